Source: an optimization exercise on an open RTL-to-GDS flow (aim: a short achievable clock period and few clock cycles). Production flows keep margins and buffers that such runs may drop.
RTL that was checked went through simulation tests only; none was proved equivalent to the original.
The runs stand in the order in which they began. Some may have run side by side, so a run need not build on the results above it, and the first need not be the original design.
Not every run is shown, and edits may drop behaviour that the tests do not exercise.
Function not checked in run 1: the RTL went through the layout flow alone.
Power figures rest on the tool's default switching activity, not on a simulated workload.

==> design/flow/design.v <==
`timescale 1ns / 1ps
`timescale 1ns / 1ps
module RV32Core(
    input wire CPU_CLK,
    input wire CPU_RST,
    output wire [31:0] imem_addr,
    input wire [31:0] imem_rdata,
    output wire [31:0] dmem_addr,
    output wire [3:0] dmem_we,
    output wire [31:0] dmem_wdata,
    input wire [31:0] dmem_rdata
    );
    wire clk = CPU_CLK;
    wire rst = CPU_RST;
    integer k;
    wire stall;              
    wire mis_e, mis_m;       
    wire redir = mis_e | mis_m;
    wire [31:0] redir_pc;
    reg  [31:0] pc_f;
    assign imem_addr = pc_f;
    reg  [31:0] btb_v;
    reg  [7:0]  btb_tag [0:31];
    reg  [11:0] btb_tgt [0:31];
    reg  [1:0]  btb_ctr [0:31];
    wire [4:0]  f_idx = pc_f[6:2];
    wire        f_take = btb_v[f_idx] & (btb_tag[f_idx] == pc_f[14:7]) & btb_ctr[f_idx][1];
    wire [31:0] pc_f4 = pc_f + 32'd4;
    wire [31:0] pred_npc = f_take ? {18'b0, btb_tgt[f_idx], 2'b00} : pc_f4;
    always @(posedge clk)
        if (rst)         pc_f <= 32'b0;
        else if (redir)  pc_f <= redir_pc;
        else if (!stall) pc_f <= pred_npc;
    reg        v_i;
    reg [31:0] pc_i, npcp_i;
    reg        held;         
    reg [31:0] ibuf;
    wire [31:0] instr_i = held ? ibuf : imem_rdata;
    always @(posedge clk) begin
        if (rst | redir)  v_i <= 1'b0;
        else if (!stall)  v_i <= 1'b1;
        if (!stall) begin
            pc_i   <= pc_f;
            npcp_i <= pred_npc;
        end
        held <= ~rst & ~redir & stall;
        if (stall) ibuf <= instr_i;
    end
    reg        v_d;
    reg [31:0] instr_d, pc_d, npcp_d;
    always @(posedge clk) begin
        if (rst | redir)  v_d <= 1'b0;
        else if (!stall)  v_d <= v_i;
        if (!stall) begin
            instr_d <= instr_i;
            pc_d    <= pc_i;
            npcp_d  <= npcp_i;
        end
    end
    wire [6:0] op  = instr_d[6:0];
    wire [2:0] f3  = instr_d[14:12];
    wire       f7b = instr_d[30];
    wire [4:0] rs1 = instr_d[19:15];
    wire [4:0] rs2 = instr_d[24:20];
    wire [4:0] rd  = instr_d[11:7];
    wire d_lui   = (op == 7'b0110111);
    wire d_auipc = (op == 7'b0010111);
    wire d_jal   = (op == 7'b1101111);
    wire d_jalr  = (op == 7'b1100111);
    wire d_br    = (op == 7'b1100011);
    wire d_load  = (op == 7'b0000011);
    wire d_store = (op == 7'b0100011);
    wire d_alui  = (op == 7'b0010011);
    wire d_alur  = (op == 7'b0110011);
    wire d_use1 = d_jalr | d_br | d_load | d_store | d_alui | d_alur;
    wire d_use2 = d_br | d_store | d_alur;
    wire d_wen  = (d_lui | d_auipc | d_jal | d_jalr | d_load | d_alui | d_alur) & (rd != 5'd0);
    wire [31:0] immI = {{20{instr_d[31]}}, instr_d[31:20]};
    wire [31:0] immS = {{20{instr_d[31]}}, instr_d[31:25], instr_d[11:7]};
    wire [31:0] immB = {{20{instr_d[31]}}, instr_d[7], instr_d[30:25], instr_d[11:8], 1'b0};
    wire [31:0] immU = {instr_d[31:12], 12'b0};
    wire [31:0] immJ = {{12{instr_d[31]}}, instr_d[19:12], instr_d[20], instr_d[30:21], 1'b0};
    wire d_isop  = d_alui | d_alur;
    wire d_sub   = (d_alur & (f3 == 3'b000) & f7b) | (d_isop & (f3 == 3'b010 || f3 == 3'b011)) | d_br;
    wire d_s_add = (d_isop & (f3 == 3'b000)) | d_lui | d_auipc | d_load | d_store;
    wire d_s_sll = d_isop & (f3 == 3'b001);
    wire d_s_sr  = d_isop & (f3 == 3'b101);
    wire d_sra   = f7b;
    wire d_s_slt = d_isop & (f3 == 3'b010);
    wire d_s_sltu= d_isop & (f3 == 3'b011);
    wire d_s_xor = d_isop & (f3 == 3'b100);
    wire d_s_or  = d_isop & (f3 == 3'b110);
    wire d_s_and = d_isop & (f3 == 3'b111);
    wire d_link  = d_jal | d_jalr;
    reg [31:0] rf [1:31];
    wire [31:0] rf1 = (rs1 == 5'd0) ? 32'b0 : rf[rs1];
    wire [31:0] rf2 = (rs2 == 5'd0) ? 32'b0 : rf[rs2];
    reg        v_e, wen_e, load_e;
    reg [4:0]  rd_e;
    reg        v_m, wen_m, load_m;
    reg [4:0]  rd_m;
    reg [31:0] res_m;
    reg        v_w, wen_w, load_w;
    reg [4:0]  rd_w;
    reg [31:0] res_w;
    reg        v_x, wen_x;
    reg [4:0]  rd_x;
    reg [31:0] res_x;
    wire [31:0] alu_res_e;    
    wire [31:0] ldat_w;       
    wire e1 = v_e & wen_e & (rd_e == rs1);
    wire m1 = v_m & wen_m & (rd_m == rs1);
    wire w1 = v_w & wen_w & (rd_w == rs1);
    wire x1 = v_x & wen_x & (rd_x == rs1);
    wire e2 = v_e & wen_e & (rd_e == rs2);
    wire m2 = v_m & wen_m & (rd_m == rs2);
    wire w2 = v_w & wen_w & (rd_w == rs2);
    wire x2 = v_x & wen_x & (rd_x == rs2);
    assign stall = v_d & ((d_use1 & ((e1 & load_e) | (~e1 & m1 & load_m))) |
                          (d_use2 & ((e2 & load_e) | (~e2 & m2 & load_m))));
    wire [31:0] r1_early = m1 ? res_m : (w1 & ~load_w) ? res_w : x1 ? res_x : rf1;
    wire [31:0] r2_early = m2 ? res_m : (w2 & ~load_w) ? res_w : x2 ? res_x : rf2;
    wire        r1_ld = ~e1 & ~m1 & w1 & load_w;
    wire        r2_ld = ~e2 & ~m2 & w2 & load_w;
    wire [31:0] r1 = e1 ? alu_res_e : r1_ld ? ldat_w : r1_early;
    wire [31:0] r2 = e2 ? alu_res_e : r2_ld ? ldat_w : r2_early;
    wire        a_pc   = d_auipc | d_jal;
    wire        a_zero = d_lui;
    wire [31:0] a_early = a_pc ? pc_d : a_zero ? 32'b0 : r1_early;
    wire [31:0] opa_n = (a_pc | a_zero) ? a_early :
                        e1 ? alu_res_e : r1_ld ? ldat_w : r1_early;
    wire        b_reg  = d_alur | d_br;
    wire [31:0] immX = d_store ? immS : (d_lui | d_auipc) ? immU : immI;
    wire [31:0] opb_n = b_reg ? r2 : immX;
    reg [31:0] opa_e, opb_e, sd_e, pc_e, npcp_e, link_e, tgt_e;
    reg        sub_e, s_add_e, s_sll_e, s_sr_e, sra_e, s_slt_e, s_sltu_e;
    reg        s_xor_e, s_or_e, s_and_e, link_sel_e;
    reg        br_e, jal_e, jalr_e, store_e;
    reg [2:0]  f3_e;
    always @(posedge clk) begin
        if (rst | redir | stall) v_e <= 1'b0;
        else                     v_e <= v_d;
        opa_e   <= opa_n;
        opb_e   <= opb_n;
        sd_e    <= r2;
        pc_e    <= pc_d;
        npcp_e  <= npcp_d;
        link_e  <= pc_d + 32'd4;
        tgt_e   <= pc_d + (d_jal ? immJ : immB);
        wen_e   <= d_wen;
        load_e  <= d_load;
        rd_e    <= rd;
        sub_e   <= d_sub;
        s_add_e <= d_s_add;
        s_sll_e <= d_s_sll;
        s_sr_e  <= d_s_sr;
        sra_e   <= d_sra;
        s_slt_e <= d_s_slt;
        s_sltu_e<= d_s_sltu;
        s_xor_e <= d_s_xor;
        s_or_e  <= d_s_or;
        s_and_e <= d_s_and;
        link_sel_e <= d_link;
        br_e    <= d_br;
        jal_e   <= d_jal;
        jalr_e  <= d_jalr;
        store_e <= d_store;
        f3_e    <= f3;
    end
    wire [31:0] b_in = opb_e ^ {32{sub_e}};
    wire [32:0] sum33 = {1'b0, opa_e} + {1'b0, b_in} + {32'b0, sub_e};
    wire [31:0] sum = sum33[31:0];
    wire        ltu = ~sum33[32];
    wire        lt  = (opa_e[31] ^ opb_e[31]) ? opa_e[31] : sum[31];
    wire        eq  = (opa_e == opb_e);
    wire [31:0] shl = opa_e << opb_e[4:0];
    wire [31:0] shr = $signed({sra_e & opa_e[31], opa_e}) >>> opb_e[4:0];
    assign alu_res_e = ({32{s_add_e}}  & sum)
                     | ({32{s_sll_e}}  & shl)
                     | ({32{s_sr_e}}   & shr)
                     | ({32{s_slt_e}}  & {31'b0, lt})
                     | ({32{s_sltu_e}} & {31'b0, ltu})
                     | ({32{s_xor_e}}  & (opa_e ^ opb_e))
                     | ({32{s_or_e}}   & (opa_e | opb_e))
                     | ({32{s_and_e}}  & (opa_e & opb_e))
                     | ({32{link_sel_e}} & link_e);
    reg cond;
    always @(*)
        case (f3_e)
            3'b000:  cond = eq;
            3'b001:  cond = ~eq;
            3'b100:  cond = lt;
            3'b101:  cond = ~lt;
            3'b110:  cond = ltu;
            default: cond = ~ltu;
        endcase
    wire taken_e = jal_e | (br_e & cond);
    wire eqT = (tgt_e == npcp_e);
    wire eqN = (link_e == npcp_e);
    assign mis_e = v_e & ~jalr_e & ~mis_m & (taken_e ? ~eqT : ~eqN);
    reg [31:0] addr_m, wdata_m, tgt_m, npcp_m, pc_m;
    reg [3:0]  we_m;
    reg        jalr_m, ctl_m, taken_m, jal_m;
    reg [1:0]  off_m;
    reg [2:0]  f3_m;
    wire [3:0] st_mask = (f3_e[1:0] == 2'b00) ? 4'b0001 :
                         (f3_e[1:0] == 2'b01) ? 4'b0011 : 4'b1111;
    always @(posedge clk) begin
        if (rst) begin
            v_m  <= 1'b0;
            we_m <= 4'b0;
        end else begin
            v_m  <= v_e & ~mis_m;
            we_m <= (v_e & store_e & ~mis_m) ? (st_mask << sum[1:0]) : 4'b0;
        end
        addr_m  <= sum;
        wdata_m <= sd_e << {sum[1:0], 3'b000};
        res_m   <= alu_res_e;
        rd_m    <= rd_e;
        wen_m   <= wen_e;
        load_m  <= load_e;
        off_m   <= sum[1:0];
        f3_m    <= f3_e;
        jalr_m  <= jalr_e;
        jal_m   <= jal_e;
        ctl_m   <= br_e | jal_e | jalr_e;
        taken_m <= taken_e | jalr_e;
        tgt_m   <= jalr_e ? {sum[31:1], 1'b0} : tgt_e;
        npcp_m  <= npcp_e;
        pc_m    <= pc_e;
    end
    assign dmem_addr  = addr_m;
    assign dmem_we    = we_m;
    assign dmem_wdata = wdata_m;
    assign mis_m = v_m & jalr_m & (tgt_m != npcp_m);
    assign redir_pc = mis_m ? tgt_m : (taken_e ? tgt_e : link_e);
    wire [4:0] u_idx = pc_m[6:2];
    wire       u_hit = btb_v[u_idx] & (btb_tag[u_idx] == pc_m[14:7]);
    wire [1:0] u_ctr = btb_ctr[u_idx];
    always @(posedge clk) begin
        if (rst)
            btb_v <= 32'b0;
        else if (v_m & ctl_m & taken_m)
            btb_v[u_idx] <= 1'b1;
        if (v_m & ctl_m) begin
            if (taken_m) begin
                btb_tag[u_idx] <= pc_m[14:7];
                btb_tgt[u_idx] <= tgt_m[13:2];
                btb_ctr[u_idx] <= (u_hit & (u_ctr != 2'b00)) ? ((u_ctr == 2'b11) ? 2'b11 : u_ctr + 2'b01)
                                                               : 2'b10;
            end else if (u_hit) begin
                btb_ctr[u_idx] <= (u_ctr == 2'b00) ? 2'b00 : u_ctr - 2'b01;
            end
        end
    end
    reg [1:0] off_w;
    reg [2:0] f3_w;
    always @(posedge clk) begin
        if (rst) v_w <= 1'b0;
        else     v_w <= v_m;
        res_w  <= res_m;
        rd_w   <= rd_m;
        wen_w  <= wen_m;
        load_w <= load_m;
        off_w  <= off_m;
        f3_w   <= f3_m;
    end
    wire [15:0] ld_half = off_w[1] ? dmem_rdata[31:16] : dmem_rdata[15:0];
    wire [7:0]  ld_byte = off_w[0] ? ld_half[15:8] : ld_half[7:0];
    wire        ld_sgn  = ~f3_w[2];
    assign ldat_w = (f3_w[1:0] == 2'b10) ? dmem_rdata :
                    (f3_w[1:0] == 2'b01) ? {{16{ld_sgn & ld_half[15]}}, ld_half} :
                                           {{24{ld_sgn & ld_byte[7]}}, ld_byte};
    always @(posedge clk) begin
        if (rst) v_x <= 1'b0;
        else     v_x <= v_w;
        res_x <= load_w ? ldat_w : res_w;
        rd_x  <= rd_w;
        wen_x <= wen_w;
    end
    always @(posedge clk)
        if (rst) begin
            for (k = 1; k < 32; k = k + 1) rf[k] <= 32'b0;
        end else if (v_x & wen_x)
            rf[rd_x] <= res_x;
endmodule
==> design/flow/run.sh <==
#!/bin/bash
# synth_recipe.tcl (not shown) runs the flow's synth.tcl, then flattens the netlist and writes it again
# the make line also repeats each setting of config.mk as NAME=value (left out here)
make -C /OpenROAD-flow-scripts/flow DESIGN_CONFIG=/design/flow/config.mk WORK_HOME=/design/flow/orfs CLKGATE_MAP_FILE= SYNTH_SCRIPT=/design/flow/synth_recipe.tcl finish
==> design/flow/config.mk <==
export PLATFORM = sky130hd
export DESIGN_NAME = RV32Core
export DESIGN_NICKNAME = RV32Core
export VERILOG_FILES = /design/flow/design.v
export SDC_FILE = /design/flow/constraint.sdc
export NUM_CORES = 4
export LEC_CHECK = 0
export ABC_CLOCK_PERIOD_IN_PS = 3000
export CAP_MARGIN = 20
export CORE_MARGIN = 2
export CORE_UTILIZATION = 30
export PLACE_DENSITY = 0.45
export SLEW_MARGIN = 20
==> design/flow/constraint.sdc <==
create_clock -name core_clock -period 12.0 [get_ports {CPU_CLK}]
set_input_delay 2.4000 -clock core_clock [delete_from_list [all_inputs] [get_ports {CPU_CLK}]]
set_output_delay 2.4000 -clock core_clock [all_outputs]
set_load 0.01 [all_outputs]
==> results of run 1 <==
[where the power goes]
| part | internal (mW) | switching [mW] |
|---|---|---|
| logic | 1.27 | 1.86 |
| clock network | 5.17 | 3.77 |
| registers | 9.66 | 0.429 |
| total | 16.1 | 6.06 |
[sequential cells by signal, indices dropped and copies added (netlist names), 64 cells and up, named ones only]
signal and cells:
btb_tgt 384, rf 1024, btb_tag 256, btb_ctr 64
[metrics by stage]
| step | std cells | total power, mW | instance area, um2 |
|---|---|---|---|
| final | 14100 | 22.2 | 140000 |
| after CTS | 14100 | 22.3 | 139000 |
| after global routing | 14100 | 22.8 | 140000 |
| after detailed placement | 13500 | 13.4 | 130000 |
| after global placement | 13500 | 13.4 | 130000 |
| after floorplan | 8387 | 11.9 | 122000 |
[critical path, cell delays in order (launching register included)]
cell and delay (ns):
dfxtp_4 0.76, mux2i_1 0.37, inv_1 0.14, fa_2 0.41, a21o_1 0.21, a311oi_1 0.29
o21bai_1 0.17, o21a_1 0.28, o211ai_2 0.22, a21boi_1 0.11, o41a_1 0.46, o22ai_4 0.25
buf_4 0.58, mux2i_4 0.33, buf_4 0.45, a221oi_1 0.18, a211oi_2 0.24
[final cells by class]
cell class,instances,area share
Inverter,163,0.00438
Antenna cell,39,0.000699
Tap cell,5405,0.0484
Multi-Input combinational cell,5035,0.355
Clock buffer,385,0.0579
Sequential cell,2507,0.498
Clock inverter,148,0.00968
Timing Repair Buffer,413,0.0258
[layout by cell type (no fill, tap or decap), types with 26 or more instances in the layout]
cell             instances
nand2_1                351
diode_2                 39
mux2_2                 159
a22oi_1                 89
nand3_1                 62
xnor2_1                136
mux2i_1                126
nor2_1                 363
dfxtp_1                547
nor2_2                  31
nor4_1                  44
clkdlybuf4s50_1        164
clkinv_1                51
ha_1                   134
nor3_1                  67
a211oi_1                62
xor2_1                 148
a221o_1                 63
clkinv_2                52
a31oi_1                 29
a21oi_1                248
and2_1                1024
nor2_4                  34
nand2b_1                27
nor2b_1                 30
buf_4                  241
inv_1                  157
o21ai_0                221
nand4_1                 59
mux4_2                 985
edfxtp_1              1920
clkbuf_1                64
a21o_1                  58
or2_2                   30
a221oi_1                83
dfxtp_2                 26
clkbuf_16              304
[cells by family after synthesis]
group,synth area share
flops,0.570
fa+ha+maj,0.0141
compound gates,0.0613
buf+inv,0.0278
simple gates,0.0983
mux,0.207
xor+xnor,0.0212
[layer usage]
metal | part of all wire | GRT usage | vias to the layer above
met5 | 0.000039 | 0 | -
met3 | 0.071 | 0.0378 | 689
met1 | 0.42 | 0.301 | 41400
met2 | 0.47 | 0.354 | 3444
met4 | 0.042 | 0.0830 | 2
li1 | - | - | 32400
[worst min-delay path by stage]
stage,endpoint,cells after the start
after floorplan,f3_w[0],0
after global placement,f3_w[0],0
after detailed placement,pc_m[10],0
after CTS,npcp_e[1],0
after global routing,npcp_e[1],0
final,f3_w[1],0
==> run summary, run 1 <==
* NumNets Final at between 8,000 and 9,000
* Min-Delay Path Class: flop to flop
* All-layer global routing usage at 0.221
* Final-report setup violation count at 0
* Layout cells sized above 1 at 0.235
* Clock sinks at 2,507
* Worst Setup EP: pc_f[29]
* Die Ht at between 600 and 700 um
* Setup Total Neg Slack at 0 ns
* Bufs on Longest Clock Path at 4
* Ports at 166
* Final Hold Slack at ~0.33 ns
* CTS tree: built
* Top-area cell type share of the netlist area at 0.473
* CP Capture Type: flop
* Synth top area cells: edfxtp_1, mux4_2, dfxtp_1
* Count leader, synth: edfxtp_1
* Crit start category: flop
* Final wirelength at 465,000 um
* Reg2reg path depth at 16
* Ys flop type: edfxtp_1
* Via/cell ratio at around 5.5
* Grt ovf at 0
* Post-synthesis sequential area ratio at 0.570
* Synth cell types at between 80 and 90
* Setup Skew at a little under 0.09 ns
* Lkg Pwr at between 40 and 50 nW
* Hold Vio Cnt, Final at 0
* Worst Setup SP: opb_e[0]
* Critical path class: flop to flop
* # Max-Cap Violations at 0
* Tcrit/Tclk final at 0.475
* CTS Root Cell: clkbuf_16
* Max-slew violations at 0
* Worst Min Path Start: f3_m[1]
* CP Max Fanout at 38
* Die width at about 640 um
* Critical path arrival at roughly 6.5 ns
* Multi-input logic area at 49,600 um2
* Synth warnings at 1
* Initial DRC Count at 8,804
* Synth Cell Area at 122,000 um2
* Fill count at around 39,000
* Clock latency on the worst-skew pair at 0.94 ns
* First-pass GRT wire length at between 600,000 and 700,000 um
* Post-synth top area cell: edfxtp_1
* Wire per inst at 33.0 um
* Worst slew pin tran at approximately 1.1 ns
* # DRC at 0
* PostCTS Resize Cnt at 0
* ANT nets after route at 0
* FF/Latch Area at slightly below 70,000 um2
* Starting Density at 0.302
* HPWL Detailed at a little over 300,000 um
* VDD IR-drop max at 0.000112 V
* Hold buffers post-CTS at 0
* Unrepaired setup endpoints after global routing: false
* Outcome: finished clean
* Core area at between 400,000 and 500,000 um2
* Largest net degree at the start of global routing at a little over 100
* H-tree levels at 5
* Iteration count of the initial detailed-routing pass at 8
* GPL Wtd Cong at about 0.9
* Site Rows at 233
* Total Die Area at 411,000 um2
* Worst path required time at approximately 13 ns
* Synth-to-Final Area Change at 14.6%
* TritonCTS buffer count at 296
* Reg-to-reg critical path startpoint: opb_e[0]
* PwrDens at 159 nW/um2
* Vias in the first global route at 77,900
* Fin crit period at 5.70 ns
* Initial antenna violation count at between 40 and 50
* Post-CTS setup buffer count at 0
* Fin util at 0.346
* Rel. slew slack at 0.232
* #FFs+latches synth at 2,507
* FFs w/ async S/R, synth at 0
* R2R setup slack at around 6.3 ns
* Vias at slightly below 80,000
* Mapped Cells at ~8,400
* Number of synthesized flops with an enable pin at ~1,900
* Leading post-synthesis cells by instance count: edfxtp_1, and2_1, mux4_2, dfxtp_1, clkbuf_1
* Fmax at between 150 and 200 MHz
* Pre-CTS WS at between 5 and 6 ns
* R2r endpoint: pc_f[29]
* CTS clk-pin slew, worst paths at about 0.080 ns
* Synthesized area per cell at around 15 um2
* Final worst slack at between 6 and 7 ns
* Port bufs at roughly 170
==> run 2: changes to the inputs <==
--- a/design/flow/design.v
+++ b/design/flow/design.v
@@ -31,31 +31,20 @@
         if (rst)         pc_f <= 32'b0;
         else if (redir)  pc_f <= redir_pc;
         else if (!stall) pc_f <= pred_npc;
-    reg        v_i;
-    reg [31:0] pc_i, npcp_i;
+    reg        v_d;
+    reg [31:0] pc_d, npcp_d;
     reg        held;         
     reg [31:0] ibuf;
-    wire [31:0] instr_i = held ? ibuf : imem_rdata;
-    always @(posedge clk) begin
-        if (rst | redir)  v_i <= 1'b0;
-        else if (!stall)  v_i <= 1'b1;
+    wire [31:0] instr_d = held ? ibuf : imem_rdata;
+    always @(posedge clk) begin
+        if (rst | redir)  v_d <= 1'b0;
+        else if (!stall)  v_d <= 1'b1;
         if (!stall) begin
-            pc_i   <= pc_f;
-            npcp_i <= pred_npc;
+            pc_d   <= pc_f;
+            npcp_d <= pred_npc;
         end
         held <= ~rst & ~redir & stall;
-        if (stall) ibuf <= instr_i;
-    end
-    reg        v_d;
-    reg [31:0] instr_d, pc_d, npcp_d;
-    always @(posedge clk) begin
-        if (rst | redir)  v_d <= 1'b0;
-        else if (!stall)  v_d <= v_i;
-        if (!stall) begin
-            instr_d <= instr_i;
-            pc_d    <= pc_i;
-            npcp_d  <= npcp_i;
-        end
+        if (stall) ibuf <= instr_d;
     end
     wire [6:0] op  = instr_d[6:0];
     wire [2:0] f3  = instr_d[14:12];
==> design/flow/flow/run.sh (new file) <==
#!/bin/bash
set -euo pipefail
bash standard.sh SETUP_SLACK_MARGIN=8 TNS_END_PERCENT=20 finish > standard_flow.log 2>&1
==> design/flow/standard.sh (new file) <==
#!/bin/bash
# synth_recipe.tcl (not shown) runs the flow's synth.tcl, then flattens the netlist and writes it again
# the make line also repeats each setting of config.mk as NAME=value (left out here)
make -C /OpenROAD-flow-scripts/flow DESIGN_CONFIG=/design/flow/config.mk WORK_HOME=/design/flow/orfs CLKGATE_MAP_FILE= SYNTH_SCRIPT=/design/flow/synth_recipe.tcl "${@:-finish}"
removed: design/flow/run.sh
==> run summary, run 2 <==
* Outcome: finished clean
* Crit start category: primary input
* Synth top area cells: edfxtp_1, dfxtp_1, mux4_2
* CP Max Fanout at 4
* Vias at 103,000
* Fin util at 0.388
* Iteration count of the initial detailed-routing pass at 7
* ANT nets after route at 0
* R2R setup slack at 7.15 ns
* Worst path required time at around 13 ns
* Site Rows at approximately 230
* Total Die Area at about 410,000 um2
* CTS clk-pin slew, worst paths at roughly 0.060 ns
* Placed Instance Area at around 130,000 um2
* TritonCTS buffer count at roughly 290
* CTS tree: built
* # DRC at 0
* VDD IR-drop max at 0.000113 V
* Number of synthesized flops with an enable pin at 1,824
* All-layer global routing usage at 0.286
* Reg2reg path depth at 17
* Most frequent cells in the layout: nand2_1, edfxtp_1, and2_1, nand3_1, dfxtp_1
* Reg power frac at 0.415
* Share of total power in combinational logic at 0.210
* Critical path arrival at between 6 and 7 ns
* CP Capture Type: flop
* Setup Skew at 0.0956 ns
* Rel. slew slack at 0.122
* Setup Total Neg Slack at 0 ns
* Wire per inst at between 30 and 40 um
* Commonest non-fill, non-tap cell in the layout: nand2_1
* HPWL Detailed at about 320,000 um
* FFs w/ async S/R, synth at 0
* Final wirelength at between 600,000 and 700,000 um
* Ports at ~170
* Lkg Pwr at around 57 nW
* GPL Wtd Cong at approximately 0.95
* Reg-to-reg critical path startpoint: held
* CTS Root Cell: clkbuf_16
* Ys flop type: edfxtp_1
* Post-synthesis sequential area ratio at 0.546
* Post-synth top area cell: edfxtp_1
* Count leader, synth: nand2_1
* Via/cell ratio at 5.95
* Port bufs at between 150 and 200
* Final Cell Area at between 150,000 and 200,000 um2
* Hold Vio Cnt, Final at 0
* Starting Density at 0.301
* Vias in the first global route at just under 100k
* Core area at about 400,000 um2
* Final worst slack at approximately 6.6 ns
* Bufs on Longest Clock Path at 4
* Worst Min Path Start: pc_e[11]
* Initial DRC Count at ~15,000
* WHS Endpoint: pc_m[11]
* Clock latency on the worst-skew pair at 0.95 ns
* Max-slew violations at 0
* Leading post-synthesis cells by instance count: nand2_1, edfxtp_1, and2_1, nand3_1, clkbuf_1
* R2r endpoint: tgt_e[29]
* Largest net degree at the start of global routing at 60
* Mapped Cells at around 11,000
* Top flop regs: rf x1024, btb_tgt x384, btb_tag x256
* Synth cell types at 83
* Clock sinks at between 2,000 and 2,500
* Min-Delay Path Class: flop to flop
* First-pass GRT wire length at between 800,000 and 900,000 um
* Die width at between 600 and 700 um
* Layout cells sized above 1 at 0.244
* Tcrit/Tclk final at 0.448
* Synth-to-Final Area Change at 28.9%
* Fmax at approximately 190 MHz
* #FFs+latches synth at ~2,400
* PwrDens at between 100 and 150 nW/um2
* Top-area cell type share of the netlist area at 0.451
* Sw Share at 0.305
* Worst slew pin tran at between 1 and 1.5 ns
* Switching Power at around 7.1 mW
* Design internal power at between 15 and 20 mW
* Worst Setup SP: imem_rdata[9]
* H-tree levels at 5
* Largest Register: rf
* Critical path class: primary input to flop
* Fill count at approximately 38,000
* Fin crit period at 5.37 ns
* WHS Path Cells at 0
* Grt ovf at 0
* NumNets Final at about 12,000
* Unrepaired setup endpoints after global routing: true
* Final-report setup violation count at 0
* # Max-Cap Violations at 0
* Clock Power Share at 0.375
* Synth Cell Area at roughly 120,000 um2
* Initial antenna violation count at between 50 and 60
* Pre-CTS WS at 3.99 ns
* Largest register FFs at approximately 1,000
* Die Ht at around 640 um
* Synthesized area per cell at approximately 11 um2
* Hold buffers post-CTS at 0
* Synth warnings at 1
run 2: changes by cell type after synthesis, sizes merged, moves of 161 or more:
cell	previous run	this run
and3	24	225
nand3	62	716
a311oi	4	338
mux4	985	385
nand2	353	2151
mux2i	127	288
run 2: worst max-delay path: stages:
cell	delay, ns
clkdlybuf4s50_1	0.61
mux2i_2	0.45
mux2i_4	0.13
fa_2	0.41
a211oi_4	0.29
o21ai_2	0.10
a311o_1	0.36
o211ai_1	0.29
nand3_1	0.14
o211ai_1	0.20
o21a_1	0.26
o21bai_2	0.10
a21o_1	0.17
a21oi_2	0.14
xnor2_1	0.13
run 2: worst max-delay path by stage:
| stage | endpoint | slack, ns | depth (start not counted) |
|---|---|---|---|
| 2_1_floorplan | tgt_e[29] | 6.22 | 21 |
| 3_3_place_gp | opa_e[16] | 3.99 | 15 |
| 3_5_place_dp | opa_e[16] | 3.99 | 15 |
| 4_1_cts | tgt_e[29] | 6.68 | 20 |
| 5_1_grt | tgt_e[29] | 6.55 | 21 |
| 6_report | tgt_e[29] | 6.63 | 15 |
run 2: area by class of cell:
cell class | count | area, um2 | share of cell area
repair inverters | 26 | 394 | 0.00252
well taps | 5405 | 6760 | 0.0432
flip-flops and latches | 2400 | 66400 | 0.424
repair buffers | 1148 | 16000 | 0.102
inverters | 155 | 758 | 0.00485
clock inverters | 145 | 1400 | 0.00897
clock buffers | 366 | 7710 | 0.0493
diodes | 29 | 72.6 | 0.000464
multi-input cells | 7602 | 57000 | 0.364
run 2: repair_timing:
| action | in CTS | in global routing |
|---|---|---|
| endpoints found under the setup margin | 1400 | 1390 |
| pin swaps | 450 | 310 |
| buffers inserted | 371 | 130 |
| resized for setup | 1352 | 348 |
| cloned | 182 | 19 |
run 2: cell families (layout without fill, tap and decap cells):
group / after synthesis / after routing / synth area share
AOI/OAI and AO/OA: 1606 / 1606 / 0.0934
xor gates and xnor gates: 297 / 297 / 0.0214
adders and majority gates: 136 / 136 / 0.0141
buffers and inverters: 1060 / 1840 / 0.0351
DFF: 2400 / 2400 / 0.546
muxes: 742 / 742 / 0.102
other: 0 / 29 / 0
and+or+nand+nor: 4812 / 4821 / 0.188
run 2: power by group through the flow:
stage,combinational [mW],sequential (mW),clock [mW]
6_report,4.88,9.65,8.73
5_1_grt,5.03,9.66,9.11
4_1_cts,4.63,9.64,8.81
3_5_place_dp,3.74,9.86,0
3_3_place_gp,3.72,9.86,0
2_1_floorplan,2.18,9.68,0
run 2: metal layers:
metal,up-vias,global-route usage,wire (um)
li1,41700,-,-
met1,52200,0.378,239000
met2,7107,0.427,263000
met3,1772,0.0641,66200
met4,12,0.170,43200
met5,-,0,68
run 2: through the flow:
| stage | cells | hold WS (ns) | total power, mW |
|---|---|---|---|
| finish | 17300 | 0.328 | 23.3 |
| floorplan | 11100 | 0.310 | 11.9 |
| detailed placement | 16000 | 0.312 | 13.6 |
| CTS | 17100 | 0.327 | 23.1 |
| global placement | 16000 | 0.314 | 13.6 |
| global route | 17300 | 0.337 | 23.8 |
Testbench counts for the RTL of run 2, summed over its fixed seeds: cycles 18,034.
==> run 3: changes to the inputs <==
--- a/design/flow/design.v
+++ b/design/flow/design.v
@@ -1,5 +1,65 @@
 `timescale 1ns / 1ps
 `timescale 1ns / 1ps
+module KSAdd32(
+    input  wire [31:0] a,
+    input  wire [31:0] b,
+    input  wire        cin,
+    output wire [31:0] s,
+    output wire        cout
+    );
+    wire [31:0] p0 = a ^ b;
+    wire [31:0] g0 = {a[31:1] & b[31:1], (a[0] & b[0]) | ((a[0] ^ b[0]) & cin)};
+    wire [31:0] g1, p1, g2, p2, g3, p3, g4, p4, g5;
+    genvar i;
+    generate
+        for (i = 0; i < 32; i = i + 1) begin : lv1
+            if (i == 0) begin : b0
+                assign g1[i] = g0[i];
+                assign p1[i] = 1'b0;
+            end else begin : bn
+                assign g1[i] = g0[i] | (p0[i] & g0[i-1]);
+                assign p1[i] = p0[i] & p0[i-1];
+            end
+        end
+        for (i = 0; i < 32; i = i + 1) begin : lv2
+            if (i < 2) begin : b0
+                assign g2[i] = g1[i];
+                assign p2[i] = 1'b0;
+            end else begin : bn
+                assign g2[i] = g1[i] | (p1[i] & g1[i-2]);
+                assign p2[i] = p1[i] & p1[i-2];
+            end
+        end
+        for (i = 0; i < 32; i = i + 1) begin : lv3
+            if (i < 4) begin : b0
+                assign g3[i] = g2[i];
+                assign p3[i] = 1'b0;
+            end else begin : bn
+                assign g3[i] = g2[i] | (p2[i] & g2[i-4]);
+                assign p3[i] = p2[i] & p2[i-4];
+            end
+        end
+        for (i = 0; i < 32; i = i + 1) begin : lv4
+            if (i < 8) begin : b0
+                assign g4[i] = g3[i];
+                assign p4[i] = 1'b0;
+            end else begin : bn
+                assign g4[i] = g3[i] | (p3[i] & g3[i-8]);
+                assign p4[i] = p3[i] & p3[i-8];
+            end
+        end
+        for (i = 0; i < 32; i = i + 1) begin : lv5
+            if (i < 16) begin : b0
+                assign g5[i] = g4[i];
+            end else begin : bn
+                assign g5[i] = g4[i] | (p4[i] & g4[i-16]);
+            end
+        end
+    endgenerate
+    assign s    = p0 ^ {g5[30:0], cin};
+    assign cout = g5[31];
+endmodule
+`timescale 1ns / 1ps
 module RV32Core(
     input wire CPU_CLK,
     input wire CPU_RST,
@@ -121,6 +181,9 @@
     wire        b_reg  = d_alur | d_br;
     wire [31:0] immX = d_store ? immS : (d_lui | d_auipc) ? immU : immI;
     wire [31:0] opb_n = b_reg ? r2 : immX;
+    wire [31:0] tgt_d;
+    wire        tgt_co;
+    KSAdd32 u_tgt_add(.a(pc_d), .b(d_jal ? immJ : immB), .cin(1'b0), .s(tgt_d), .cout(tgt_co));
     reg [31:0] opa_e, opb_e, sd_e, pc_e, npcp_e, link_e, tgt_e;
     reg        sub_e, s_add_e, s_sll_e, s_sr_e, sra_e, s_slt_e, s_sltu_e;
     reg        s_xor_e, s_or_e, s_and_e, link_sel_e;
@@ -135,7 +198,7 @@
         pc_e    <= pc_d;
         npcp_e  <= npcp_d;
         link_e  <= pc_d + 32'd4;
-        tgt_e   <= pc_d + (d_jal ? immJ : immB);
+        tgt_e   <= tgt_d;
         wen_e   <= d_wen;
         load_e  <= d_load;
         rd_e    <= rd;
@@ -157,9 +220,10 @@
         f3_e    <= f3;
     end
     wire [31:0] b_in = opb_e ^ {32{sub_e}};
-    wire [32:0] sum33 = {1'b0, opa_e} + {1'b0, b_in} + {32'b0, sub_e};
-    wire [31:0] sum = sum33[31:0];
-    wire        ltu = ~sum33[32];
+    wire [31:0] sum;
+    wire        cout;
+    KSAdd32 u_alu_add(.a(opa_e), .b(b_in), .cin(sub_e), .s(sum), .cout(cout));
+    wire        ltu = ~cout;
     wire        lt  = (opa_e[31] ^ opb_e[31]) ? opa_e[31] : sum[31];
     wire        eq  = (opa_e == opb_e);
     wire [31:0] shl = opa_e << opb_e[4:0];
==> run summary, run 3 <==
* Layout cells sized above 1 at 0.259
* Largest register FFs at 1,024
* #FFs+latches synth at ~2,400
* Min-Delay Path Class: flop to flop
* Synth warnings at 1
* Ports at about 170
* ANT nets after route at 0
* Commonest non-fill, non-tap cell in the layout: nand2_1
* Iteration count of the initial detailed-routing pass at 9
* Vias at approximately 110k
* Final Cell Area at around 160,000 um2
* Critical path arrival at approximately 6.2 ns
* Worst Min Path Start: f3_m[1]
* Top flop regs: rf x1024, btb_tgt x384, btb_tag x256
* All-layer global routing usage at 0.296
* Power, Total at between 20 and 25 mW
* Largest Register: rf
* CTS clk-pin slew, worst paths at ~0.060 ns
* CP Cell Sequence: buf_6, nor2b_4, a32oi_4, nor2_4, and2_4, buf_12, buf_12, mux2i_4, fa_2, a21o_1, a21oi_2, nand2b_4, a21boi_4, o31ai_4, a21bo_2, a311o_1, and3_4, o41ai_4, a221o_1, a21oi_2, xnor2_1
* Fin util at 0.400
* Synth-to-Final Area Change at 33.0%
* Synth cell types at between 80 and 90
* Slowest stage delay, CP at between 0.3 and 0.4 ns
* Worst path slowest cell: fa_2
* Fmax at 188 MHz
* Unrepaired setup endpoints after global routing: true
* Top-area cell type share of the netlist area at 0.452
* CP Max Fanout at 5
* Clock latency on the worst-skew pair at approximately 0.94 ns
* Initial antenna violation count at 54
* Max-slew violations at 0
* CTS Root Cell: clkbuf_16
* Core area at between 400,000 and 500,000 um2
* Wire per inst at 35.2 um
* Critical path class: primary input to flop
* Post-synth top area cell: edfxtp_1
* Port bufs at about 170
* Tcrit/Tclk final at 0.443
* Most frequent cells in the layout: nand2_1, edfxtp_1, nand3_1, and2_1, buf_4
* Number of synthesized flops with an enable pin at ~1,800
* Clock sinks at between 2,000 and 2,500
* # Max-Cap Violations at 0
* WHS Path Cells at 0
* Leading post-synthesis cells by instance count: nand2_1, edfxtp_1, nand3_1, and2_1, clkbuf_1
* Outcome: finished clean
* GPL Wtd Cong at ~0.95
* Ys flop type: edfxtp_1
* VDD IR-drop max at roughly 0.00012 V
* NumNets Final at 12,500
* Setup Total Neg Slack at 0 ns
* Reg2reg path depth at 22
* Lkg Pwr at 59.1 nW
* Count leader, synth: nand2_1
* Vias in the first global route at about 100k
* CP Capture Type: flop
* Hold Vio Cnt, Final at 0
* HPWL Detailed at 330,000 um
* Via/cell ratio at just under 6
* R2R setup slack at 6.87 ns
* FFs w/ async S/R, synth at 0
* Setup Skew at 0.0847 ns
* Total Die Area at between 400,000 and 500,000 um2
* Synth top area cells: edfxtp_1, dfxtp_1, nand2_1
* First-pass GRT wire length at approximately 850,000 um
* Worst Setup SP: imem_rdata[0]
* Site Rows at 233
* Die Ht at approximately 640 um
* Starting Density at 0.301
* Final wirelength at between 600,000 and 700,000 um
* Fin crit period at between 5 and 6 ns
* Crit start category: primary input
* Synth Cell Area at around 120,000 um2
* Final Hold Slack at 0.326 ns
* Mapped Cells at around 12,000
* TritonCTS buffer count at slightly below 300
* H-tree levels at 5
* Final-report setup violation count at 0
* CTS tree: built
* WHS Endpoint: f3_w[1]
* Rel. slew slack at 0.121
* Worst path required time at 12.86 ns
* Placed Instance Area at approximately 130,000 um2
* Synthesized area per cell at around 11 um2
* Post-synthesis sequential area ratio at 0.547
* Initial DRC Count at between 15,000 and 20,000
* Die width at 640 um
* Bufs on Longest Clock Path at 4
* R2r endpoint: tgt_e[31]
* PwrDens at between 100 and 150 nW/um2
* Grt ovf at 0
* Largest net degree at the start of global routing at 72
* Hold buffers post-CTS at 0
* Worst slew pin tran at about 1.3 ns
* # DRC at 0
* Reg-to-reg critical path startpoint: held
[run 3: worst max-delay path by stage]
stage / to / slack (ns)
6_report: tgt_e[31] / 6.68
5_1_grt: tgt_e[31] / 6.56
4_1_cts: tgt_e[31] / 6.70
3_5_place_dp: opb_e[31] / 4.11
3_3_place_gp: opa_e[0] / 3.90
2_1_floorplan: tgt_e[31] / 6.13
[run 3: report_power, final]
group | switching (mW) | internal [mW]
registers | 0.396 | 9.29
clock network | 3.79 | 5.28
logic | 3.12 | 2.07
[run 3: logic make-up after synthesis]
| logic type | count (synthesis) | synth area share |
|---|---|---|
| compound gates | 1543 | 0.0894 |
| xor+xnor | 297 | 0.0215 |
| fa+ha+maj | 136 | 0.0142 |
| buf+inv | 1093 | 0.0346 |
| flops | 2400 | 0.547 |
| mux | 581 | 0.0821 |
| simple gates | 5484 | 0.211 |
[run 3: area by class of cell]
class                           instances  area [um2]
Timing Repair Buffer                 1379       19300
Clock inverter                        123        1250
Fill cell                           37800      241000
Timing Repair inverter                 13         206
Inverter                              130         629
Clock buffer                          402        8300
Sequential cell                      2400       66500
Tap cell                             5405        6760
Antenna cell                           17        42.5
Multi-Input combinational cell       8054       58200
[run 3: through the flow]
step | worst slack (ns) | instances
after floorplan | 6.13 | 11500
after global placement | 3.90 | 16500
after detailed placement | 4.11 | 16500
after CTS | 6.70 | 17700
after global routing | 6.56 | 17900
final | 6.68 | 17900
[run 3: worst max-delay path, delay by kind of cell]
kind | cells | cell delay (ns)
compound gates | 10 | 1.98
simple gates | 5 | 0.73
fa+ha+maj | 1 | 0.39
buf+inv | 3 | 0.34
mux | 1 | 0.19
xor+xnor | 1 | 0.12
[run 3: metal layers]
metal / vias to the layer above / global-route usage / part of all wire
li1: 43400 / - / -
met1: 53800 / 0.390 / 0.39
met2: 7607 / 0.437 / 0.42
met3: 1845 / 0.0691 / 0.11
met4: 12 / 0.184 / 0.076
met5: - / 0 / 0.00013
[run 3: repair_timing]
item,4_1_cts,5_1_grt
setup buffers,458,224
setup endpoints to repair,2232,1793
gates cloned,199,25
gates resized for setup,1540,669
pin swaps,483,521
Testbench counts for the RTL of run 3, summed over its fixed seeds: cycles 18,034.
==> run 4: changes to the inputs <==
--- a/design/flow/design.v
+++ b/design/flow/design.v
@@ -129,6 +129,7 @@
     wire [31:0] immB = {{20{instr_d[31]}}, instr_d[7], instr_d[30:25], instr_d[11:8], 1'b0};
     wire [31:0] immU = {instr_d[31:12], 12'b0};
     wire [31:0] immJ = {{12{instr_d[31]}}, instr_d[19:12], instr_d[20], instr_d[30:21], 1'b0};
+    wire [31:0] immT = d_jal ? immJ : immB;
     wire d_isop  = d_alui | d_alur;
     wire d_sub   = (d_alur & (f3 == 3'b000) & f7b) | (d_isop & (f3 == 3'b010 || f3 == 3'b011)) | d_br;
     wire d_s_add = (d_isop & (f3 == 3'b000)) | d_lui | d_auipc | d_load | d_store;
@@ -141,9 +142,12 @@
     wire d_s_or  = d_isop & (f3 == 3'b110);
     wire d_s_and = d_isop & (f3 == 3'b111);
     wire d_link  = d_jal | d_jalr;
+    wire [31:0] pdiff_d;
+    wire        pdiff_co;
+    KSAdd32 u_pdiff(.a(npcp_d), .b(~pc_d), .cin(1'b1), .s(pdiff_d), .cout(pdiff_co));
+    wire eqT_d = (pdiff_d == immT);
+    wire eqN_d = (pdiff_d == 32'd4);
     reg [31:0] rf [1:31];
-    wire [31:0] rf1 = (rs1 == 5'd0) ? 32'b0 : rf[rs1];
-    wire [31:0] rf2 = (rs2 == 5'd0) ? 32'b0 : rf[rs2];
     reg        v_e, wen_e, load_e;
     reg [4:0]  rd_e;
     reg        v_m, wen_m, load_m;
@@ -165,59 +169,117 @@
     wire m2 = v_m & wen_m & (rd_m == rs2);
     wire w2 = v_w & wen_w & (rd_w == rs2);
     wire x2 = v_x & wen_x & (rd_x == rs2);
-    assign stall = v_d & ((d_use1 & ((e1 & load_e) | (~e1 & m1 & load_m))) |
-                          (d_use2 & ((e2 & load_e) | (~e2 & m2 & load_m))));
-    wire [31:0] r1_early = m1 ? res_m : (w1 & ~load_w) ? res_w : x1 ? res_x : rf1;
-    wire [31:0] r2_early = m2 ? res_m : (w2 & ~load_w) ? res_w : x2 ? res_x : rf2;
-    wire        r1_ld = ~e1 & ~m1 & w1 & load_w;
-    wire        r2_ld = ~e2 & ~m2 & w2 & load_w;
-    wire [31:0] r1 = e1 ? alu_res_e : r1_ld ? ldat_w : r1_early;
-    wire [31:0] r2 = e2 ? alu_res_e : r2_ld ? ldat_w : r2_early;
-    wire        a_pc   = d_auipc | d_jal;
-    wire        a_zero = d_lui;
-    wire [31:0] a_early = a_pc ? pc_d : a_zero ? 32'b0 : r1_early;
-    wire [31:0] opa_n = (a_pc | a_zero) ? a_early :
-                        e1 ? alu_res_e : r1_ld ? ldat_w : r1_early;
-    wire        b_reg  = d_alur | d_br;
+    wire pe1 = d_use1 & e1 & load_e;
+    wire pm1 = d_use1 & ~e1 & m1 & load_m;
+    wire pe2 = d_use2 & e2 & load_e;
+    wire pm2 = d_use2 & ~e2 & m2 & load_m;
+    reg  pe1_e, pm1_e, pe2_e, pm2_e, breg_e;
+    assign stall = v_e & (pe1_e | pm1_e | pe2_e | pm2_e);
+    wire rz1 = (rs1 == 5'd0);
+    wire rz2 = (rs2 == 5'd0);
+    wire f1_e  = e1;
+    wire f1_m  = ~e1 & m1;
+    wire f1_w  = ~e1 & ~m1 & w1 & ~load_w;
+    wire f1_l  = ~e1 & ~m1 & w1 & load_w;
+    wire f1_x  = ~e1 & ~m1 & ~w1 & x1;
+    wire f1_rf = ~e1 & ~m1 & ~w1 & ~x1 & ~rz1;
+    wire f2_e  = e2;
+    wire f2_m  = ~e2 & m2;
+    wire f2_w  = ~e2 & ~m2 & w2 & ~load_w;
+    wire f2_l  = ~e2 & ~m2 & w2 & load_w;
+    wire f2_x  = ~e2 & ~m2 & ~w2 & x2;
+    wire f2_rf = ~e2 & ~m2 & ~w2 & ~x2 & ~rz2;
+    wire [31:0] rf1_raw = rf[rs1];
+    wire [31:0] rf2_raw = rf[rs2];
+    reg  [31:0] opa_e, opb_e, sd_e;
+    wire ka  = stall & ~pm1_e;             
+    wire la  = stall & pm1_e;              
+    wire kb  = stall & ~(pm2_e & breg_e);  
+    wire lb  = stall & pm2_e & breg_e;     
+    wire ks  = stall & ~pm2_e;             
+    wire ls  = stall & pm2_e;              
+    wire go  = ~stall;
+    wire        a_pc  = go & (d_auipc | d_jal);
+    wire        a_reg = go & ~d_auipc & ~d_jal & ~d_lui;
+    wire [31:0] opa_n = ({32{a_pc}}          & pc_d)
+                      | ({32{a_reg & f1_e}}  & alu_res_e)
+                      | ({32{a_reg & f1_m}}  & res_m)
+                      | ({32{a_reg & f1_w}}  & res_w)
+                      | ({32{a_reg & f1_l}}  & ldat_w)
+                      | ({32{a_reg & f1_x}}  & res_x)
+                      | ({32{a_reg & f1_rf}} & rf1_raw)
+                      | ({32{ka}}            & opa_e)
+                      | ({32{la}}            & ldat_w);
+    wire        b_reg = d_alur | d_br;
+    wire        b_imm = go & ~b_reg;
+    wire        b_rs  = go & b_reg;
     wire [31:0] immX = d_store ? immS : (d_lui | d_auipc) ? immU : immI;
-    wire [31:0] opb_n = b_reg ? r2 : immX;
-    wire [31:0] tgt_d;
-    wire        tgt_co;
-    KSAdd32 u_tgt_add(.a(pc_d), .b(d_jal ? immJ : immB), .cin(1'b0), .s(tgt_d), .cout(tgt_co));
-    reg [31:0] opa_e, opb_e, sd_e, pc_e, npcp_e, link_e, tgt_e;
+    wire [31:0] opb_n = ({32{b_imm}}        & immX)
+                      | ({32{b_rs & f2_e}}  & alu_res_e)
+                      | ({32{b_rs & f2_m}}  & res_m)
+                      | ({32{b_rs & f2_w}}  & res_w)
+                      | ({32{b_rs & f2_l}}  & ldat_w)
+                      | ({32{b_rs & f2_x}}  & res_x)
+                      | ({32{b_rs & f2_rf}} & rf2_raw)
+                      | ({32{kb}}           & opb_e)
+                      | ({32{lb}}           & ldat_w);
+    wire [31:0] sd_n  = ({32{go & f2_e}}  & alu_res_e)
+                      | ({32{go & f2_m}}  & res_m)
+                      | ({32{go & f2_w}}  & res_w)
+                      | ({32{go & f2_l}}  & ldat_w)
+                      | ({32{go & f2_x}}  & res_x)
+                      | ({32{go & f2_rf}} & rf2_raw)
+                      | ({32{ks}}         & sd_e)
+                      | ({32{ls}}         & ldat_w);
+    reg [31:0] pc_e, link_e, immT_e;
+    reg        eqT_e, eqN_e;
     reg        sub_e, s_add_e, s_sll_e, s_sr_e, sra_e, s_slt_e, s_sltu_e;
     reg        s_xor_e, s_or_e, s_and_e, link_sel_e;
     reg        br_e, jal_e, jalr_e, store_e;
     reg [2:0]  f3_e;
     always @(posedge clk) begin
-        if (rst | redir | stall) v_e <= 1'b0;
-        else                     v_e <= v_d;
-        opa_e   <= opa_n;
-        opb_e   <= opb_n;
-        sd_e    <= r2;
-        pc_e    <= pc_d;
-        npcp_e  <= npcp_d;
-        link_e  <= pc_d + 32'd4;
-        tgt_e   <= tgt_d;
-        wen_e   <= d_wen;
-        load_e  <= d_load;
-        rd_e    <= rd;
-        sub_e   <= d_sub;
-        s_add_e <= d_s_add;
-        s_sll_e <= d_s_sll;
-        s_sr_e  <= d_s_sr;
-        sra_e   <= d_sra;
-        s_slt_e <= d_s_slt;
-        s_sltu_e<= d_s_sltu;
-        s_xor_e <= d_s_xor;
-        s_or_e  <= d_s_or;
-        s_and_e <= d_s_and;
-        link_sel_e <= d_link;
-        br_e    <= d_br;
-        jal_e   <= d_jal;
-        jalr_e  <= d_jalr;
-        store_e <= d_store;
-        f3_e    <= f3;
+        opa_e <= opa_n;
+        opb_e <= opb_n;
+        sd_e  <= sd_n;
+        if (rst | mis_m)
+            v_e <= 1'b0;
+        else if (stall) begin
+            pe1_e <= 1'b0;
+            pm1_e <= pe1_e;
+            pe2_e <= 1'b0;
+            pm2_e <= pe2_e;
+        end else begin
+            v_e     <= v_d & ~mis_e;
+            pe1_e   <= pe1;
+            pm1_e   <= pm1;
+            pe2_e   <= pe2;
+            pm2_e   <= pm2;
+            breg_e  <= b_reg;
+            pc_e    <= pc_d;
+            link_e  <= pc_d + 32'd4;
+            immT_e  <= immT;
+            eqT_e   <= eqT_d;
+            eqN_e   <= eqN_d;
+            wen_e   <= d_wen;
+            load_e  <= d_load;
+            rd_e    <= rd;
+            sub_e   <= d_sub;
+            s_add_e <= d_s_add;
+            s_sll_e <= d_s_sll;
+            s_sr_e  <= d_s_sr;
+            sra_e   <= d_sra;
+            s_slt_e <= d_s_slt;
+            s_sltu_e<= d_s_sltu;
+            s_xor_e <= d_s_xor;
+            s_or_e  <= d_s_or;
+            s_and_e <= d_s_and;
+            link_sel_e <= d_link;
+            br_e    <= d_br;
+            jal_e   <= d_jal;
+            jalr_e  <= d_jalr;
+            store_e <= d_store;
+            f3_e    <= f3;
+        end
     end
     wire [31:0] b_in = opb_e ^ {32{sub_e}};
     wire [31:0] sum;
@@ -237,6 +299,9 @@
                      | ({32{s_or_e}}   & (opa_e | opb_e))
                      | ({32{s_and_e}}  & (opa_e & opb_e))
                      | ({32{link_sel_e}} & link_e);
+    wire [31:0] tgt_e;
+    wire        tgt_co;
+    KSAdd32 u_tgt_add(.a(pc_e), .b(immT_e), .cin(1'b0), .s(tgt_e), .cout(tgt_co));
     reg cond;
     always @(*)
         case (f3_e)
@@ -248,23 +313,25 @@
             default: cond = ~ltu;
         endcase
     wire taken_e = jal_e | (br_e & cond);
-    wire eqT = (tgt_e == npcp_e);
-    wire eqN = (link_e == npcp_e);
-    assign mis_e = v_e & ~jalr_e & ~mis_m & (taken_e ? ~eqT : ~eqN);
+    assign mis_e = v_e & ~stall & ~jalr_e & ~mis_m & (taken_e ? ~eqT_e : ~eqN_e);
     reg [31:0] addr_m, wdata_m, tgt_m, npcp_m, pc_m;
     reg [3:0]  we_m;
-    reg        jalr_m, ctl_m, taken_m, jal_m;
+    reg        jalr_m, ctl_m, taken_m;
     reg [1:0]  off_m;
     reg [2:0]  f3_m;
+    reg [31:0] npcp_e;
+    always @(posedge clk)
+        if (!stall) npcp_e <= npcp_d;
     wire [3:0] st_mask = (f3_e[1:0] == 2'b00) ? 4'b0001 :
                          (f3_e[1:0] == 2'b01) ? 4'b0011 : 4'b1111;
+    wire e_go = v_e & ~stall & ~mis_m;
     always @(posedge clk) begin
         if (rst) begin
             v_m  <= 1'b0;
             we_m <= 4'b0;
         end else begin
-            v_m  <= v_e & ~mis_m;
-            we_m <= (v_e & store_e & ~mis_m) ? (st_mask << sum[1:0]) : 4'b0;
+            v_m  <= e_go;
+            we_m <= (e_go & store_e) ? (st_mask << sum[1:0]) : 4'b0;
         end
         addr_m  <= sum;
         wdata_m <= sd_e << {sum[1:0], 3'b000};
@@ -275,7 +342,6 @@
         off_m   <= sum[1:0];
         f3_m    <= f3_e;
         jalr_m  <= jalr_e;
-        jal_m   <= jal_e;
         ctl_m   <= br_e | jal_e | jalr_e;
         taken_m <= taken_e | jalr_e;
         tgt_m   <= jalr_e ? {sum[31:1], 1'b0} : tgt_e;
==> run summary, run 4 <==
* Leading post-synthesis cells by instance count: edfxtp_1, nand2_1, and2_1, nand3_1, clkbuf_1
* Port bufs at 165
* Commonest non-fill, non-tap cell in the layout: edfxtp_1
* VDD IR-drop max at approximately 0.00012 V
* Largest Register: rf
* Worst Min Path Start: f3_m[2]
* NumNets Final at roughly 11,000
* Crit start category: primary input
* Synth Cell Area at 123,000 um2
* CP Capture Type: flop
* Synthesized area per cell at about 12 um2
* Synth cell types at 83
* Synth top area cells: edfxtp_1, mux4_2, dfxtp_1
* Top-area cell type share of the netlist area at 0.481
* Critical path class: primary input to flop
* Via/cell ratio at 5.95
* HPWL Detailed at 356,000 um
* First-pass GRT wire length at about 820,000 um
* Number of synthesized flops with an enable pin at about 2,000
* Vias at 99,700
* Fin crit period at about 4.6 ns
* FFs w/ async S/R, synth at 0
* Worst Setup SP: imem_rdata[7]
* Vias in the first global route at between 90,000 and 100k
* Final-report setup violation count at 0
* Wire per inst at between 30 and 40 um
* Initial DRC Count at ~15,000
* #FFs+latches synth at about 2,400
* Post-synthesis sequential area ratio at 0.553
* Starting Density at 0.301
* Hold Vio Cnt, Final at 0
* Worst path required time at 12.77 ns
* Largest net degree at the start of global routing at 71
* Count leader, synth: edfxtp_1
* ANT nets after route at 0
* CP Max Fanout at 4
* Rel. slew slack at 0.184
* Ys flop type: edfxtp_1
* CTS Root Cell: clkbuf_16
* GPL Wtd Cong at approximately 0.95
* Die Ht at about 640 um
* Grt ovf at 0
* Synth warnings at 1
* Core area at 409,000 um2
* Die width at 644 um
* Tcrit/Tclk final at 0.387
* CTS clk-pin slew, worst paths at 0.07 ns
* Lkg Pwr at 55.6 nW
* Reg-to-reg critical path startpoint: sub_e
* Ports at between 150 and 200
* Layout cells sized above 1 at 0.255
* Top flop regs: rf x1024, btb_tgt x384, btb_tag x256
* Critical path arrival at approximately 5.4 ns
* Final wirelength at around 600,000 um
* TritonCTS buffer count at approximately 280
* CTS tree: built
* Iteration count of the initial detailed-routing pass at 8
* Worst slew pin tran at 1.22 ns
* Clock latency on the worst-skew pair at approximately 0.95 ns
* All-layer global routing usage at 0.284
* Mapped Cells at approximately 10,000
* Max-slew violations at 0
* Fmax at roughly 220 MHz
* Post-synth top area cell: edfxtp_1
* Initial antenna violation count at 56
* H-tree levels at 5
* Most frequent cells in the layout: edfxtp_1, nand2_1, and2_1, nand3_1, mux4_2
* Outcome: finished clean
* Setup Skew at roughly 0.093 ns
* Clock sinks at 2,412
* Site Rows at between 200 and 250
* Bufs on Longest Clock Path at 4
* Synth-to-Final Area Change at 26.1%
* Final Hold Slack at 0.308 ns
* Min-Delay Path Class: flop to flop
* Setup Total Neg Slack at 0 ns
* Unrepaired setup endpoints after global routing: true
* Largest register FFs at just over 1,000
* Total Die Area at a little over 400,000 um2
* # DRC at 0
* # Max-Cap Violations at 0
* PwrDens at 178 nW/um2
-- run 4: changes by cell type in the layout (fill, tap and decap cells not counted), sizes merged, moves of 61 or more --
cell    change
a311oi    -157
buf       -239
dfxtp     -133
edfxtp    +145
inv        +61
mux4      +277
nand2     -798
nand3     -482
-- run 4: report_power, final --
part           total [mW]  internal, mW  switching, mW  leakage, nW
clock network        8.55          4.85           3.71         4.35
registers            10.6          9.92          0.726         23.1
logic                8.39          2.96           5.43         28.1
-- run 4: cell type report --
type	count	area [um2]
Fill cell	38900	254000
Sequential cell	2412	68100
Multi-Input combinational cell	7037	56700
Timing Repair Buffer	1110	13500
Clock buffer	390	7970
Tap cell	5451	6820
Clock inverter	122	898
Inverter	191	880
Timing Repair inverter	12	146
Antenna cell	33	82.6
-- run 4: path summary, 6_finish.rpt --
path / end / slack, ns / cells after the start
setup / recovery: eqT_e / 7.35 / 7
hold / removal: f3_w[2] / 0.31 / 0
setup reg to reg: pc_f[27] / 7.44 / 19
hold reg to reg: f3_w[2] / 0.31 / 0
-- run 4: repair_timing --
item	4_1_cts	5_1_grt
endpoints found under the hold margin	0	0
hold buffers	0	0
gates cloned	114	5
resized for setup	1275	309
setup buffers	349	119
pin swaps	274	154
setup endpoints to repair	976	854
-- run 4: metal layers --
metal  GRT usage  routed length [um]
met4       0.177               44800
met3      0.0657               64200
met5           0                  97
met1       0.361              231000
met2       0.439              270000
-- run 4: cell families after synthesis --
kind of cell / Yosys count / share of synthesized area
compound gates: 1562 / 0.0876
simple gates: 4251 / 0.166
mux: 767 / 0.124
flops: 2412 / 0.553
buf+inv: 1032 / 0.0322
xor+xnor: 281 / 0.0200
fa+ha+maj: 168 / 0.0173
-- run 4: worst max-delay path, cell delays in order --
cell             delay [ns]
clkdlybuf4s50_1        0.91
mux2i_1                0.36
a21oi_1                0.69
xnor2_1                0.17
or4_4                  0.54
nor4_4                 0.14
o2111a_1               0.20
-- run 4: per-stage QoR --
stage	cells	total power, mW	worst slack (ns)	util	cell area, um2
finish	16800	27.6	7.35	0.379	155000
global route	16700	28.2	7.27	0.379	155000
CTS	16600	27.2	7.50	0.373	153000
detailed placement	15600	17.5	4.24	0.323	132000
global placement	15600	17.5	4.22	0.323	132000
floorplan	10500	14.1	4.10	-	123000
Testbench counts for the RTL of run 4, summed over its fixed seeds: cycles 18,034.
==> run 5: changes to the inputs <==
--- a/design/flow/design.v
+++ b/design/flow/design.v
@@ -5,7 +5,8 @@
     input  wire [31:0] b,
     input  wire        cin,
     output wire [31:0] s,
-    output wire        cout
+    output wire        cout,
+    output wire        c31       
     );
     wire [31:0] p0 = a ^ b;
     wire [31:0] g0 = {a[31:1] & b[31:1], (a[0] & b[0]) | ((a[0] ^ b[0]) & cin)};
@@ -58,6 +59,7 @@
     endgenerate
     assign s    = p0 ^ {g5[30:0], cin};
     assign cout = g5[31];
+    assign c31  = g5[30];
 endmodule
 `timescale 1ns / 1ps
 module RV32Core(
@@ -76,7 +78,6 @@
     wire stall;              
     wire mis_e, mis_m;       
     wire redir = mis_e | mis_m;
-    wire [31:0] redir_pc;
     reg  [31:0] pc_f;
     assign imem_addr = pc_f;
     reg  [31:0] btb_v;
@@ -87,24 +88,27 @@
     wire        f_take = btb_v[f_idx] & (btb_tag[f_idx] == pc_f[14:7]) & btb_ctr[f_idx][1];
     wire [31:0] pc_f4 = pc_f + 32'd4;
     wire [31:0] pred_npc = f_take ? {18'b0, btb_tgt[f_idx], 2'b00} : pc_f4;
+    wire        e_chk;                  
+    wire        e_cond;                 
+    wire        eqT_e, eqN_e;           
+    wire [31:0] tgt_e, link_e, tgt_m;
+    wire        stall_nx;
+    wire [31:0] pc_nrm = stall_nx ? pc_f : pred_npc;
+    wire        eqT_x;                  
+    wire [31:0] tgt_x;                  
+    wire [31:0] pc_c1  = (e_chk & ~eqT_x) ? tgt_x  : pc_nrm;
+    wire [31:0] pc_c0  = (e_chk & ~eqN_e) ? link_e : pc_nrm;
     always @(posedge clk)
         if (rst)         pc_f <= 32'b0;
-        else if (redir)  pc_f <= redir_pc;
-        else if (!stall) pc_f <= pred_npc;
+        else             pc_f <= e_cond ? pc_c1 : pc_c0;
     reg        v_d;
     reg [31:0] pc_d, npcp_d;
-    reg        held;         
-    reg [31:0] ibuf;
-    wire [31:0] instr_d = held ? ibuf : imem_rdata;
+    wire [31:0] instr_d = imem_rdata;
     always @(posedge clk) begin
         if (rst | redir)  v_d <= 1'b0;
         else if (!stall)  v_d <= 1'b1;
-        if (!stall) begin
-            pc_d   <= pc_f;
-            npcp_d <= pred_npc;
-        end
-        held <= ~rst & ~redir & stall;
-        if (stall) ibuf <= instr_d;
+        pc_d   <= pc_f;
+        npcp_d <= pred_npc;
     end
     wire [6:0] op  = instr_d[6:0];
     wire [2:0] f3  = instr_d[14:12];
@@ -145,7 +149,9 @@
     wire [31:0] pdiff_d;
     wire        pdiff_co;
     KSAdd32 u_pdiff(.a(npcp_d), .b(~pc_d), .cin(1'b1), .s(pdiff_d), .cout(pdiff_co));
-    wire eqT_d = (pdiff_d == immT);
+    wire eqB_d = (pdiff_d == immB);
+    wire eqJ_d = (pdiff_d == immJ);
+    wire eqT_d = d_jal ? eqJ_d : eqB_d;
     wire eqN_d = (pdiff_d == 32'd4);
     reg [31:0] rf [1:31];
     reg        v_e, wen_e, load_e;
@@ -175,6 +181,7 @@
     wire pm2 = d_use2 & ~e2 & m2 & load_m;
     reg  pe1_e, pm1_e, pe2_e, pm2_e, breg_e;
     assign stall = v_e & (pe1_e | pm1_e | pe2_e | pm2_e);
+    assign stall_nx = stall ? (pe1_e | pe2_e) : (v_d & (pe1 | pm1 | pe2 | pm2));
     wire rz1 = (rs1 == 5'd0);
     wire rz2 = (rs2 == 5'd0);
     wire f1_e  = e1;
@@ -231,17 +238,21 @@
                       | ({32{go & f2_rf}} & rf2_raw)
                       | ({32{ks}}         & sd_e)
                       | ({32{ls}}         & ldat_w);
-    reg [31:0] pc_e, link_e, immT_e;
-    reg        eqT_e, eqN_e;
-    reg        sub_e, s_add_e, s_sll_e, s_sr_e, sra_e, s_slt_e, s_sltu_e;
+    reg [31:0] pc_e, link_e_r, immT_e;
+    reg        eqT_e_r, eqN_e_r;
+    assign link_e = link_e_r;
+    assign eqT_e = eqT_e_r;
+    assign eqN_e = eqN_e_r;
+    reg        s_addp_e, s_subp_e, s_sll_e, s_sr_e, sra_e, s_slt_e, s_sltu_e;
     reg        s_xor_e, s_or_e, s_and_e, link_sel_e;
     reg        br_e, jal_e, jalr_e, store_e;
+    reg        c_eq_e, c_ne_e, c_lt_e, c_ge_e, c_ltu_e, c_geu_e;
     reg [2:0]  f3_e;
     always @(posedge clk) begin
         opa_e <= opa_n;
         opb_e <= opb_n;
         sd_e  <= sd_n;
-        if (rst | mis_m)
+        if (rst)
             v_e <= 1'b0;
         else if (stall) begin
             pe1_e <= 1'b0;
@@ -256,15 +267,15 @@
             pm2_e   <= pm2;
             breg_e  <= b_reg;
             pc_e    <= pc_d;
-            link_e  <= pc_d + 32'd4;
+            link_e_r <= pc_d + 32'd4;
             immT_e  <= immT;
-            eqT_e   <= eqT_d;
-            eqN_e   <= eqN_d;
+            eqT_e_r <= eqT_d;
+            eqN_e_r <= eqN_d;
             wen_e   <= d_wen;
             load_e  <= d_load;
             rd_e    <= rd;
-            sub_e   <= d_sub;
-            s_add_e <= d_s_add;
+            s_addp_e <= d_s_add & ~d_sub;
+            s_subp_e <= d_s_add & d_sub;
             s_sll_e <= d_s_sll;
             s_sr_e  <= d_s_sr;
             sra_e   <= d_sra;
@@ -275,22 +286,30 @@
             s_and_e <= d_s_and;
             link_sel_e <= d_link;
             br_e    <= d_br;
+            c_eq_e  <= d_br & (f3 == 3'b000);
+            c_ne_e  <= d_br & (f3 == 3'b001);
+            c_lt_e  <= d_br & (f3 == 3'b100);
+            c_ge_e  <= d_br & (f3 == 3'b101);
+            c_ltu_e <= d_br & (f3 == 3'b110);
+            c_geu_e <= d_br & (f3 == 3'b111);
             jal_e   <= d_jal;
             jalr_e  <= d_jalr;
             store_e <= d_store;
             f3_e    <= f3;
         end
     end
-    wire [31:0] b_in = opb_e ^ {32{sub_e}};
-    wire [31:0] sum;
-    wire        cout;
-    KSAdd32 u_alu_add(.a(opa_e), .b(b_in), .cin(sub_e), .s(sum), .cout(cout));
-    wire        ltu = ~cout;
-    wire        lt  = (opa_e[31] ^ opb_e[31]) ? opa_e[31] : sum[31];
+    wire [31:0] sum, dif;
+    wire        sum_co, dif_co;
+    KSAdd32 u_alu_add(.a(opa_e), .b(opb_e), .cin(1'b0), .s(sum), .cout(sum_co));
+    wire        dif_c31;
+    KSAdd32 u_alu_sub(.a(opa_e), .b(~opb_e), .cin(1'b1), .s(dif), .cout(dif_co), .c31(dif_c31));
+    wire        ltu = ~((opa_e[31] & ~opb_e[31]) | ((opa_e[31] ^ ~opb_e[31]) & dif_c31));
+    wire        lt  = ~((~opa_e[31] & opb_e[31]) | ((~opa_e[31] ^ opb_e[31]) & dif_c31));
     wire        eq  = (opa_e == opb_e);
     wire [31:0] shl = opa_e << opb_e[4:0];
     wire [31:0] shr = $signed({sra_e & opa_e[31], opa_e}) >>> opb_e[4:0];
-    assign alu_res_e = ({32{s_add_e}}  & sum)
+    assign alu_res_e = ({32{s_addp_e}} & sum)
+                     | ({32{s_subp_e}} & dif)
                      | ({32{s_sll_e}}  & shl)
                      | ({32{s_sr_e}}   & shr)
                      | ({32{s_slt_e}}  & {31'b0, lt})
@@ -299,22 +318,22 @@
                      | ({32{s_or_e}}   & (opa_e | opb_e))
                      | ({32{s_and_e}}  & (opa_e & opb_e))
                      | ({32{link_sel_e}} & link_e);
-    wire [31:0] tgt_e;
     wire        tgt_co;
     KSAdd32 u_tgt_add(.a(pc_e), .b(immT_e), .cin(1'b0), .s(tgt_e), .cout(tgt_co));
-    reg cond;
-    always @(*)
-        case (f3_e)
-            3'b000:  cond = eq;
-            3'b001:  cond = ~eq;
-            3'b100:  cond = lt;
-            3'b101:  cond = ~lt;
-            3'b110:  cond = ltu;
-            default: cond = ~ltu;
-        endcase
-    wire taken_e = jal_e | (br_e & cond);
-    assign mis_e = v_e & ~stall & ~jalr_e & ~mis_m & (taken_e ? ~eqT_e : ~eqN_e);
-    reg [31:0] addr_m, wdata_m, tgt_m, npcp_m, pc_m;
+    wire taken_e = jal_e
+                 | (c_eq_e  & eq)  | (c_ne_e  & ~eq)
+                 | (c_lt_e  & lt)  | (c_ge_e  & ~lt)
+                 | (c_ltu_e & ltu) | (c_geu_e & ~ltu);
+    wire [31:0] jx = opa_e ^ opb_e;
+    wire [31:1] jk = {(opa_e[30:1] & opb_e[30:1]) | (jx[30:1] & ~npcp_e[30:1]), opa_e[0] & opb_e[0]};
+    wire        jalr_ok = ((jx[31:1] ^ npcp_e[31:1]) == jk[31:1]);
+    assign eqT_x  = jalr_e ? jalr_ok : eqT_e;
+    assign tgt_x  = jalr_e ? {sum[31:1], 1'b0} : tgt_e;
+    assign e_cond = taken_e | jalr_e;
+    assign e_chk  = v_e & ~stall;
+    assign mis_e  = e_chk & (e_cond ? ~eqT_x : ~eqN_e);
+    reg [31:0] addr_m, wdata_m, tgt_m_r, npcp_m, pc_m;
+    assign tgt_m = tgt_m_r;
     reg [3:0]  we_m;
     reg        jalr_m, ctl_m, taken_m;
     reg [1:0]  off_m;
@@ -324,7 +343,7 @@
         if (!stall) npcp_e <= npcp_d;
     wire [3:0] st_mask = (f3_e[1:0] == 2'b00) ? 4'b0001 :
                          (f3_e[1:0] == 2'b01) ? 4'b0011 : 4'b1111;
-    wire e_go = v_e & ~stall & ~mis_m;
+    wire e_go = v_e & ~stall;
     always @(posedge clk) begin
         if (rst) begin
             v_m  <= 1'b0;
@@ -344,36 +363,52 @@
         jalr_m  <= jalr_e;
         ctl_m   <= br_e | jal_e | jalr_e;
         taken_m <= taken_e | jalr_e;
-        tgt_m   <= jalr_e ? {sum[31:1], 1'b0} : tgt_e;
+        tgt_m_r <= jalr_e ? {sum[31:1], 1'b0} : tgt_e;
         npcp_m  <= npcp_e;
         pc_m    <= pc_e;
     end
     assign dmem_addr  = addr_m;
     assign dmem_we    = we_m;
     assign dmem_wdata = wdata_m;
-    assign mis_m = v_m & jalr_m & (tgt_m != npcp_m);
-    assign redir_pc = mis_m ? tgt_m : (taken_e ? tgt_e : link_e);
+    assign mis_m = 1'b0;     
     wire [4:0] u_idx = pc_m[6:2];
     wire       u_hit = btb_v[u_idx] & (btb_tag[u_idx] == pc_m[14:7]);
     wire [1:0] u_ctr = btb_ctr[u_idx];
+    reg        bu_v, bu_taken, bu_hit;
+    reg [1:0]  bu_ctr;
+    reg [4:0]  bu_idx;
+    reg [7:0]  bu_tag;
+    reg [11:0] bu_tgt;
+    always @(posedge clk) begin
+        bu_v     <= ~rst & v_m & ctl_m;
+        bu_taken <= taken_m;
+        bu_hit   <= u_hit;
+        bu_ctr   <= u_ctr;
+        bu_idx   <= u_idx;
+        bu_tag   <= pc_m[14:7];
+        bu_tgt   <= tgt_m[13:2];
+    end
     always @(posedge clk) begin
         if (rst)
             btb_v <= 32'b0;
-        else if (v_m & ctl_m & taken_m)
-            btb_v[u_idx] <= 1'b1;
-        if (v_m & ctl_m) begin
-            if (taken_m) begin
-                btb_tag[u_idx] <= pc_m[14:7];
-                btb_tgt[u_idx] <= tgt_m[13:2];
-                btb_ctr[u_idx] <= (u_hit & (u_ctr != 2'b00)) ? ((u_ctr == 2'b11) ? 2'b11 : u_ctr + 2'b01)
-                                                               : 2'b10;
-            end else if (u_hit) begin
-                btb_ctr[u_idx] <= (u_ctr == 2'b00) ? 2'b00 : u_ctr - 2'b01;
+        else if (bu_v & bu_taken)
+            btb_v[bu_idx] <= 1'b1;
+        if (bu_v) begin
+            if (bu_taken) begin
+                btb_tag[bu_idx] <= bu_tag;
+                btb_tgt[bu_idx] <= bu_tgt;
+                btb_ctr[bu_idx] <= (bu_hit & (bu_ctr != 2'b00)) ? ((bu_ctr == 2'b11) ? 2'b11 : bu_ctr + 2'b01)
+                                                                : 2'b10;
+            end else if (bu_hit) begin
+                btb_ctr[bu_idx] <= (bu_ctr == 2'b00) ? 2'b00 : bu_ctr - 2'b01;
             end
         end
     end
-    reg [1:0] off_w;
-    reg [2:0] f3_w;
+    reg lw_w, lh0_w, lh1_w, lb0_w, lb1_w, lb2_w, lb3_w, ls_w;
+    wire m_word = (f3_m[1:0] == 2'b10);
+    wire m_half = (f3_m[1:0] == 2'b01);
+    wire m_byte = (f3_m[1:0] == 2'b00);
+    wire m_sgn  = ~f3_m[2];
     always @(posedge clk) begin
         if (rst) v_w <= 1'b0;
         else     v_w <= v_m;
@@ -381,15 +416,27 @@
         rd_w   <= rd_m;
         wen_w  <= wen_m;
         load_w <= load_m;
-        off_w  <= off_m;
-        f3_w   <= f3_m;
+        lw_w   <= m_word;
+        lh0_w  <= m_half & ~off_m[1];
+        lh1_w  <= m_half &  off_m[1];
+        lb0_w  <= m_byte & (off_m == 2'd0);
+        lb1_w  <= m_byte & (off_m == 2'd1);
+        lb2_w  <= m_byte & (off_m == 2'd2);
+        lb3_w  <= m_byte & (off_m == 2'd3);
+        ls_w   <= m_sgn;
     end
-    wire [15:0] ld_half = off_w[1] ? dmem_rdata[31:16] : dmem_rdata[15:0];
-    wire [7:0]  ld_byte = off_w[0] ? ld_half[15:8] : ld_half[7:0];
-    wire        ld_sgn  = ~f3_w[2];
-    assign ldat_w = (f3_w[1:0] == 2'b10) ? dmem_rdata :
-                    (f3_w[1:0] == 2'b01) ? {{16{ld_sgn & ld_half[15]}}, ld_half} :
-                                           {{24{ld_sgn & ld_byte[7]}}, ld_byte};
+    wire [31:0] dr = dmem_rdata;
+    wire sb_w = ls_w & ((lb0_w & dr[7]) | (lb1_w & dr[15]) | (lb2_w & dr[23]) | (lb3_w & dr[31]));
+    wire sh_w = ls_w & ((lh0_w & dr[15]) | (lh1_w & dr[31]));
+    assign ldat_w[7:0]   = ({8{lw_w | lh0_w | lb0_w}} & dr[7:0])
+                         | ({8{lb1_w}}                & dr[15:8])
+                         | ({8{lh1_w | lb2_w}}        & dr[23:16])
+                         | ({8{lb3_w}}                & dr[31:24]);
+    assign ldat_w[15:8]  = ({8{lw_w | lh0_w}}         & dr[15:8])
+                         | ({8{lh1_w}}                & dr[31:24])
+                         | {8{sb_w}};
+    assign ldat_w[31:16] = ({16{lw_w}}                & dr[31:16])
+                         | {16{sb_w | sh_w}};
     always @(posedge clk) begin
         if (rst) v_x <= 1'b0;
         else     v_x <= v_w;
@@ -397,8 +444,11 @@
         rd_x  <= rd_w;
         wen_x <= wen_w;
     end
+    reg rst_q;
     always @(posedge clk)
-        if (rst) begin
+        rst_q <= rst;
+    always @(posedge clk)
+        if (rst_q) begin
             for (k = 1; k < 32; k = k + 1) rf[k] <= 32'b0;
         end else if (v_x & wen_x)
             rf[rd_x] <= res_x;
--- a/design/flow/config.mk
+++ b/design/flow/config.mk
@@ -6,8 +6,10 @@
 export NUM_CORES = 4
 export LEC_CHECK = 0
 export ABC_CLOCK_PERIOD_IN_PS = 3000
-export CAP_MARGIN = 20
+export CAP_MARGIN = 35
 export CORE_MARGIN = 2
 export CORE_UTILIZATION = 30
 export PLACE_DENSITY = 0.45
-export SLEW_MARGIN = 20
+export SLEW_MARGIN = 35
+export SYNTH_HIERARCHICAL = 1
+export SYNTH_MINIMUM_KEEP_SIZE = 0
==> run summary, run 5 <==
* CP Capture Type: flop
* Clock latency on the worst-skew pair at 0.93 ns
* Hold buffers post-CTS at 0
* CP Max Fanout at 13
* Clock sinks at between 2,000 and 2,500
* # Max-Cap Violations at 0
* Synthesized area per cell at 13.9 um2
* PwrDens at roughly 180 nW/um2
* VDD IR-drop max at approximately 0.00011 V
* CP Cell Sequence: buf_4, inv_1, ha_1, nor4_1, nand4_1, nor2_1, mux2i_1, and4_4, clkinv_8, nor2_4, buf_8, o311ai_0, o31a_1, o22ai_1
* Final worst slack at roughly 7.6 ns
* Critical path arrival at roughly 5.2 ns
* # DRC at 0
* Bufs on Longest Clock Path at 4
* Crit start category: flop
* Worst path required time at approximately 13 ns
* Fin crit period at between 4 and 5 ns
* Rel. slew slack at 0.303
* Die Ht at roughly 640 um
* Family with the most delay on the worst path: simple AND/OR/NAND/NOR gates
* Most frequent cells in the layout: edfxtp_1, and2_1, mux4_2, buf_4, nand2_1
* Final non-filler cell total at approximately 15,000
* Fmax at around 230 MHz
* Core area at just over 400,000 um2
* NumNets Final at 9,487
* HPWL Detailed at approximately 340,000 um
* Unrepaired setup endpoints after global routing: true
* Wire per inst at 36.5 um
* Fin util at 0.366
* Tcrit/Tclk final at 0.363
* Site Rows at approximately 230
* TritonCTS buffer count at between 200 and 300
* Slowest stage delay, CP at 0.63 ns
* CTS clk-pin slew, worst paths at about 0.060 ns
* Initial antenna violation count at 60
* Synth Cell Area at about 120,000 um2
* Setup Total Neg Slack at 0 ns
* Synth warnings at 7
* Worst slew pin tran at 1.04 ns
* Placed Instance Area at roughly 130,000 um2
* ANT nets after route at 0
* Largest Register: rf
* Worst path slowest cell: nor4_1
* Final-report setup violation count at 0
* Starting Density at 0.301
* CTS tree: built
* H-tree levels at 5
* Initial DRC Count at approximately 11,000
* Setup Skew at 0.0969 ns
* GPL Wtd Cong at roughly 0.95
* Synth-to-Final Area Change at 21.7%
* Die width at roughly 640 um
* Outcome: finished clean
* Layout cells sized above 1 at 0.282
* All-layer global routing usage at 0.257
* Max-slew violations at 0
* CTS Root Cell: clkbuf_16
* Mapped Cells at just under 9,000
* Placed insts at approximately 14,000
* Worst Path Buf+Inv at 4
* Top flop regs: rf x1024, btb_tgt x384, btb_tag x256
* Min-Delay Path Class: flop to flop
* Largest register FFs at just over 1,000
* Largest net degree at the start of global routing at 68
* Via/cell ratio at approximately 5.8
* Pre-CTS WS at just under 5 ns
* Final wirelength at between 500,000 and 600,000 um
* Critical path class: flop to flop
* Hold Vio Cnt, Final at 0
* Final Cell Area at around 150,000 um2
* First-pass GRT wire length at around 730,000 um
* Iteration count of the initial detailed-routing pass at 8
* Lkg Pwr at slightly above 50 nW
* Commonest non-fill, non-tap cell in the layout: edfxtp_1
* Grt ovf at 0
* Vias in the first global route at ~85,000
* Vias at 86,300
* Port bufs at 165
* Ports at between 150 and 200
* Total Die Area at slightly above 400,000 um2
-- run 5: cell count changes in the layout (fill, tap and decap cells not counted), sizes merged, moves of 90 or more --
cell | previous run | this run
mux2i | 125 | 232
edfxtp | 1969 | 1878
nand2 | 1661 | 405
nand3 | 687 | 88
buf | 912 | 611
mux4 | 596 | 961
a311oi | 195 | 2
a21oi | 302 | 392
and3 | 118 | 21
-- run 5: metrics by stage --
step	power [mW]	hold WS, ns
after floorplan	13.9	0.310
after global placement	17.0	0.320
after detailed placement	17.1	0.318
after CTS	26.4	0.284
after global routing	27.3	0.283
final	26.6	0.269
-- run 5: what timing repair did --
action | in CTS | in global routing
setup endpoints to repair | 417 | 343
cloned | 57 | 8
gates resized for setup | 688 | 272
endpoints found under the hold margin | 0 | 0
pin swaps | 89 | 80
buffers inserted | 171 | 67
-- run 5: area by class of cell --
type / count / area, um2
timing repair inverter: 1 / 8.76
sequential: 2360 / 66300
clock buffer: 367 / 7680
antenna: 21 / 52.6
timing repair buffer: 802 / 9810
clock inverter: 141 / 1350
tap: 5428 / 6790
multi-input combinational: 5545 / 55700
inverter: 194 / 792
fill: 38300 / 257000
-- run 5: final timing paths --
kind	start	endpoint	slack (ns)	depth (start not counted)
worst min-delay path	tgt_m[12]	bu_tgt[10]	0.27	0
worst min register to register	tgt_m[12]	bu_tgt[10]	0.27	0
worst max-delay path	opa_e[31]	pc_f[2]	7.65	14
worst max register to register	opa_e[31]	pc_f[2]	7.65	14
-- run 5: per-layer routing --
layer / vias to the layer above / wire length, um / track usage
li1: 35000 / - / -
met3: 1042 / 43200 / 0.0446
met4: 10 / 31700 / 0.126
met2: 4634 / 251000 / 0.411
met5: - / 74 / 0
met1: 45700 / 217000 / 0.337
-- run 5: power breakdown --
| group | internal (mW) | total (mW) | switching, mW |
|---|---|---|---|
| Sequential | 9.63 | 10.5 | 0.829 |
| Clock | 4.99 | 8.59 | 3.60 |
| Combinational | 2.88 | 7.53 | 4.65 |
| Total | 17.5 | 26.6 | 9.08 |
Testbench counts for the RTL of run 5, summed over its fixed seeds: cycles 17,970.
==> run 6: changes to the inputs <==
==> design/flow/flow/run.sh (replaced) <==
#!/bin/bash
set -euo pipefail
bash standard.sh SETUP_SLACK_MARGIN=9 TNS_END_PERCENT=30 finish > standard_flow.log 2>&1
==> run summary, run 6 <==
* Outcome: finished clean
* Hold buffers post-CTS at 0
* Initial antenna violation count at 66
* VDD IR-drop max at 0.000106 V
* Clock Power Share at 0.315
* ANT nets after route at 0
* HPWL Detailed at approximately 330,000 um
* Layout cells sized above 1 at 0.333
* Via/cell ratio at 5.81
* Vias at between 80,000 and 90,000
* Port bufs at approximately 170
* Sw Share at 0.345
* Clock latency on the worst-skew pair at 0.96 ns
* Setup Skew at about 0.068 ns
* Hold Vio Cnt, Final at 0
* Unrepaired setup endpoints after global routing: true
* Synthesized area per cell at 13.9 um2
* H-tree levels at 5
* Die Ht at ~640 um
* Switching Power at ~9.3 mW
* Final non-filler cell total at 15,100
* Die width at ~640 um
* Synth Cell Area at 122,000 um2
* Worst slew pin tran at ~1.0 ns
* # Max-Cap Violations at 0
* Critical path arrival at a little over 5 ns
* Worst path required time at about 13 ns
* Largest net degree at the start of global routing at 69
* Fmax at about 240 MHz
* Share of total power in combinational logic at 0.297
* Starting Density at 0.301
* Synth warnings at 7
* Lkg Pwr at 54.0 nW
* Bufs on Longest Clock Path at 4
* First-pass GRT wire length at ~750,000 um
* Critical path class: primary input to flop
* WHS Path Cells at 0
* Core area at about 400,000 um2
* CP Max Fanout at 6
* Reg power frac at 0.388
* Final wirelength at 557,000 um
* Fin crit period at about 4.3 ns
* GPL Wtd Cong at 0.937
* Final-report setup violation count at 0
* Mapped Cells at around 9,000
* PwrDens at between 150 and 200 nW/um2
* Rel. slew slack at 0.310
* NumNets Final at 9,707
* Max-slew violations at 0
* Reg2reg path depth at 20
* Initial DRC Count at roughly 12,000
* Grt ovf at 0
* Largest Register: rf
* Wire per inst at ~37 um
* Design internal power at 17.7 mW
* All-layer global routing usage at 0.264
* CP Capture Type: flop
* Crit start category: primary input
* Most frequent cells in the layout: edfxtp_1, and2_1, mux4_2, buf_4, nand2_1
* Vias in the first global route at approximately 86,000
* Ports at between 150 and 200
* Site Rows at 234
* CTS clk-pin slew, worst paths at ~0.05 ns
* Min-Delay Path Class: flop to flop
* # DRC at 0
* Commonest non-fill, non-tap cell in the layout: edfxtp_1
* Top flop regs: rf x1024, btb_tgt x384, btb_tag x256
* CTS tree: built
* Iteration count of the initial detailed-routing pass at 6
* Placed insts at ~14,000
* Total Die Area at a little over 400,000 um2
* Setup Total Neg Slack at 0 ns
* Tcrit/Tclk final at 0.354
* Clock sinks at approximately 2,400
* CTS Root Cell: clkbuf_16
* TritonCTS buffer count at between 200 and 300
* Largest register FFs at between 1,000 and 1,500
* Fin util at 0.378
* Synth-to-Final Area Change at 25.6%
## run 6: area by class of cell
type / instances / area [um2]
Antenna cell: 24 / 60.1
Clock buffer: 384 / 7870
Clock inverter: 129 / 1080
Fill cell: 38000 / 252000
Inverter: 194 / 811
Multi-Input combinational cell: 5542 / 56900
Sequential cell: 2360 / 66400
Tap cell: 5428 / 6790
Timing Repair Buffer: 1019 / 13300
Timing Repair inverter: 1 / 8.76
## run 6: what timing repair did
item,in CTS,in global routing
pin swaps,214,124
setup buffers,320,106
gates resized for setup,1661,333
endpoints found under the setup margin,1491,1225
cloned,105,9
## run 6: critical path: stages
cell      delay (ns)
buf_16          0.14
buf_16          0.15
xnor2_2         0.14
nand4_1         0.08
or3_4           0.37
mux2i_4         0.21
a41oi_4         0.32
nand2_4         0.10
buf_12          0.15
buf_12          0.13
or3_4           0.33
a21oi_4         0.15
a211oi_2        0.06
o32ai_2         0.27
## run 6: worst paths after layout
check / start / end / slack (ns)
max: imem_rdata[23] / pc_f[29] / 7.75
min: tgt_m[3] / bu_tgt[1] / 0.33
max reg2reg: opb_e[12] / pc_f[30] / 7.83
min reg2reg: tgt_m[3] / bu_tgt[1] / 0.33
## run 6: layer usage
metal	share of wire	global-route usage	vias up	wire length, um
met5	0.00040	0	-	224
met4	0.061	0.138	10	34200
met3	0.083	0.0427	1126	46500
met2	0.47	0.422	4972	259000
met1	0.39	0.344	46200	217000
li1	-	-	35400	-
## run 6: per-stage QoR
| stage | hold slack (ns) | instance area, um2 | power, mW | setup slack [ns] |
|---|---|---|---|---|
| 5_1_grt | 0.337 | 153000 | 27.7 | 7.71 |
| 3_3_place_gp | 0.319 | 131000 | 16.9 | 5.33 |
| 2_1_floorplan | 0.310 | 122000 | 13.9 | 7.20 |
| 3_5_place_dp | 0.316 | 131000 | 17.0 | 5.32 |
| 6_report | 0.329 | 153000 | 27.0 | 7.75 |
| 4_1_cts | 0.332 | 151000 | 26.7 | 7.84 |
## run 6: power groups by stage
stage	clock network, mW	registers (mW)	logic [mW]
finish	8.50	10.5	8.01
global route	8.91	10.5	8.28
CTS	8.61	10.5	7.57
detailed placement	0	10.7	6.31
global placement	0	10.6	6.29
floorplan	0	10.2	3.70
==> run 7: changes to the inputs <==
--- a/design/flow/config.mk
+++ b/design/flow/config.mk
@@ -9,7 +9,7 @@
 export CAP_MARGIN = 35
 export CORE_MARGIN = 2
 export CORE_UTILIZATION = 30
-export PLACE_DENSITY = 0.45
+export PLACE_DENSITY = 0.55
 export SLEW_MARGIN = 35
 export SYNTH_HIERARCHICAL = 1
 export SYNTH_MINIMUM_KEEP_SIZE = 0
==> run summary, run 7 <==
* Outcome: finished clean
* Iteration count of the initial detailed-routing pass at 10
* # Max-Cap Violations at 0
* Core area at approximately 410,000 um2
* CTS Root Cell: clkbuf_16
* Final-report setup violation count at 0
* Fmax at between 200 and 250 MHz
* Reg-to-reg critical path startpoint: opb_e[10]
* Clock sinks at between 2,000 and 2,500
* Layout cells sized above 1 at 0.343
* Crit path top cell by count: buf_16
* Fill count at about 37,000
* R2R setup slack at 7.73 ns
* Final worst slack at 7.66 ns
* CTS tree: built
* Sw Share at 0.340
* H-tree levels at 5
* Setup Skew at between 0.09 and 0.1 ns
* R2r endpoint: pc_f[2]
* Ports at between 150 and 200
* Worst path slowest cell: or3_4
* Design internal power at approximately 18 mW
* GPL Wtd Cong at 0.995
* Critical path arrival at 5.15 ns
* All-layer global routing usage at 0.252
* First-pass GRT wire length at 724,000 um
* Crit start category: primary input
* Wire per inst at 35.4 um
* Synthesized area per cell at 13.9 um2
* Tcrit/Tclk final at 0.361
* Via/cell ratio at about 6.0
* CP Capture Type: flop
* Initial DRC Count at about 14,000
* Vias in the first global route at about 88,000
* Port bufs at approximately 170
* CP Cell Sequence: buf_16, buf_16, xnor2_4, nand4_1, or3_4, mux2i_2, a41oi_2, nand2_4, buf_6, buf_16, or3_1, a21oi_2, a211oi_1, o32ai_1
* Vias at just over 90,000
* Fin crit period at ~4.3 ns
* Max-slew violations at 0
* Worst Setup SP: imem_rdata[21]
* Worst Min Path Start: f3_e[2]
* NumNets Final at 9,792
* Power, Total at 26.9 mW
* ANT nets after route at 0
* Commonest non-fill, non-tap cell in the layout: edfxtp_1
* Worst slew pin tran at 0.982 ns
* Initial antenna violation count at a little over 50
* Grt ovf at 0
* Setup Total Neg Slack at 0 ns
* Worst path required time at 12.82 ns
* Placed insts at 14,000
* Bufs on Longest Clock Path at 4
* Min-Delay Path Class: flop to flop
* Largest Register: rf
* TritonCTS buffer count at roughly 270
* Clock latency on the worst-skew pair at just over 0.9 ns
* Unrepaired setup endpoints after global routing: true
* Critical path class: primary input to flop
* CP Max Fanout at 7
* CTS clk-pin slew, worst paths at ~0.060 ns
* Fin util at 0.383
* Die Ht at between 600 and 700 um
* Switching Power at ~9 mW
* Lkg Pwr at around 55 nW
* Reg power frac at 0.392
* Final Hold Slack at roughly 0.34 ns
* Reg2reg path depth at 19
* Largest net degree at the start of global routing at 68
* Largest register FFs at about 1,000
* Slowest stage delay, CP at ~0.44 ns
* Pre-CTS WS at roughly 5 ns
* Most frequent cells in the layout: edfxtp_1, and2_1, mux4_2, buf_4, nand2_1
* Top flop regs: rf x1024, btb_tgt x384, btb_tag x256
* WHS Endpoint: f3_m[2]
* WHS Path Cells at 0
* Clock Power Share at 0.310
* Hold Vio Cnt, Final at 0
* # DRC at 0
* Synth Cell Area at about 120,000 um2
* Total Die Area at a little over 400,000 um2
* Site Rows at approximately 230
* PwrDens at roughly 170 nW/um2
* Mapped Cells at 8,789
* HPWL Detailed at ~310,000 um
* VDD IR-drop max at 0.000118 V
* Final wirelength at 537,000 um
* Share of total power in combinational logic at 0.298
* Die width at 642 um
* Final non-filler cell total at ~15,000
* Final Cell Area at 155,000 um2
* Rel. slew slack at 0.341
* Placed Instance Area at 131,000 um2
* Synth warnings at 7
* Hold buffers post-CTS at 0
* Starting Density at 0.301
* Synth-to-Final Area Change at 27.4%
run 7: power by group through the flow:
stage	Clock, mW	Combinational, mW	Sequential (mW)
after floorplan	0	3.70	10.2
after global placement	0	5.96	10.6
after detailed placement	0	6.01	10.7
after CTS	8.40	7.43	10.5
after global routing	8.71	8.23	10.6
final	8.34	8.01	10.5
run 7: layer usage:
metal	track usage	routed length, um	up-vias
met1	0.316	195000	46800
li1	-	-	35600
met5	0	29	-
met3	0.0641	62900	1646
met4	0.165	42300	6
met2	0.384	236000	6769
run 7: cell type report:
class | count | area (um2) | area share
Timing Repair Buffer | 1118 | 15300 | 0.0985
Clock buffer | 353 | 7550 | 0.0486
Tap cell | 5428 | 6790 | 0.0437
Antenna cell | 36 | 90.1 | 0.000580
Clock inverter | 131 | 1220 | 0.00789
Sequential cell | 2360 | 66400 | 0.427
Timing Repair inverter | 1 | 11.3 | 0.0000725
Multi-Input combinational cell | 5546 | 57200 | 0.368
Inverter | 194 | 788 | 0.00507
run 7: worst max-delay path by stage:
stage / slack [ns] / cells after the start / end
global route: 7.62 / 15 / pc_f[27]
finish: 7.66 / 14 / pc_f[31]
floorplan: 7.20 / 3 / br_e
detailed placement: 5.09 / 19 / pc_f[30]
global placement: 5.18 / 9 / sd_e[5]
CTS: 7.84 / 3 / imem_addr[2]
run 7: what timing repair did:
| item | in CTS | in global routing |
|---|---|---|
| gates cloned | 116 | 28 |
| setup buffers | 381 | 127 |
| pin swaps | 200 | 119 |
| resized for setup | 1743 | 307 |
| endpoints found under the setup margin | 1142 | 1002 |
run 7: worst max-delay path: cells and delay by family:
family | cells | cell delay [ns]
AO/OA/AOI/OAI | 4 | 0.76
XOR/XNOR | 1 | 0.17
buffers and inverters | 4 | 0.58
multiplexers | 1 | 0.18
AND/OR/NAND/NOR | 4 | 1.03

[afterwards: timing with drivers on the ports]
The flow's constraints put no driver on any port. The routed layouts listed below were extracted and timed again, unchanged, in two steps.
Step 1 sets driving cells, clkbuf_16 on the clock port and buf_2 on the other inputs (assumed; they add their load-dependent delay and slew).
Step 2 times the ports against the registers' clock, not the clock port: input delays grow and output delays shrink by t, the midpoint of the rising clock arrivals with the driver on.
Slacks: no drivers / after step 1 / after step 2; pairs: no drivers / after step 1.
run	t (ns)	setup slack, ns	worst setup path after step 2	clock arrival spread, ns
run 1	0.988	6.304 / 6.304 / 5.979	input to register	0.097 / 0.097
run 2	1.004	6.626 / 6.687 / 5.684	input to register	0.097 / 0.097
run 3	1.005	6.681 / 6.751 / 5.746	input to register	0.096 / 0.096
run 4	1.015	7.351 / 7.437 / 6.425	input to register	0.099 / 0.099
run 5	1.000	7.645 / 7.395 / 6.395	input to register	0.109 / 0.109
run 6	1.039	7.746 / 7.434 / 6.395	input to register	0.069 / 0.069
run 7	1.000	7.664 / 7.519 / 6.519	input to register	0.094 / 0.094
After both steps setup and hold are still met in every run listed. For run 6, which loses most, drivers alone change the setup slack by -0.312 ns; drivers and shift together by -1.351 ns.
